Context: an optimization exercise on an open-source flow, tuned for small area, a short achievable clock period and few clock cycles. The choices shown serve that exercise and are no tape-out recipe. Where RTL was checked, it was by simulation tests only, not by an equivalence proof against the original. Order is by start time. A run may have started before the one above it ended, and the first run may already hold edits. The series may have gaps, and a smaller design here may also do less where the tests do not look. No functional check of the RTL was part of runs 3 to 7.

--- flow/config.mk ---
export PLATFORM = sky130hd
export DESIGN_NAME = MDU
export DESIGN_NICKNAME = MDU
export VERILOG_FILES = /design/flow/design.v
export SDC_FILE = /design/flow/constraint.sdc
export NUM_CORES = 4
export LEC_CHECK = 0
export CAP_MARGIN = 20
export CELL_PAD_IN_SITES_DETAIL_PLACEMENT = 1
export CELL_PAD_IN_SITES_GLOBAL_PLACEMENT = 2
export CORE_MARGIN = 2
export CORE_UTILIZATION = 30
export PLACE_DENSITY = 0.5
export SLEW_MARGIN = 20
--- flow/run.sh ---
#!/bin/bash
# synth_recipe.tcl (not shown) runs the flow's synth.tcl, then flattens the netlist and writes it again
# the make line also repeats each setting of config.mk as NAME=value (left out here)
make -C /OpenROAD-flow-scripts/flow DESIGN_CONFIG=/design/flow/config.mk WORK_HOME=/design/flow/orfs CLKGATE_MAP_FILE= SYNTH_SCRIPT=/design/flow/synth_recipe.tcl finish
--- flow/constraint.sdc ---
create_clock -name core_clock -period 10.0 [get_ports {clk}]
set_input_delay 2.0000 -clock core_clock [delete_from_list [all_inputs] [get_ports {clk}]]
set_output_delay 2.0000 -clock core_clock [all_outputs]
set_load 0.01 [all_outputs]
--- flow/design.v ---
`timescale 1ns/1ps
module mux16_1 #(
    parameter DATA_WIDTH = 32
)(
    input   [DATA_WIDTH - 1:0] in0, in1, in2, in3, in4, in5, in6, in7, in8, in9
,   input   [DATA_WIDTH - 1:0] in10, in11, in12, in13, in14, in15
,   input   [3:0]               sel
,   output reg  [DATA_WIDTH - 1:0] res
);
    always @(*) begin
        case (sel)
            4'd0:       res = in0;
            4'd1:       res = in1;
            4'd2:       res = in2;
            4'd3:       res = in3;
            4'd4:       res = in4;    
            4'd5:       res = in5;
            4'd6:       res = in6;
            4'd7:       res = in7;
            4'd8:       res = in8;
            4'd9:       res = in9;
            4'd10:      res = in10;
            4'd11:      res = in11;
            4'd12:      res = in12;
            4'd13:      res = in13;
            4'd14:      res = in14;
            4'd15:      res = in15;
            default:    res = {32{1'b0}};
        endcase
    end 
endmodule
`timescale 1ns/1ps
module booth_decode #(
    parameter DATA_WIDH = 32
)(
    input   [DATA_WIDH - 1:0] A
,   input   [3:0]             sel
,   input   is_signed
,   output  [DATA_WIDH + 1:0] res
);
    wire [DATA_WIDH + 1:0] pp;
    wire [DATA_WIDH + 1:0] A_ex;
    assign A_ex = (is_signed) ? {{2{A[DATA_WIDH-1]}}, A} : {2'b0, A};
    mux16_1 #(.DATA_WIDTH(DATA_WIDH + 2)) mux16_1_inst (
        .in0({(DATA_WIDH + 2){1'b0}}),                     
        .in1(A_ex),                         
        .in2(A_ex),                         
        .in3(A_ex << 1),                    
        .in4(A_ex << 1),                    
        .in5((A_ex << 1) + A_ex),                
        .in6((A_ex << 1) + A_ex),                
        .in7(A_ex << 2),                    
        .in8(~(A_ex << 2) + 1'b1),          
        .in9(~(A_ex << 1) - A_ex + 1'b1),      
        .in10(~(A_ex << 1) - A_ex + 1'b1),     
        .in11(~(A_ex << 1) + 1'b1),         
        .in12(~(A_ex << 1) + 1'b1),         
        .in13(~(A_ex) + 1'b1),              
        .in14(~(A_ex) + 1'b1),              
        .in15({(DATA_WIDH + 2){1'b0}}),                    
        .sel(sel),
        .res(pp)
    );
    assign res = pp;
endmodule
`timescale 1ns/1ps
module csa #(
    parameter WIDTH = 32
)(
	input  [WIDTH - 1:0] x, y, z
,   output [WIDTH - 1:0] sum, carry
);
	wire [WIDTH - 1:0] carry_stage;
	genvar i;
	generate
		for (i = 0; i < WIDTH; i = i + 1) begin : CSA_STAGE
			fulladder fa (
				.a(x[i]),
				.b(y[i]),
				.cin(z[i]),
				.sum(sum[i]),
				.carry(carry_stage[i])
			);
		end
	endgenerate
	assign carry = carry_stage;
endmodule
module fulladder (
	input a, b, cin
,   output sum, carry
);
	assign {carry, sum} = a + b + cin;
endmodule
`timescale 1ns/1ps
module mul32 #(
    parameter DATA_WIDH = 32
)(
    input   clk, rst_n, valid_input
,   input   [1:0] is_unsigned         
,   input   [DATA_WIDH - 1:0] a, b
,   output  [DATA_WIDH - 1:0] R_high, R_low
,   output  valid_output 
,   output  reg is_busy
);
    localparam IDLE = 0, COMPUTE = 1, DONE = 2;
    localparam num_reg = 6;
    localparam OUTW    = DATA_WIDH*2;
    wire [OUTW-1:0] pp      [0:10];
    wire [OUTW-1:0] sum     [0:0];
    wire [OUTW-1:0] carry   [0:0];
    wire [61:0]     A_ex;
    wire sign_fill;
    reg [1:0]           state;
    reg [OUTW-1:0]      tmp         [0:num_reg-1];
    reg [OUTW-1:0]      result;
    reg [DATA_WIDH-1:0] reg_rs1, reg_rs2;
    reg [2:0]           compute_count;
    assign sign_fill = (is_unsigned == 2'b01) ? reg_rs2[DATA_WIDH-1] : 1'b0;
    integer i;
    always @(posedge clk or negedge rst_n) begin
        if (~rst_n) begin
            for (i = 0; i < num_reg; i = i + 1'b1) begin
                tmp[i] <= 64'd0;
            end
            state           <= IDLE;
            result          <= 64'd0;
            reg_rs1         <= 32'd0;
            reg_rs2         <= 32'd0;
            compute_count   <= 3'd0;
            is_busy         <= 1'b0;
        end
        else begin
            case(state)
                IDLE: begin
                    tmp[0]          <= 64'd0;
                    tmp[1]          <= 64'd0;
                    tmp[2]          <= 64'd0;
                    tmp[3]          <= 64'd0;
                    tmp[4]          <= 64'd0;
                    tmp[5]          <= 64'd0;
                    reg_rs1         <= 32'd0;
                    reg_rs2         <= 32'd0;
                    compute_count   <= 3'd0;
                    is_busy         <= 1'b0;
                    if (valid_input) begin
                        reg_rs1 <= a;
                        reg_rs2 <= b;
                        state   <= COMPUTE;
                        is_busy <= 1'b1;
                    end 
                end 
                COMPUTE: begin
                    compute_count   <= compute_count + 1'b1;
                    case(compute_count)
                        3'd0: begin
                            tmp[0]  <= pp[0]         + (pp[1] << 3);
                            tmp[1]  <= (pp[2] << 6)  + (pp[3] << 9);
                            tmp[2]  <= (pp[4] << 12) + (pp[5] << 15);
                            tmp[3]  <= (pp[6] << 18) + (pp[7] << 21);
                            tmp[4]  <= (pp[8] << 24) + (pp[9] << 27);
                            tmp[5]  <= (pp[10] << 30);
                        end
                        3'd1: begin
                            tmp[0]  <= tmp[0] + tmp[1];
                            tmp[1]  <= tmp[2] + tmp[3];
                            tmp[2]  <= tmp[4] + tmp[5];        
                        end 
                        3'd2: begin
                            tmp[0]  <= sum[0];
                            tmp[1]  <= carry[0] << 1;
                        end
                        3'd3: begin
                            result  <= tmp[0] + tmp[1];
                            state   <= DONE;
                        end  
                    endcase
                end 
                DONE: begin
                    state           <= IDLE;
                    is_busy         <= 1'b0;
                    compute_count   <= 3'd0;
                end
            endcase
        end 
    end 
    assign R_high       = result[63:32];
    assign R_low        = result[31:0];
    assign valid_output = (state == DONE) ? 1'b1 : 1'b0;
    wire [3:0] sel0  = {reg_rs2[2:0],  1'b0};
    wire [3:0] sel1  = reg_rs2[5:2];
    wire [3:0] sel2  = reg_rs2[8:5];
    wire [3:0] sel3  = reg_rs2[11:8];
    wire [3:0] sel4  = reg_rs2[14:11];
    wire [3:0] sel5  = reg_rs2[17:14];
    wire [3:0] sel6  = reg_rs2[20:17];
    wire [3:0] sel7  = reg_rs2[23:20];
    wire [3:0] sel8  = reg_rs2[26:23];
    wire [3:0] sel9  = reg_rs2[29:26];
    wire [3:0] sel10 = {sign_fill, reg_rs2[31:29]};
    assign A_ex = (is_unsigned[0]) ? {{30{reg_rs1[31]}}, reg_rs1} : {30'd0, reg_rs1};
    booth_decode #(.DATA_WIDH(62)) u_bd0  (.A(A_ex), .is_signed(is_unsigned[0]), .sel(sel0),  .res(pp[0]));
    booth_decode #(.DATA_WIDH(62)) u_bd1  (.A(A_ex), .is_signed(is_unsigned[0]), .sel(sel1),  .res(pp[1]));
    booth_decode #(.DATA_WIDH(62)) u_bd2  (.A(A_ex), .is_signed(is_unsigned[0]), .sel(sel2),  .res(pp[2]));
    booth_decode #(.DATA_WIDH(62)) u_bd3  (.A(A_ex), .is_signed(is_unsigned[0]), .sel(sel3),  .res(pp[3]));
    booth_decode #(.DATA_WIDH(62)) u_bd4  (.A(A_ex), .is_signed(is_unsigned[0]), .sel(sel4),  .res(pp[4]));
    booth_decode #(.DATA_WIDH(62)) u_bd5  (.A(A_ex), .is_signed(is_unsigned[0]), .sel(sel5),  .res(pp[5]));
    booth_decode #(.DATA_WIDH(62)) u_bd6  (.A(A_ex), .is_signed(is_unsigned[0]), .sel(sel6),  .res(pp[6]));
    booth_decode #(.DATA_WIDH(62)) u_bd7  (.A(A_ex), .is_signed(is_unsigned[0]), .sel(sel7),  .res(pp[7]));
    booth_decode #(.DATA_WIDH(62)) u_bd8  (.A(A_ex), .is_signed(is_unsigned[0]), .sel(sel8),  .res(pp[8]));
    booth_decode #(.DATA_WIDH(62)) u_bd9  (.A(A_ex), .is_signed(is_unsigned[0]), .sel(sel9),  .res(pp[9]));
    booth_decode #(.DATA_WIDH(62)) u_bd10 (.A(A_ex), .is_signed(is_unsigned[0]), .sel(sel10), .res(pp[10]));
    csa #(.WIDTH(OUTW)) csa0(.x(tmp[0]), .y(tmp[1]), .z(tmp[2]), .sum(sum[0]), .carry(carry[0]));
endmodule
`timescale 1ns/1ps
module Div_unit #(
    parameter DATA_WIDTH = 32
)(
    input   [DATA_WIDTH:0]      A, M
,   input   [DATA_WIDTH - 1:0]  Q
,   output  [DATA_WIDTH:0]      A_new
,   output  [DATA_WIDTH - 1:0]  Q_new
);
    wire [DATA_WIDTH:0]     A_tmp;
    wire [DATA_WIDTH - 1:0] Q_tmp;
    assign {A_tmp, Q_tmp}   = {A[DATA_WIDTH-1:0], Q, 1'b0};
    assign A_new            = (A[DATA_WIDTH] ? A_tmp + M : A_tmp - M);
    assign Q_new            = {Q_tmp[DATA_WIDTH-1:1], (~A_new[DATA_WIDTH])};
endmodule
module DivStageK #(
  parameter W = 32,
  parameter K = 3
)(
  input  [W:0]    A_in
,   input  [W:0]    M_in
,   input  [W-1:0]  Q_in
,   output [W:0]    A_out
,   output [W-1:0]  Q_out
);
  wire [W:0]    A_bus [0:K];
  wire [W-1:0]  Q_bus [0:K];
  assign A_bus[0] = A_in;
  assign Q_bus[0] = Q_in;
  genvar i;
  generate
    for (i = 0; i < K; i = i + 1) begin : G
      Div_unit u_div_unit (
        .A     (A_bus[i]),
        .M     (M_in),
        .Q     (Q_bus[i]),
        .A_new (A_bus[i+1]),
        .Q_new (Q_bus[i+1])
      );
    end
  endgenerate
  assign A_out = A_bus[K];
  assign Q_out = Q_bus[K];
endmodule
`timescale 1ns/1ps
module non_restore #(
    parameter DATA_WIDTH = 32
)(
    input   clk, rst_n, is_unsigned, valid_input
,   input   [DATA_WIDTH - 1:0] dividend, divisor
,   output  [DATA_WIDTH - 1:0] quotient, remainder
,   output  valid_output
,   output  reg is_busy
);
    localparam IDLE = 0, INIT = 1, CALC = 2, DONE = 3;
    localparam num_reg = 17;
    localparam num_tmp = 17;
    reg [1:0]               state;
    reg [DATA_WIDTH-1:0]    reg_a, reg_b;
    reg [DATA_WIDTH:0]      M;
    reg [DATA_WIDTH:0]      A, A_res;
    reg [DATA_WIDTH-1:0]    Q, Q_res;
    reg                     sign;
    reg                     sign_r;
    reg [4:0]               count_calc;
    wire [DATA_WIDTH:0]     A_new [0:1];
    wire [DATA_WIDTH-1:0]   Q_new [0:1];
    wire [DATA_WIDTH:0]     divisor_ex;
    wire sign_a;
    wire sign_b;
    wire [DATA_WIDTH-1:0] abs_a, abs_b;
    wire [DATA_WIDTH:0] M0;
    assign divisor_ex   = (is_unsigned) ? {1'b0, reg_b} : {reg_b[DATA_WIDTH-1], reg_b};
    assign sign_a       = ~is_unsigned & reg_a[DATA_WIDTH-1];
    assign sign_b       = ~is_unsigned & reg_b [DATA_WIDTH-1];
    assign abs_a        = sign_a ? (~reg_a + 1'b1) : reg_a;
    assign abs_b        = sign_b ? (~reg_b  + 1'b1) : reg_b;
    assign M0           = {1'b0, abs_b};
    integer i;
    always @(posedge clk or negedge rst_n) begin
        if (~rst_n) begin
            for (i = 0; i < num_reg; i = i + 1) begin
                Q[i] <= {DATA_WIDTH{1'b0}};
                M[i] <= {(DATA_WIDTH + 1){1'b0}};
                A[i] <= {(DATA_WIDTH + 1){1'b0}};
            end 
            A           <= {(DATA_WIDTH + 1){1'b0}};
            A_res       <= {(DATA_WIDTH + 1){1'b0}};
            M           <= {(DATA_WIDTH + 1){1'b0}};
            reg_a       <= {(DATA_WIDTH){1'b0}};
            reg_b       <= {(DATA_WIDTH){1'b0}};
            Q           <= {DATA_WIDTH{1'b0}};
            Q_res       <= {DATA_WIDTH{1'b0}};
            state       <= IDLE;
            count_calc  <= 5'd0;
            is_busy     <= 1'b0;
            sign        <= 1'b0;
            sign_r      <= 1'b0;
        end 
        else begin
            case(state)
                IDLE: begin
                    A       <= {(DATA_WIDTH + 1){1'b0}};
                    reg_a   <= {(DATA_WIDTH){1'b0}};
                    reg_b   <= {(DATA_WIDTH){1'b0}};
                    Q       <= {DATA_WIDTH{1'b0}};
                    is_busy <= 1'b0;
                    if (valid_input) begin
                        reg_a   <= dividend;
                        reg_b   <= divisor;
                        state   <= INIT;
                        is_busy <= 1'b1;
                    end 
                end
                INIT: begin
                    M       <= M0;
                    Q       <= abs_a;
                    sign    <= (sign_a ^ sign_b) & (|reg_b);
                    sign_r  <= sign_a;
                    state   <= CALC;
                end 
                CALC: begin
                    count_calc  <= count_calc + 1'b1;
                    if (count_calc == 5'd0) begin
                        A   <= A_new[0];
                        Q   <= Q_new[0];
                    end
                    else if (count_calc <= 5'd15) begin
                        A   <= A_new[1];
                        Q   <= Q_new[1];
                    end
                    else begin
                        A_res   <= A_new[0];
                        Q_res   <= Q_new[0];
                        state   <= DONE;
                    end
                end
                DONE: begin
                    count_calc  <= 5'd0;
                    is_busy     <= 1'b0;
                    state       <= IDLE;
                end
            endcase
        end 
    end 
    wire [DATA_WIDTH-1:0] rem_abs;
    assign rem_abs      = (A_res[DATA_WIDTH])   ? A_res + M         : A_res;
    assign quotient     = (sign)                ? ~Q_res + 1'b1     : Q_res;
    assign remainder    = (sign_r)              ? ~rem_abs + 1'b1   : rem_abs;
    assign valid_output = (state == DONE);
    Div_unit u_stage_first (
        .A(A),
        .M(M),
        .Q(Q),
        .A_new(A_new[0]),
        .Q_new(Q_new[0])
    );
    DivStageK #(.W(DATA_WIDTH), .K(2)) stg(
        .A_in(A),
        .M_in(M),
        .Q_in(Q),
        .A_out(A_new[1]),
        .Q_out(Q_new[1]) 
    );
endmodule
`timescale 1ns/1ps
module MDU #(
    parameter DATA_WIDTH = 32
)(
    input   clk, rst_n, is_high, valid_input
,   input   [1:0]                   Mul_Div_unsigned 
,   input   [1:0]                   MulDivControl
,   input   [DATA_WIDTH - 1:0]      rs1, rs2
,   output reg [DATA_WIDTH - 1:0]   OutData
,   output stall
);
    wire    [DATA_WIDTH - 1:0]  E_MulHigh, E_MulLow;
    wire    [DATA_WIDTH - 1:0]  E_quotient, E_remainder;
    wire    mul_busy, div_busy, done;
    wire    valid_outputMul, valid_outputDiv;
    reg                         valid_inputMul, valid_inputDiv;
    reg     [1:0]               reg_control;
    reg     [DATA_WIDTH-1:0]    A, B;
    assign done = valid_outputDiv | valid_outputMul;
    assign stall = ((mul_busy | div_busy | valid_input) & (~done));
    always @(*) begin
        case(MulDivControl)
            2'b00: begin
                valid_inputMul  = valid_input;
                valid_inputDiv  = 1'b0;
                OutData         = (is_high) ? E_MulHigh : E_MulLow;
            end 
            2'b01: begin
                valid_inputMul  = 1'b0;
                valid_inputDiv  = valid_input;
                OutData         = E_quotient;
            end 
            2'b10: begin
                valid_inputMul  = 1'b0;
                valid_inputDiv  = valid_input;
                OutData         = E_remainder;
            end
            default: begin
                valid_inputMul = 1'b0;
                valid_inputDiv = 1'b0;
                OutData        = 32'd0;
            end
        endcase
    end
    mul32 mul_inst(
       .clk(clk),
       .rst_n(rst_n),
       .valid_input(valid_inputMul),
       .is_unsigned(Mul_Div_unsigned),
       .a(rs1),
       .b(rs2),
       .valid_output(valid_outputMul),
       .R_high(E_MulHigh),
       .R_low(E_MulLow),
       .is_busy(mul_busy)
    );
    non_restore div_inst(
       .clk(clk),
       .rst_n(rst_n),
       .valid_input(valid_inputDiv),
       .is_unsigned(Mul_Div_unsigned[0]),
       .dividend(rs1),
       .divisor(rs2),
       .valid_output(valid_outputDiv),
       .quotient(E_quotient),
       .remainder(E_remainder),
       .is_busy(div_busy)
    );
endmodule
==> key figures, run 1 <==
Status
  • Status: timing/DRC/antenna clean

Global route
  • GRT overflow: 0
  • Number of global-route vias before repair: about 96000
  • First-pass GRT wire length: 782 mm
  • Gr usage total: 0.389
  • Largest net degree at the start of global routing: approximately 140
  • Initial antenna violation count: 50

Layout
  • Most common cell after layout, fill and taps aside: a21oi_1
  • Nets@finish: 11800
  • Share of cells above drive strength 1: 0.107
  • Layout area overhead: 13.2%
  • Most frequent cells in the layout: a21oi_1 (1382), nand2_1 (1085), o21ai_0 (964), nor2_1 (749), dfrtp_1 (659)
  • FILL cells: 33300

CTS
  • Clock transition at path regs: 0.06 ns
  • Post_cts resized: 0
  • Total CTS buffers: 100
  • Cts hold-fix bufs: 0
  • Worst-Skew Late Latency: between 0.9 and 1 ns
  • TritonCTS clock tree: yes
  • Post-CTS Setup Inserts: 0
  • Clk buf depth: 4
  • Clock root buffer: clkbuf_16
  • H-tree depth: 3
  • CTS sink cnt: roughly 660

Placement
  • Routability cong.: 1.01
  • Final HPWL DP: between 400 and 500 mm
  • Buffers on Ports: roughly 100

Critical path
  • WS Path Type: reg -> reg
  • CP Max Fanout: 9
  • Worst Path Required: 10.79 ns
  • Crit. End Element: register
  • Arr. time, crit path: just over 10 ns
  • Highest-delay cell along the critical path: or4_4
  • Startpoint types: register
  • Worst path most repeated cell: buf_4
  • CP max stage delay: 0.47 ns

STA
  • Setup Skew: 0.102 ns
  • Count of final max-slew check failures: 0
  • Fin crit share: 0.946
  • Worst-Margin Slew: 1.26 ns
  • Max Freq: about 0.11 GHz
  • RSZ-0062 raised after global routing: no
  • Final setup viols: 0
  • Slew margin rel.: 0.157
  • Setup TNS Final: 0 ns
  • Min cycle time layout: 9.46 ns
  • Final Hold Vio Count: 0

Logic synthesis
  • Top cells by area, synth: dfrtp_1 (20%), ha_1 (8.9%), a21oi_1 (8.4%)
  • FFs w/ async S/R, synth: 1.00
  • Seq cells post-synth: 664
  • Ys Warns: 7
  • Mean post-synth cell area: around 7.4 µm²
  • Mapped Cells: 11200
  • Number of library cell types mapped by synthesis: 96
  • Syn nets: between 10000 and 15000
  • Post-synthesis sequential area ratio: 0.200
  • Mapped cell area: 82900 µm²
  • EDFF count, synth: 0
  • Yosys top cell area share: 0.200
  • Ys flop type: dfrtp_1
  • Largest area contributor in the netlist: dfrtp_1

Die
  • Die ar.: roughly 280000 µm²
  • # IOs: 105
  • Core area: roughly 280000 µm²
  • Die X: 530 µm
  • Die height: 530 µm
  • Std cell rows: 193
  • Starting Density: 0.301

Drt
  • Antenna viol nets, final: 0
  • DR DRC count: 0
  • First drt pass iteration count: 9
  • DR iter-0 viols: 11600
  • DR vias/cell: 6.54
  • Routed WL: 565 mm
  • Routed WL per cell: 38.0 µm
  • Via count: 97300

Min path
  • Hold crit path type: reg -> reg

Run
  • Max_cap viols: 0
## worst max-delay path, delay by kind of cell, from the launching register on
kind	cells	cell delay (ns)
AO/OA/AOI/OAI	12	2.63
AND/OR/NAND/NOR	14	3.82
adder cells (fa/ha/maj)	3	0.79
buffers and inverters	7	1.19
flip-flops	1	0.38
XOR/XNOR	3	0.56
## per-stage QoR
step	cell area [µm²]	cells	worst slack, ns	utilization	hold slack (ns)
CTS	93800	14900	0.468	0.340	0.443
global route	93800	14900	0.00485	0.340	0.467
floorplan	82900	11200	1.63	-	0.439
finish	93900	14900	0.542	0.340	0.448
global placement	90400	14700	0.737	0.328	0.458
detailed placement	90400	14700	0.634	0.328	0.467
## logic make-up after synthesis
| logic type | after synthesis | share of synthesized area |
|---|---|---|
| muxes | 192 | 0.0245 |
| and+or+nand+nor | 2923 | 0.160 |
| AOI/OAI and AO/OA | 4616 | 0.367 |
| xor gates and xnor gates | 758 | 0.0806 |
| buffers and inverters | 1393 | 0.0633 |
| adders and majority gates | 654 | 0.104 |
| DFF | 664 | 0.200 |
## final cells by class
cell class | count | area [µm²] | area share
Clock buffer | 126 | 2680 | 0.0286
Tap cell | 3705 | 4640 | 0.0494
Inverter | 455 | 1710 | 0.0182
Sequential cell | 664 | 16600 | 0.177
Multi-Input combinational cell | 9143 | 61800 | 0.659
Antenna cell | 13 | 32.5 | 0.000347
Timing Repair Buffer | 714 | 5710 | 0.0608
Clock inverter | 53 | 667 | 0.00710
## synthesized netlist by cell type, drive strengths merged, types with 21 or more instances
master,n
a21oi,1387
nand2,1096
o21ai,974
clkbuf,866
nor2,795
dfrtp,664
ha,590
xnor2,509
inv,447
a221oi,422
a21o,295
nand3,276
o221ai,256
xor2,247
nor3,151
o22ai,150
nand2b,114
a31oi,111
mux2i,103
a22oi,100
o221a,100
nor2b,96
mux2,89
a211oi,88
o21bai,87
a221o,82
and3,78
nand4,73
buf,72
o21a,71
o31ai,65
fa,63
or3,54
o211ai,53
a222oi,50
a21boi,43
and2,37
nor4,34
or2,31
a2111oi,26
a211o,21
o41ai,21
## registers in the layout, indices dropped and copies added (netlist names), 3 cells and up
register                flops
div_inst.reg_b             32
div_inst.M                 32
div_inst.A_res             33
mul_inst.compute_count      3
mul_inst.reg_rs1           32
div_inst.count_calc         5
div_inst.A                 33
div_inst.reg_a             32
div_inst.Q                 32
mul_inst.result            64
mul_inst.tmp              294
div_inst.Q_res             32
mul_inst.reg_rs2           32
## path summary, 6_finish.rpt
| check | from | endpoint | slack (ns) | cells past startpoint |
|---|---|---|---|---|
| max in group asynchronous | rst_n | mul_inst.tmp[4][53] | 6.72 | 3 |
| min reg2reg | mul_inst.tmp[0][5] | mul_inst.result[5] | 0.45 | 1 |
| min | mul_inst.tmp[0][5] | mul_inst.result[5] | 0.45 | 1 |
| max | div_inst.M[1] | div_inst.Q[0] | 0.54 | 39 |
| min in group asynchronous | rst_n | div_inst.A_res[1] | 1.11 | 1 |
| max reg2reg | div_inst.M[1] | div_inst.Q[0] | 0.54 | 39 |
## metal layers
metal / global-route usage / vias to the layer above / part of all wire
met5: 0.00222 / - / 0.00044
met4: 0.185 / 28 / 0.058
met3: 0.0875 / 1114 / 0.088
met2: 0.559 / 4892 / 0.40
met1: 0.546 / 49700 / 0.45
li1: - / 41600 / -
Testbench counts, summed over its fixed seeds: cycles 104,602.
Power of run 1 is left out: the tool's default activity adds up to more than one toggle a clock period on the data nets, which glitch-free logic cannot reach.
==> run 2, diff against run 1 <==
==> flow/design.v (replaced) <==
`timescale 1ns/1ps
module MDU #(
    parameter DATA_WIDTH = 32
)(
    input   clk, rst_n, is_high, valid_input
,   input   [1:0]                   Mul_Div_unsigned
,   input   [1:0]                   MulDivControl
,   input   [DATA_WIDTH - 1:0]      rs1, rs2
,   output  [DATA_WIDTH - 1:0]      OutData
,   output  stall
);
    localparam S_IDLE = 3'd0, S_NEG = 3'd1, S_SKIP = 3'd2, S_STEP = 3'd3,
               S_ALIGN = 3'd4, S_COPY = 3'd5, S_NEGR = 3'd6, S_DONE = 3'd7;
    reg [2:0]  state;
    reg [4:0]  cnt;
    reg [2:0]  jc;
    reg        mdiv, mrem, negres, selH, bprev, bext, nostep;
    reg [34:0] H;
    reg [31:0] L;
    reg [32:0] D;
    wire is_div = MulDivControl[0] | MulDivControl[1];
    wire is_rem = MulDivControl[1];
    wire dsg    = ~Mul_Div_unsigned[0];
    wire a_sg   = is_div ? dsg : (~is_high | Mul_Div_unsigned[0]);
    wire b_sg   = is_div ? dsg : (~is_high | (Mul_Div_unsigned[0] & ~Mul_Div_unsigned[1]));
    wire [32:0] A33 = {a_sg & rs1[31], rs1};
    wire [32:0] B33 = {b_sg & rs2[31], rs2};
    function [2:0] jof(input [32:0] v);
        begin
            if      (&v[32:1]  | ~|v[32:1])  jof = 3'd4;
            else if (&v[32:9]  | ~|v[32:9])  jof = 3'd3;
            else if (&v[32:17] | ~|v[32:17]) jof = 3'd2;
            else if (&v[32:25] | ~|v[32:25]) jof = 3'd1;
            else                             jof = 3'd0;
        end
    endfunction
    function [5:0] bitlen(input [31:0] x);
        integer i;
        begin
            bitlen = 6'd0;
            for (i = 0; i < 32; i = i + 1)
                if (x[i]) bitlen = i + 1;
        end
    endfunction
    wire [2:0] ja   = jof(A33);
    wire [2:0] jb   = jof(B33);
    wire       swap = ja > jb;
    wire [2:0] jm   = swap ? ja : jb;
    wire       negA  = dsg & rs1[31];
    wire       bneg  = dsg & rs2[31];
    wire       bzero = ~|rs2;
    wire [5:0] bla   = bitlen(rs1 ^ {32{negA}}) + {5'd0, negA};
    wire [5:0] blb   = bitlen(rs2 ^ {32{bneg}});
    wire [6:0] nsk   = 7'd31 + {1'b0, blb} - {1'b0, bla};
    wire [2:0] jd    = bzero ? 3'd0 : (nsk[6] ? 3'd0 : (nsk[5] ? 3'd4 : {1'b0, nsk[4:3]}));
    wire       negq  = dsg & (rs1[31] ^ rs2[31]) & ~bzero;
    wire       selA  = (state == S_IDLE) & (is_div ? negA : ~swap);
    wire       selL1 = is_div | swap;
    wire [32:0] Din  = selA ? A33 : B33;
    wire step   = (state == S_STEP);
    wire xdiv   = mdiv & step;
    wire mstep  = ~mdiv & step;
    wire last17 = mstep & (cnt == 5'd0) & (jc == 3'd0);
    wire b1     = last17 ? bext : L[1];
    wire b0     = last17 ? bext : L[0];
    wire bone   = b0 ^ bprev;
    wire btwo   = (~b1 & b0 & bprev) | (b1 & ~b0 & ~bprev);
    wire bneg_d = b1 & ~(b0 & bprev);
    wire one  = mstep ? bone   : 1'b1;
    wire two  = mstep ? btwo   : 1'b0;
    wire inv  = mstep ? bneg_d : (xdiv ? ~D[32] : 1'b1);
    wire [34:0] D35 = {{2{D[32]}}, D};
    wire [34:0] Y   = (one ? D35 : (two ? {D35[33:0], 1'b0} : 35'd0)) ^ {35{inv}};
    wire [34:0] X   = xdiv ? {H[33:0], L[31]} : {{2{H[34]}}, H[34:2]};
    wire [34:0] S   = X + Y + {34'd0, inv};
    always @(posedge clk or negedge rst_n) begin
        if (~rst_n) begin
            state <= S_IDLE;
        end else begin
            case (state)
                S_IDLE:  if (valid_input)
                             state <= is_div ? (negA ? S_NEG : (jd != 3'd0 ? S_SKIP : S_STEP)) : S_STEP;
                S_NEG:   state <= (jc != 3'd0) ? S_SKIP : S_STEP;
                S_SKIP:  if (jc == 3'd1) state <= nostep ? (negres ? S_COPY : S_DONE) : S_STEP;
                S_STEP:  if (cnt == 5'd0)
                             state <= mdiv ? (negres ? S_COPY : S_DONE)
                                           : (jc != 3'd0 ? S_ALIGN : S_DONE);
                S_ALIGN: if (jc == 3'd1) state <= S_DONE;
                S_COPY:  state <= S_NEGR;
                S_NEGR:  state <= S_DONE;
                default: state <= S_IDLE;
            endcase
        end
    end
    always @(posedge clk) begin
        case (state)
            S_IDLE: if (valid_input) begin
                H      <= 35'd0;
                L      <= selL1 ? rs1 : rs2;
                D      <= Din;
                mdiv   <= is_div;
                mrem   <= is_rem;
                bext   <= swap ? A33[32] : B33[32];
                bprev  <= 1'b0;
                selH   <= is_div ? is_rem : is_high;
                negres <= is_rem ? negA : negq;
                nostep <= jd[2];
                if (is_div) begin
                    jc  <= jd;
                    cnt <= 5'd31 - {jd[1:0], 3'd0};
                end else begin
                    jc  <= jm;
                    cnt <= 5'd16 - {jm, 2'd0};
                end
            end
            S_NEG: begin
                L <= S[31:0];
                D <= Din;
            end
            S_SKIP: begin
                H  <= {H[26:0], L[31:24]};
                L  <= {L[23:0], 8'd0};
                jc <= jc - 3'd1;
            end
            S_STEP: begin
                cnt   <= cnt - 5'd1;
                bprev <= L[1];
                if (mdiv) begin
                    H <= S[34] ? X : S;
                    L <= {L[30:0], ~S[34]};
                end else begin
                    H <= S;
                    L <= {H[1:0], L[31:2]};
                end
            end
            S_ALIGN: begin
                H  <= {{8{H[34]}}, H[34:8]};
                L  <= {H[7:0], L[31:8]};
                jc <= jc - 3'd1;
            end
            S_COPY: begin
                D <= {1'b0, mrem ? H[31:0] : L};
                H <= 35'd0;
            end
            S_NEGR: begin
                L    <= S[31:0];
                selH <= 1'b0;
            end
            default: ;
        endcase
    end
    assign OutData = selH ? H[31:0] : L;
    assign stall   = valid_input & (state != S_DONE);
endmodule
==> key figures, run 2 <==
Critical path
  • Worst path most repeated cell: a21oi_1
  • Arr. time, crit path: 8.04 ns
  • Worst path top cell family by delay: compound AO/OA/AOI/OAI gates
  • CP max stage delay: 0.75 ns
  • WS Path Type: in -> reg
  • Startpoint types: primary input
  • Worst Path Required: 10.18 ns
  • CP Max Fanout: 14
  • Number of buffer and inverter stages on the critical path: 2
  • Highest-delay cell along the critical path: clkdlybuf4s50_1
  • Crit. End Element: register

Status
  • Status: timing/DRC/antenna clean

CTS
  • H-tree depth: 4
  • TritonCTS clock tree: yes
  • Cts hold-fix bufs: 0
  • Clk buf depth: 2
  • Worst-Skew Late Latency: 0.45 ns
  • Clock root buffer: clkbuf_16
  • CTS sink cnt: 118
  • Post-CTS Setup Inserts: 0
  • Clock transition at path regs: ~0.060 ns
  • Post_cts resized: 0
  • Total CTS buffers: 17

STA
  • Fin crit share: 0.785
  • Setup TNS Final: 0 ns
  • Final setup viols: 0
  • Min cycle time layout: ~7.9 ns
  • Max Freq: approximately 0.13 GHz
  • Slew margin rel.: 0.322
  • Count of final max-slew check failures: 0
  • Setup Skew: 0.0106 ns
  • RSZ-0062 raised after global routing: no
  • Worst-Margin Slew: 1.01 ns
  • Final Hold Vio Count: 0

Min path
  • Hold crit path type: reg -> reg

Layout
  • Most frequent cells in the layout: nand2_1 (257), a21oi_1 (161), edfxtp_1 (115), nor2_1 (108), clkdlybuf4s50_1 (104)
  • Largest Register: H
  • Register area: 3530 µm²
  • FILL cells: 5473
  • Flip-flop count of the largest register after layout: 35
  • Layout area overhead: 16.0%
  • Multi-input gate area: 9640 µm²
  • Nets@finish: 1954
  • Top flop regs: H (35), D (33), L (32)
  • Most common cell after layout, fill and taps aside: nand2_1
  • Share of cells above drive strength 1: 0.0744

Logic synthesis
  • Most frequent cells after synthesis: nand2_1 (257), a21oi_1 (165), clkbuf_1 (140)
  • Ys flop type: edfxtp_1
  • Syn nets: 1948
  • Top cells by area, synth: edfxtp_1 (25%), nand2_1 (7.0%), a21oi_1 (6.0%)
  • Largest area contributor in the netlist: edfxtp_1
  • Mapped cell area: 13800 µm²
  • Number of library cell types mapped by synthesis: 86
  • Mean post-synth cell area: 7.56 µm²
  • Ys Warns: 1
  • Mapped Cells: 1823
  • EDFF count, synth: 115
  • Post-synthesis sequential area ratio: 0.256
  • FFs w/ async S/R, synth: 0.0254
  • Top-count cell post-synth: nand2_1
  • Yosys top cell area share: 0.251
  • Seq cells post-synth: 118

Placement
  • Routability cong.: between 0.8 and 0.9
  • Final HPWL DP: 54.6 mm
  • Buffers on Ports: 104

Global route
  • First-pass GRT wire length: 105 mm
  • Initial antenna violation count: 1
  • Number of global-route vias before repair: 14600
  • Largest net degree at the start of global routing: 66
  • Gr usage total: 0.301
  • GRT overflow: 0

Die
  • Die X: 218 µm
  • Core area: between 40000 and 50000 µm²
  • Die height: approximately 220 µm
  • Std cell rows: 78
  • Die ar.: about 48000 µm²
  • Starting Density: 0.304
  • # IOs: ~110

Drt
  • Routed WL per cell: 29.6 µm
  • DR DRC count: 0
  • Routed WL: 72.4 mm
  • Antenna viol nets, final: 0
  • DR vias/cell: 6.09
  • Via count: around 15000
  • First drt pass iteration count: 9
  • DR iter-0 viols: 1374

Run
  • Max_cap viols: 0
[run 2: changes by cell type after synthesis, sizes merged, moves of 243 or more]
| cell | delta |
|---|---|
| a21oi | -1221 |
| o21ai | -872 |
| nand2 | -839 |
| clkbuf | -725 |
| nor2 | -681 |
| dfrtp | -661 |
| ha | -538 |
| xnor2 | -459 |
| a221oi | -419 |
| inv | -408 |
| a21o | -275 |
| o221ai | -243 |
[run 2: metrics by stage]
step                      instance area, µm²  hold slack [ns]  instances  utilization  setup WS, ns
after global routing                   16000            0.638       2442        0.352          1.66
after floorplan                        13800            0.573       1823            -          3.04
after CTS                              16000            0.617       2442        0.352          2.14
after detailed placement               15400            0.609       2410        0.339          1.69
final                                  16000            0.612       2444        0.352          2.15
after global placement                 15400            0.603       2409        0.338          1.83
[run 2: logic make-up (layout without fill, tap and decap cells)]
kind of cell,Yosys count,after routing,share of synthesized area
other,0,2,0
AO/OA/AOI/OAI,572,572,0.267
multiplexers,101,101,0.0767
AND/OR/NAND/NOR,716,716,0.253
buffers and inverters,193,212,0.0530
XOR/XNOR,70,70,0.0455
adder cells (fa/ha/maj),53,53,0.0487
flip-flops,118,118,0.256
[run 2: final cells by class]
class | count | share of cell area
multi-input cells | 1512 | 0.603
flip-flops and latches | 118 | 0.221
repair buffers | 140 | 0.0833
well taps | 600 | 0.0470
clock buffers | 19 | 0.0271
inverters | 40 | 0.00947
clock inverters | 13 | 0.00861
diodes | 2 | 0.000313
[run 2: metal layers]
layer  track usage  vias to the layer above  share of wire
met5             0                        -              0
met4        0.0569                        0          0.012
met3        0.0230                       47          0.044
met2         0.497                      429           0.47
met1         0.430                     7599           0.47
li1              -                     6818              -
[run 2: path summary, 6_finish.rpt]
path                           from  depth (start not counted)  endpoint  slack (ns)
max                         rs1[31]                         25    cnt[3]        2.15
min                          cnt[0]                          1    cnt[0]        0.61
max reg2reg                state[1]                         22     H[20]        2.72
min reg2reg                  cnt[0]                          1    cnt[0]        0.61
max in group asynchronous     rst_n                          1  state[2]        8.08
min in group asynchronous     rst_n                          1  state[2]        1.74
Testbench counts for the RTL of run 2, summed over its fixed seeds: cycles 112,443.
Power of run 2 is not shown: the default activity estimate is doubtful for this run.
==> run 3, diff against run 2 <==
--- a/flow/design.v
+++ b/flow/design.v
@@ -16,3 +16,3 @@
     reg [2:0]  jc;
-    reg        mdiv, mrem, negres, selH, bprev, bext, nostep;
+    reg        mdiv, mrem, negres, selH, bprev, bext, nostep, done;
     reg [34:0] H;
@@ -36,8 +36,8 @@
     endfunction
-    function [5:0] bitlen(input [31:0] x);
+    function [3:0] lzn(input [31:0] x);
         integer i;
         begin
-            bitlen = 6'd0;
-            for (i = 0; i < 32; i = i + 1)
-                if (x[i]) bitlen = i + 1;
+            lzn = 4'd8;
+            for (i = 0; i < 8; i = i + 1)
+                if (|x[4*i +: 4]) lzn = 4'd7 - i;
         end
@@ -51,6 +51,6 @@
     wire       bzero = ~|rs2;
-    wire [5:0] bla   = bitlen(rs1 ^ {32{negA}}) + {5'd0, negA};
-    wire [5:0] blb   = bitlen(rs2 ^ {32{bneg}});
-    wire [6:0] nsk   = 7'd31 + {1'b0, blb} - {1'b0, bla};
-    wire [2:0] jd    = bzero ? 3'd0 : (nsk[6] ? 3'd0 : (nsk[5] ? 3'd4 : {1'b0, nsk[4:3]}));
+    wire [3:0] za    = lzn(rs1 ^ {32{negA}});
+    wire [3:0] zb    = lzn(rs2 ^ {32{bneg}});
+    wire [4:0] nsk   = {1'b0, za} + 5'd7 - {1'b0, zb} - {4'd0, negA};
+    wire [2:0] jd    = (bzero | nsk[4]) ? 3'd0 : ((nsk[3] & (nsk[2] | nsk[1])) ? 3'd4 : nsk[3:1]);
     wire       negq  = dsg & (rs1[31] ^ rs2[31]) & ~bzero;
@@ -75,2 +75,6 @@
     wire [34:0] S   = X + Y + {34'd0, inv};
+    wire nxt_done = (state == S_NEGR)
+                  | ((state == S_SKIP)  & (jc == 3'd1) & nostep & ~negres)
+                  | ((state == S_STEP)  & (cnt == 5'd0) & (mdiv ? ~negres : (jc == 3'd0)))
+                  | ((state == S_ALIGN) & (jc == 3'd1));
     always @(posedge clk or negedge rst_n) begin
@@ -78,3 +82,5 @@
             state <= S_IDLE;
+            done  <= 1'b0;
         end else begin
+            done <= nxt_done;
             case (state)
@@ -96,3 +102,3 @@
         case (state)
-            S_IDLE: if (valid_input) begin
+            S_IDLE, S_DONE: begin
                 H      <= 35'd0;
@@ -116,2 +122,3 @@
             S_NEG: begin
+                H <= 35'd0;
                 L <= S[31:0];
@@ -143,4 +150,6 @@
                 H <= 35'd0;
+                L <= S[31:0];
             end
-            S_NEGR: begin
+            default: begin  
+                H    <= 35'd0;
                 L    <= S[31:0];
@@ -148,3 +157,2 @@
             end
-            default: ;
         endcase
@@ -152,3 +160,3 @@
     assign OutData = selH ? H[31:0] : L;
-    assign stall   = valid_input & (state != S_DONE);
+    assign stall   = valid_input & ~done;
 endmodule
--- a/flow/config.mk
+++ b/flow/config.mk
@@ -7,2 +7,3 @@
 export LEC_CHECK = 0
+export ABC_CLOCK_PERIOD_IN_PS = 4500
 export CAP_MARGIN = 20
@@ -13,2 +14,3 @@
 export PLACE_DENSITY = 0.5
+export SETUP_SLACK_MARGIN = 5
 export SLEW_MARGIN = 20
==> key figures, run 3 <==
Critical path
  • R2R setup slack: 4.32 ns
  • Arr. time, crit path: approximately 6.1 ns
  • Critical path destination: H[30]
  • Highest-delay cell along the critical path: or4b_4
  • FF-to-FF path depth: 25
  • CP Max Fanout: 7
  • Worst path top cell family by delay: simple AND/OR/NAND/NOR gates
  • Worst flop-to-flop path startpoint: cnt[0]
  • Startpoint types: register
  • Worst Path Required: 10.37 ns
  • CP Depth: 25
  • Crit. End Element: register
  • Number of buffer and inverter stages on the critical path: 7
  • WS Path Type: reg -> reg
  • CP max stage delay: 0.52 ns
  • Critical path launch point: cnt[0]
  • Reg-to-Reg End: H[30]
  • Worst path most repeated cell: buf_12

Global route
  • Initial antenna violation count: 0
  • Met1 global-route usage: 0.467
  • Largest net degree at the start of global routing: 66
  • Gr usage total: 0.326
  • GRT overflow: 0
  • GRT busiest layer: met2
  • GR Util met3: 0.0319
  • Number of global-route vias before repair: ~13000
  • First-pass GRT wire length: 93.3 mm
  • Met2 Usage GRT: 0.516

Run
  • Max_cap viols: 0

Placement
  • Routability cong.: roughly 0.87
  • Final HPWL DP: 45.7 mm
  • Buffers on Ports: 104

Die
  • Core area: 37600 µm²
  • # IOs: 105
  • Die height: 199 µm
  • Std cell rows: 71
  • Starting Density: 0.303
  • Die X: 199 µm
  • Die ar.: approximately 40000 µm²

Layout
  • Most frequent cells in the layout: nand2_1 (210), buf_4 (106), a21oi_1 (79), dfxtp_1 (66), nor2_1 (65)
  • Top flop regs: H (35), D (33), L (32)
  • Largest Register: H
  • Most common cell after layout, fill and taps aside: nand2_1
  • Share of cells above drive strength 1: 0.341
  • Flip-flop count of the largest register after layout: 35
  • Diodes inserted: 0
  • Nets@finish: around 1800
  • Layout area overhead: 49.5%

CTS
  • Clock transition at path regs: 0.06 ns
  • Clock root buffer: clkbuf_16
  • Worst-Skew Late Latency: 0.43 ns
  • TritonCTS clock tree: yes
  • Clk buf depth: 2
  • CTS sink cnt: ~120
  • Cts hold-fix bufs: 0
  • H-tree depth: 4
  • Total CTS buffers: 17

Drt
  • DR iter-0 viols: around 1400
  • Routed WL per cell: 29.7 µm
  • Routed WL: 65.2 mm
  • Via count: between 10000 and 15000
  • First drt pass iteration count: 7
  • DR DRC count: 0
  • DR vias/cell: 6.00
  • Antenna viol nets, final: 0

Logic synthesis
  • Post-synthesis sequential area ratio: 0.254
  • Syn nets: ~1600
  • Mean post-synth cell area: 7.71 µm²
  • Mapped cell area: 11400 µm²
  • Largest area contributor in the netlist: edfxtp_1
  • Top cells by area, synth: edfxtp_1 (13%), dfxtp_1 (12%), nand2_1 (8.4%)
  • Seq cells post-synth: 119
  • Mapped Cells: approximately 1500
  • Top-count cell post-synth: nand2_1
  • Ys Warns: 1
  • Number of library cell types mapped by synthesis: between 70 and 80
  • FFs w/ async S/R, synth: 0.0336
  • Ys flop type: dfxtp_1
  • EDFF count, synth: between 40 and 50
  • Most frequent cells after synthesis: nand2_1 (254), a21oi_1 (100), clkbuf_1 (83)
  • Yosys top cell area share: 0.129

STA
  • RSZ-0062 raised after global routing: yes
  • Fin crit share: 0.568
  • Setup TNS Final: 0 ns
  • Max Freq: 0.176 GHz
  • Worst-Margin Slew: about 1.1 ns
  • Final setup viols: 0
  • Min cycle time layout: 5.68 ns
  • Final Hold Vio Count: 0
  • Setup Skew: 0.00971 ns
  • Count of final max-slew check failures: 0
  • Slew margin rel.: 0.261

Status
  • Status: timing/DRC/antenna clean

Min path
  • Hold crit path type: reg -> reg
-- run 3: changes by cell type in the layout (fill, tap and decap cells not counted), sizes merged, moves of 31 or more --
cell | before | now
edfxtp | 115 | 49
a22oi | 28 | 61
clkdlybuf4s50 | 104 | 37
xor2 | 19 | 50
o21ai | 102 | 67
nor2 | 114 | 80
buf | 36 | 182
and3 | 52 | 15
a21oi | 166 | 100
dfxtp | 0 | 66
-- run 3: cell families after synthesis --
kind of cell / count (synthesis) / synth area share
flip-flops: 119 / 0.254
multiplexers: 89 / 0.0838
AO/OA/AOI/OAI: 447 / 0.265
buffers and inverters: 129 / 0.0440
adder cells (fa/ha/maj): 54 / 0.0612
AND/OR/NAND/NOR: 567 / 0.235
XOR/XNOR: 73 / 0.0573
-- run 3: how the worst min path moves through the flow --
stage           from  cells after the start  slack (ns)  endpoint
6_report       H[32]                      2        0.58     H[24]
5_1_grt        H[32]                      2        0.63     H[24]
4_1_cts        H[32]                      2        0.58     H[24]
3_5_place_dp   H[32]                      2        0.57     H[24]
3_3_place_gp   H[32]                      2        0.57     H[24]
2_1_floorplan  H[33]                      2        0.50     H[25]
-- run 3: layer usage --
layer  part of all wire  vias up
li1                   -     5923
met1               0.47     6699
met2               0.46      441
met3              0.046       86
met4              0.031        0
met5                  0        -
-- run 3: stage by stage --
| step | setup WS [ns] | hold WS [ns] | instance area (µm²) | utilization | std cells |
|---|---|---|---|---|---|
| final | 4.32 | 0.579 | 17000 | 0.454 | 2191 |
| after global routing | 4.13 | 0.625 | 17000 | 0.454 | 2191 |
| after CTS | 4.42 | 0.581 | 16000 | 0.426 | 2165 |
| after detailed placement | 2.78 | 0.570 | 13100 | 0.349 | 2018 |
| after global placement | 2.79 | 0.574 | 13100 | 0.349 | 2018 |
| after floorplan | 4.47 | 0.496 | 11700 | - | 1478 |
-- run 3: worst min-delay path, cell delays in order, from the launching register on --
cell      delay [ns]
dfxtp_1         0.37
a22oi_1         0.10
o211ai_1        0.08
-- run 3: repair_timing --
action / CTS / global route
buffers inserted: 99 / 22
resized for setup: 405 / 215
pin swaps: 104 / 135
cloned: 16 / 4
setup endpoints to repair: 110 / 109
-- run 3: final cells by class --
class / count / area, µm²
sequential: 119 / 2900
multi-input combinational: 1232 / 10000
fill: 4332 / 20500
timing repair buffer: 266 / 2790
clock buffer: 19 / 433
tap: 511 / 639
clock inverter: 13 / 133
inverter: 31 / 123
Power of run 3 is not shown: the default activity estimate is doubtful for this run.
==> run 4, diff against run 3 <==
--- a/flow/config.mk
+++ b/flow/config.mk
@@ -7,3 +7,2 @@
 export LEC_CHECK = 0
-export ABC_CLOCK_PERIOD_IN_PS = 4500
 export CAP_MARGIN = 20
==> key figures, run 4 <==
Status
  • Status: timing/DRC/antenna clean

Logic synthesis
  • Top cells by area, synth: edfxtp_1 (13%), dfxtp_1 (12%), nand2_1 (8.4%)
  • Mapped cell area: 11400 µm²
  • Mapped Cells: 1478
  • Ys Warns: 1
  • Mean post-synth cell area: 7.71 µm²
  • Number of library cell types mapped by synthesis: 74
  • Top-count cell post-synth: nand2_1
  • Syn nets: 1604
  • Post-synthesis sequential area ratio: 0.254
  • FFs w/ async S/R, synth: 0.0336
  • Largest area contributor in the netlist: edfxtp_1
  • Most frequent cells after synthesis: nand2_1 (254), a21oi_1 (100), clkbuf_1 (83)
  • Seq cells post-synth: 119
  • EDFF count, synth: 49
  • Ys flop type: dfxtp_1
  • Yosys top cell area share: 0.129

Global route
  • Gr usage total: 0.326
  • Largest net degree at the start of global routing: 66
  • GRT overflow: 0
  • First-pass GRT wire length: 93.3 mm
  • Number of global-route vias before repair: between 10000 and 15000
  • Initial antenna violation count: 0

CTS
  • Total CTS buffers: 17
  • Clk buf depth: 2
  • Cts hold-fix bufs: 0
  • Worst-Skew Late Latency: 0.43 ns
  • Clock transition at path regs: 0.06 ns
  • H-tree depth: 4
  • CTS sink cnt: 119
  • TritonCTS clock tree: yes
  • Clock root buffer: clkbuf_16

Layout
  • Flip-flop count of the largest register after layout: 35
  • Nets@finish: 1793
  • Most common cell after layout, fill and taps aside: nand2_1
  • Largest Register: H
  • Top flop regs: H (35), D (33), L (32)
  • Register area: 2900 µm²
  • FILL cells: 4332
  • Most frequent cells in the layout: nand2_1 (210), buf_4 (106), a21oi_1 (79), dfxtp_1 (66), nor2_1 (65)
  • Share of cells above drive strength 1: 0.341
  • Diodes inserted: 0
  • Layout area overhead: 49.5%
  • Multi-input gate area: 10000 µm²

Drt
  • DR DRC count: 0
  • Routed WL: between 60 and 70 mm
  • First drt pass iteration count: 7
  • Via count: 13100
  • DR iter-0 viols: 1388
  • Antenna viol nets, final: 0
  • DR vias/cell: 6.00
  • Routed WL per cell: just under 30 µm

Die
  • Core area: 37600 µm²
  • Die ar.: 39600 µm²
  • Die height: ~200 µm
  • Starting Density: 0.303
  • # IOs: 105
  • Die X: 199 µm
  • Std cell rows: 71

Critical path
  • Worst Path Required: 10.37 ns
  • Crit. End Element: register
  • CP Max Fanout: 7
  • WS Path Type: reg -> reg
  • Arr. time, crit path: 6.05 ns
  • Startpoint types: register

Placement
  • Final HPWL DP: 45.7 mm
  • Buffers on Ports: 104
  • Routability cong.: 0.869
  • Post-Place Setup Slack: 2.78 ns

STA
  • Final worst setup slack: 4.32 ns
  • Slew margin rel.: 0.261
  • Min cycle time layout: 5.68 ns
  • Final setup viols: 0
  • Final Hold Vio Count: 0
  • Max Freq: 0.176 GHz
  • Worst-Margin Slew: approximately 1.1 ns
  • Count of final max-slew check failures: 0
  • Setup TNS Final: 0 ns
  • RSZ-0062 raised after global routing: yes
  • Setup Skew: just under 0.01 ns
  • Fin crit share: 0.568

Run
  • Max_cap viols: 0

Min path
  • Hold crit path type: reg -> reg
==> run 4: cell counts after synthesis <==
Identical to the previous run, type by type.
==> run 4: critical path: stages (launching register included) <==
cell and delay [ns]:
edfxtp_1 0.42, inv_2 0.11, ha_4 0.12, or4b_4 0.52, nor3_4 0.21, mux2_4 0.33, ha_4 0.23, nand2b_4 0.17
buf_12 0.16, buf_12 0.12, nor2_4 0.15, buf_4 0.16, a22oi_1 0.08, xor2_1 0.17, ha_1 0.42, and2_1 0.26
and3_1 0.24, nor2b_1 0.40, a31oi_4 0.16, a31o_4 0.28, a21boi_4 0.22, buf_12 0.19, buf_12 0.12, buf_16 0.12
nand3_1 0.10, nand3_1 0.12
==> run 4: routing by layer <==
metal  part of all wire  GRT usage
met1               0.47      0.467
met2               0.46      0.516
met3              0.046     0.0319
met4              0.031      0.101
met5                  0          0
==> run 4: cell type report <==
type | count | share of cell area
repair buffers | 266 | 0.164
flip-flops and latches | 119 | 0.170
inverters | 31 | 0.00719
clock buffers | 19 | 0.0254
well taps | 511 | 0.0375
multi-input cells | 1232 | 0.589
clock inverters | 13 | 0.00778
==> run 4: per-stage QoR <==
step	area [µm²]	hold WS [ns]	instances	utilization
3_5_place_dp	13100	0.570	2018	0.349
5_1_grt	17000	0.625	2191	0.454
3_3_place_gp	13100	0.574	2018	0.349
6_report	17000	0.579	2191	0.454
4_1_cts	16000	0.581	2165	0.426
2_1_floorplan	11700	0.496	1478	-
==> run 4: path summary, 6_finish.rpt <==
check                             from  endpoint  slack (ns)  cells after the start
max in group asynchronous        rst_n  state[1]        8.03                      1
worst min-delay path             H[32]     H[24]        0.58                      2
worst max-delay path            cnt[0]     H[30]        4.32                     25
worst min register to register   H[32]     H[24]        0.58                      2
min in group asynchronous        rst_n      done        1.77                      1
worst max register to register  cnt[0]     H[30]        4.32                     25
==> run 4: cells by family after synthesis <==
| kind of cell | synth area share |
|---|---|
| AO/OA/AOI/OAI | 0.265 |
| XOR/XNOR | 0.0573 |
| adder cells (fa/ha/maj) | 0.0612 |
| buffers and inverters | 0.0440 |
| flip-flops | 0.254 |
| multiplexers | 0.0838 |
| AND/OR/NAND/NOR | 0.235 |
==> run 4: repair_timing <==
| item | 4_1_cts | 5_1_grt |
|---|---|---|
| resized for setup | 405 | 215 |
| pin swaps | 104 | 135 |
| setup buffers | 99 | 22 |
| setup endpoints to repair | 110 | 109 |
| gates cloned | 16 | 4 |
Power of run 4 is not shown: the default activity estimate is doubtful for this run.
==> run 5, diff against run 4 <==
--- a/flow/design.v
+++ b/flow/design.v
@@ -11,8 +11,11 @@
 );
-    localparam S_IDLE = 3'd0, S_NEG = 3'd1, S_SKIP = 3'd2, S_STEP = 3'd3,
-               S_ALIGN = 3'd4, S_COPY = 3'd5, S_NEGR = 3'd6, S_DONE = 3'd7;
-    reg [2:0]  state;
+    localparam S_IDLE = 4'd0, S_NEG = 4'd1, S_SKIP = 4'd2, S_STEP = 4'd3,
+               S_ALIGN = 4'd4, S_FIX = 4'd5, S_COPY = 4'd6, S_NEGR = 4'd7,
+               S_DONE = 4'd8, S_SWAP = 4'd9;
+    reg [3:0]  state, nstate;
+    reg        done;
     reg [4:0]  cnt;
     reg [2:0]  jc;
-    reg        mdiv, mrem, negres, selH, bprev, bext, nostep, done;
+    reg        mdiv, mrem, negres, selH, bext, nostep, bneg_r;
+    reg        one_r, two_r, inv_r;
     reg [34:0] H;
@@ -56,25 +59,58 @@
     wire       negq  = dsg & (rs1[31] ^ rs2[31]) & ~bzero;
-    wire       selA  = (state == S_IDLE) & (is_div ? negA : ~swap);
-    wire       selL1 = is_div | swap;
-    wire [32:0] Din  = selA ? A33 : B33;
-    wire step   = (state == S_STEP);
-    wire xdiv   = mdiv & step;
-    wire mstep  = ~mdiv & step;
-    wire last17 = mstep & (cnt == 5'd0) & (jc == 3'd0);
-    wire b1     = last17 ? bext : L[1];
-    wire b0     = last17 ? bext : L[0];
-    wire bone   = b0 ^ bprev;
-    wire btwo   = (~b1 & b0 & bprev) | (b1 & ~b0 & ~bprev);
-    wire bneg_d = b1 & ~(b0 & bprev);
-    wire one  = mstep ? bone   : 1'b1;
-    wire two  = mstep ? btwo   : 1'b0;
-    wire inv  = mstep ? bneg_d : (xdiv ? ~D[32] : 1'b1);
+    wire        idle  = (state == S_IDLE) | (state == S_DONE);
+    wire        st_swap = (state == S_SWAP);
+    wire        selA  = idle & (~is_div | negA);
+    wire        selL1 = is_div | st_swap;
+    wire [32:0] Din   = selA ? A33 : B33;
+    wire [31:0] Lin   = selL1 ? rs1 : rs2;
+    wire st_step = (state == S_STEP);
+    wire xdiv    = mdiv & st_step;
+    wire xfix    = (state == S_FIX);
     wire [34:0] D35 = {{2{D[32]}}, D};
-    wire [34:0] Y   = (one ? D35 : (two ? {D35[33:0], 1'b0} : 35'd0)) ^ {35{inv}};
-    wire [34:0] X   = xdiv ? {H[33:0], L[31]} : {{2{H[34]}}, H[34:2]};
-    wire [34:0] S   = X + Y + {34'd0, inv};
-    wire nxt_done = (state == S_NEGR)
-                  | ((state == S_SKIP)  & (jc == 3'd1) & nostep & ~negres)
-                  | ((state == S_STEP)  & (cnt == 5'd0) & (mdiv ? ~negres : (jc == 3'd0)))
-                  | ((state == S_ALIGN) & (jc == 3'd1));
+    wire [34:0] Y   = (one_r ? D35 : (two_r ? {D35[33:0], 1'b0} : 35'd0)) ^ {35{inv_r}};
+    wire [34:0] X   = xdiv ? {H[33:0], L[31]} : (xfix ? H : {{2{H[34]}}, H[34:2]});
+    wire [34:0] S   = X + Y + {34'd0, inv_r};
+    always @(*) begin
+        case (state)
+            S_IDLE:  nstate = valid_input ? (is_div ? (negA ? S_NEG : (jd != 3'd0 ? S_SKIP : S_STEP))
+                                                    : (swap ? S_SWAP : S_STEP))
+                                          : S_IDLE;
+            S_SWAP:  nstate = S_STEP;
+            S_NEG:   nstate = (jc != 3'd0) ? S_SKIP : S_STEP;
+            S_SKIP:  nstate = (jc != 3'd1) ? S_SKIP : (nostep ? (negres ? S_COPY : S_DONE) : S_STEP);
+            S_STEP:  nstate = (cnt != 5'd0) ? S_STEP
+                            : (mdiv ? ((mrem & S[34]) ? S_FIX : (negres ? S_COPY : S_DONE))
+                                    : (jc != 3'd0 ? S_ALIGN : S_DONE));
+            S_ALIGN: nstate = (jc != 3'd1) ? S_ALIGN : S_DONE;
+            S_FIX:   nstate = negres ? S_COPY : S_DONE;
+            S_COPY:  nstate = S_NEGR;
+            S_NEGR:  nstate = S_DONE;
+            default: nstate = S_IDLE;
+        endcase
+    end
+    wire        last17 = (cnt == 5'd1) & (jc == 3'd0);
+    wire [1:0]  nb     = idle ? (swap ? rs1[1:0] : rs2[1:0]) : (st_swap ? rs1[1:0] : (last17 ? {bext, bext} : L[3:2]));
+    wire        np     = (idle | st_swap) ? 1'b0 : L[1];
+    wire        bk_one = nb[0] ^ np;
+    wire        bk_two = (~nb[1] & nb[0] & np) | (nb[1] & ~nb[0] & ~np);
+    wire        bk_neg = nb[1] & ~(nb[0] & np);
+    reg n_one, n_two, n_inv;
+    always @(*) begin
+        n_one = 1'b1; n_two = 1'b0; n_inv = 1'b1;
+        case (state)
+            S_IDLE, S_DONE:
+                if (~is_div) begin
+                    n_one = bk_one; n_two = bk_two; n_inv = bk_neg;
+                end else
+                    n_inv = negA | ~bneg;
+            S_NEG, S_SKIP:
+                n_inv = ~bneg_r;
+            S_STEP, S_SWAP:
+                if (~mdiv) begin
+                    n_one = bk_one; n_two = bk_two; n_inv = bk_neg;
+                end else
+                    n_inv = (cnt != 5'd0) ? ~(bneg_r ^ S[34]) : bneg_r;
+            default: ;
+        endcase
+    end
     always @(posedge clk or negedge rst_n) begin
@@ -84,16 +120,4 @@
         end else begin
-            done <= nxt_done;
-            case (state)
-                S_IDLE:  if (valid_input)
-                             state <= is_div ? (negA ? S_NEG : (jd != 3'd0 ? S_SKIP : S_STEP)) : S_STEP;
-                S_NEG:   state <= (jc != 3'd0) ? S_SKIP : S_STEP;
-                S_SKIP:  if (jc == 3'd1) state <= nostep ? (negres ? S_COPY : S_DONE) : S_STEP;
-                S_STEP:  if (cnt == 5'd0)
-                             state <= mdiv ? (negres ? S_COPY : S_DONE)
-                                           : (jc != 3'd0 ? S_ALIGN : S_DONE);
-                S_ALIGN: if (jc == 3'd1) state <= S_DONE;
-                S_COPY:  state <= S_NEGR;
-                S_NEGR:  state <= S_DONE;
-                default: state <= S_IDLE;
-            endcase
+            state <= nstate;
+            done  <= (nstate == S_DONE);
         end
@@ -101,2 +125,5 @@
     always @(posedge clk) begin
+        one_r <= n_one;
+        two_r <= n_two;
+        inv_r <= n_inv;
         case (state)
@@ -104,3 +131,3 @@
                 H      <= 35'd0;
-                L      <= selL1 ? rs1 : rs2;
+                L      <= Lin;
                 D      <= Din;
@@ -108,4 +135,4 @@
                 mrem   <= is_rem;
+                bneg_r <= bneg;
                 bext   <= swap ? A33[32] : B33[32];
-                bprev  <= 1'b0;
                 selH   <= is_div ? is_rem : is_high;
@@ -120,2 +147,7 @@
                 end
+            end
+            S_SWAP: begin
+                H <= 35'd0;
+                L <= Lin;
+                D <= Din;
             end
@@ -132,11 +164,6 @@
             S_STEP: begin
-                cnt   <= cnt - 5'd1;
-                bprev <= L[1];
-                if (mdiv) begin
-                    H <= S[34] ? X : S;
-                    L <= {L[30:0], ~S[34]};
-                end else begin
-                    H <= S;
-                    L <= {H[1:0], L[31:2]};
-                end
+                cnt <= cnt - 5'd1;
+                H   <= S;
+                if (mdiv) L <= {L[30:0], ~S[34]};
+                else      L <= {H[1:0], L[31:2]};
             end
@@ -146,2 +173,6 @@
                 jc <= jc - 3'd1;
+            end
+            S_FIX: begin
+                H <= S;
+                L <= S[31:0];
             end
==> key figures, run 5 <==
Drt
  • Routed WL per cell: roughly 28 µm
  • DR vias/cell: 5.85
  • DR iter-0 viols: 897
  • Routed WL: 57.8 mm
  • Antenna viol nets, final: 0
  • Via count: roughly 12000
  • DR DRC count: 0
  • First drt pass iteration count: 5

Critical path
  • Worst Path Required: 10.33 ns
  • Critical path launch point: MulDivControl[1]
  • Arr. time, crit path: 5.34 ns
  • Worst flop-to-flop path startpoint: state[2]
  • CP Max Fanout: 7
  • Startpoint types: primary input
  • WS Path Type: in -> reg
  • Crit. End Element: register
  • FF-to-FF path depth: 16

CTS
  • Clk buf depth: 2
  • Clock root buffer: clkbuf_16
  • TritonCTS clock tree: yes
  • H-tree depth: 4
  • Total CTS buffers: 17
  • CTS sink cnt: between 100 and 150
  • Clock transition at path regs: about 0.060 ns
  • Worst-Skew Late Latency: 0.45 ns

STA
  • RSZ-0062 raised after global routing: yes
  • Fin crit share: 0.502
  • Final setup viols: 0
  • Setup TNS Final: 0 ns
  • Final Hold Vio Count: 0
  • Worst-Margin Slew: 0.797 ns
  • Max Freq: 0.199 GHz
  • Slew margin rel.: 0.469
  • Min cycle time layout: 5.02 ns
  • Count of final max-slew check failures: 0
  • Setup Skew: 0.0132 ns

Logic synthesis
  • EDFF count, synth: 49
  • Mean post-synth cell area: 8.03 µm²
  • Yosys top cell area share: 0.128
  • Mapped Cells: 1426
  • Ys Warns: 1
  • Mapped cell area: 11500 µm²
  • Number of library cell types mapped by synthesis: 72
  • Top-count cell post-synth: nand2_1
  • Top cells by area, synth: edfxtp_1 (13%), dfxtp_1 (12%), mux2i_1 (8.2%)
  • Syn nets: 1552
  • Seq cells post-synth: around 120
  • FFs w/ async S/R, synth: 0.0407
  • Largest area contributor in the netlist: edfxtp_1
  • Post-synthesis sequential area ratio: 0.260
  • Ys flop type: dfxtp_1
  • Most frequent cells after synthesis: nand2_1 (127), nor2_1 (121), a21oi_1 (112)

Global route
  • Initial antenna violation count: 1
  • Largest net degree at the start of global routing: 62
  • Gr usage total: 0.290
  • GRT overflow: 0
  • First-pass GRT wire length: 83.8 mm
  • Number of global-route vias before repair: 12000

Layout
  • Nets@finish: 1655
  • FILL cells: 4464
  • Final Util: 0.390
  • Most common cell after layout, fill and taps aside: nand2_1
  • Top flop regs: H (35), D (33), L (32)
  • Multi-input gate area: 8820 µm²
  • Layout area overhead: 28.3%
  • Diodes inserted: 0
  • Share of cells above drive strength 1: 0.230
  • Register area: 2980 µm²
  • Largest Register: H
  • Final instance area: 14700 µm²
  • Flip-flop count of the largest register after layout: 35
  • Most frequent cells in the layout: nand2_1 (124), nor2_1 (109), a21oi_1 (102), mux2i_1 (91), buf_4 (76)

Die
  • Die X: 199 µm
  • Core area: 37700 µm²
  • Starting Density: 0.304
  • Die height: 199 µm
  • Std cell rows: 71
  • Die ar.: 39800 µm²
  • # IOs: 105

Min path
  • Hold crit path type: reg -> reg
  • Min-delay src: L[0]
  • Hold depth: 2

Placement
  • Buffers on Ports: around 100
  • Area post-placement: 13100 µm²
  • Final HPWL DP: 42.5 mm
  • Routability cong.: 0.865

Run
  • Max_cap viols: 0

Status
  • Status: timing/DRC/antenna clean
[run 5: cell types whose count changed after synthesis, moves of 30 or more]
cell and delta:
nand2_1 -127, nor2_1 +42, mux2i_1 +57, o21ai_0 +34, xnor2_1 +33, xor2_1 -31, nand3_1 -30
[run 5: worst max-delay path, cell delays in order]
cell and delay [ns]:
buf_6 0.12, or4b_4 0.55, nand3_4 0.12, nor4_4 0.06
nor3b_4 0.15, a41o_2 0.27, nor2_2 0.21, ha_4 0.24
a21o_1 0.21, a21oi_4 0.20, buf_6 0.13, a31oi_4 0.04
a21oi_2 0.16, nor2_1 0.07, a211oi_2 0.27, ha_2 0.33
or2_4 0.22
[run 5: layout make-up]
type                    count  area share
inverters                  33      0.0101
clock inverters            15      0.0101
repair buffers            180       0.103
multi-input cells        1173       0.600
repair inverters            1    0.000596
clock buffers              17      0.0289
flip-flops and latches    123       0.203
well taps                 511      0.0435
[run 5: metrics by stage]
| stage | setup slack, ns | hold slack [ns] | cells |
|---|---|---|---|
| after floorplan | 5.00 | 0.493 | 1426 |
| after global routing | 4.86 | 0.604 | 2053 |
| after detailed placement | 3.34 | 0.574 | 1962 |
| after global placement | 3.29 | 0.554 | 1962 |
| after CTS | 5.00 | 0.588 | 2025 |
| final | 4.98 | 0.595 | 2053 |
[run 5: cells by family (layout without fill, tap and decap cells)]
logic type | after synthesis | in the layout | share of synthesized area
compound gates | 477 | 478 | 0.275
xor+xnor | 74 | 74 | 0.0566
fa+ha+maj | 54 | 54 | 0.0609
buf+inv | 131 | 246 | 0.0435
flops | 123 | 123 | 0.260
mux | 134 | 134 | 0.121
simple gates | 433 | 433 | 0.183
[run 5: path summary, 6_finish.rpt]
check / slack (ns) / end
worst max-delay path: 4.98 / one_r
worst min-delay path: 0.59 / L[8]
worst max register to register: 5.21 / state[2]
worst min register to register: 0.59 / L[8]
max in group asynchronous: 7.98 / state[1]
min in group asynchronous: 1.79 / done
[run 5: timing repair]
item / CTS / global route
hold buffers: 0 / 0
setup endpoints to repair: 40 / 23
gates resized for setup: 354 / 115
pin swaps: 56 / 52
buffers inserted: 30 / 26
cloned: 1 / 1
[run 5: per-layer routing]
| layer | share of wire | GRT usage | wire (µm) |
|---|---|---|---|
| met5 | 0 | 0 | 0 |
| met4 | 0.019 | 0.0661 | 1120 |
| met3 | 0.041 | 0.0341 | 2350 |
| met2 | 0.46 | 0.456 | 26400 |
| met1 | 0.48 | 0.423 | 27900 |
Power of run 5 is not shown: the default activity estimate is doubtful for this run.
==> run 6, diff against run 5 <==
--- a/flow/config.mk
+++ b/flow/config.mk
@@ -13,3 +13,3 @@
 export PLACE_DENSITY = 0.5
-export SETUP_SLACK_MARGIN = 5
+export SETUP_SLACK_MARGIN = 4
 export SLEW_MARGIN = 20
==> key figures, run 6 <==
Status
  • Status: timing/DRC/antenna clean

CTS
  • Total CTS buffers: 17
  • Clock root buffer: clkbuf_16
  • H-tree depth: 4
  • TritonCTS clock tree: yes
  • CTS sink cnt: ~120
  • Clock transition at path regs: 0.06 ns
  • Cts hold-fix bufs: 0
  • Clk buf depth: 2
  • Worst-Skew Late Latency: 0.44 ns

Global route
  • Met2 Usage GRT: 0.453
  • Gr usage total: 0.287
  • Met1 global-route usage: 0.422
  • Number of global-route vias before repair: 11800
  • First-pass GRT wire length: 82.7 mm
  • GRT overflow: 0
  • Largest net degree at the start of global routing: between 60 and 70
  • GR Util met3: 0.0263
  • GRT busiest layer: met2
  • Initial antenna violation count: 0

Min path
  • Min-delay src: L[0]
  • Hold depth: 2
  • Hold crit path type: reg -> reg
  • Hold endpoint: L[8]

Layout
  • Top flop regs: H (35), D (33), L (32)
  • Most common cell after layout, fill and taps aside: nand2_1
  • Nets@finish: approximately 1600
  • Most frequent cells in the layout: nand2_1 (127), nor2_1 (117), a21oi_1 (110), mux2i_1 (93), clkdlybuf4s50_1 (88)
  • FILL cells: 4468
  • Largest Register: H
  • Flip-flop count of the largest register after layout: 35
  • Share of cells above drive strength 1: 0.104
  • Diodes inserted: 0
  • Layout area overhead: 20.8%

Critical path
  • Reg-to-Reg End: state[3]
  • FF-to-FF path depth: 16
  • Crit. End Element: register
  • WS Path Type: in -> reg
  • R2R setup slack: 4.40 ns
  • CP Max Fanout: 10
  • Startpoint types: primary input
  • Worst Path Required: 10.31 ns
  • Worst flop-to-flop path startpoint: state[0]
  • Arr. time, crit path: just over 6 ns

Logic synthesis
  • Top-count cell post-synth: nand2_1
  • Mapped cell area: about 11000 µm²
  • Seq cells post-synth: 123
  • Largest area contributor in the netlist: edfxtp_1
  • Most frequent cells after synthesis: nand2_1 (127), nor2_1 (121), a21oi_1 (112)
  • Top cells by area, synth: edfxtp_1 (13%), dfxtp_1 (12%), mux2i_1 (8.2%)
  • Post-synthesis sequential area ratio: 0.260
  • FFs w/ async S/R, synth: 0.0407
  • Mapped Cells: 1426
  • Syn nets: 1552
  • Ys flop type: dfxtp_1
  • Number of library cell types mapped by synthesis: 72
  • Mean post-synth cell area: 8.03 µm²
  • EDFF count, synth: 49
  • Ys Warns: 1
  • Yosys top cell area share: 0.128

STA
  • RSZ-0062 raised after global routing: yes
  • Final Hold Vio Count: 0
  • Setup Skew: about 0.018 ns
  • WHS: 0.608 ns
  • Fin crit share: 0.582
  • Min cycle time layout: 5.82 ns
  • Worst-Margin Slew: 1.12 ns
  • Final setup viols: 0
  • Setup TNS Final: 0 ns
  • Slew margin rel.: 0.254
  • Count of final max-slew check failures: 0
  • Max Freq: 0.172 GHz

Drt
  • DR iter-0 viols: ~950
  • Via count: 11700
  • Routed WL: 56.7 mm
  • DR DRC count: 0
  • DR vias/cell: roughly 5.8
  • First drt pass iteration count: 5
  • Antenna viol nets, final: 0
  • Routed WL per cell: 28.3 µm

Die
  • Die X: 199 µm
  • Std cell rows: 71
  • # IOs: 105
  • Starting Density: 0.304
  • Die ar.: roughly 40000 µm²
  • Die height: 199 µm
  • Core area: 37700 µm²

Placement
  • Buffers on Ports: about 100
  • Final HPWL DP: 42.9 mm
  • Routability cong.: 0.841

Run
  • Max_cap viols: 0
==> run 6: how the worst max path moves through the flow <==
stage | start | endpoint | slack (ns) | depth (start not counted)
after CTS | Mul_Div_unsigned[0] | cnt[3] | 4.02 | 21
after floorplan | Mul_Div_unsigned[0] | state[0] | 4.50 | 21
final | rs1[29] | one_r | 4.18 | 17
after global routing | rs2[13] | cnt[3] | 3.96 | 19
after global placement | rs2[31] | cnt[3] | 3.08 | 18
after detailed placement | rs2[31] | cnt[3] | 3.05 | 18
==> run 6: cells by family after synthesis <==
logic type,after synthesis,synth area share
AO/OA/AOI/OAI,477,0.275
XOR/XNOR,74,0.0566
adder cells (fa/ha/maj),54,0.0609
buffers and inverters,131,0.0435
flip-flops,123,0.260
multiplexers,134,0.121
AND/OR/NAND/NOR,433,0.183
==> run 6: layer usage <==
metal / routed length, µm / vias to the layer above
met3: 2520 / 42
met4: 974 / 0
li1: - / 5481
met1: 27800 / 5842
met5: 0 / -
met2: 25400 / 334
==> run 6: metrics by stage <==
stage	util	worst slack, ns	cell area [µm²]	instances
after floorplan	-	4.50	11500	1426
after global routing	0.367	3.96	13800	2004
after global placement	0.344	3.08	13000	1963
final	0.367	4.18	13800	2004
after detailed placement	0.344	3.05	13000	1963
after CTS	0.363	4.02	13700	2002
==> run 6: timing repair <==
item	CTS	global route
setup endpoints to repair	9	15
gates cloned	1	0
pin swaps	0	3
setup buffers	6	2
gates resized for setup	23	39
==> run 6: final cells by class <==
class                   instances  area, µm²  share of cell area
flip-flops and latches        123       2980               0.215
well taps                     511        639              0.0462
clock inverters                 9       87.6             0.00633
repair buffers                132       1280              0.0928
clock buffers                  23        479              0.0346
inverters                      33        134             0.00968
multi-input cells            1172       8220               0.594
repair inverters                1       7.51            0.000543
==> run 6: critical path, cell delays in order <==
cell             delay, ns
clkdlybuf4s50_1       0.61
nor4_4                0.45
nand4_1               0.26
nor4_1                0.42
and2_1                0.19
a41o_2                0.18
nor2_1                0.09
ha_1                  0.30
a21o_1                0.17
a21oi_1               0.14
a31oi_1               0.05
buf_4                 0.19
a21oi_1               0.17
nor2_1                0.07
a211oi_2              0.27
ha_1                  0.28
or2_2                 0.29
Power of run 6 is not shown: the default activity estimate is doubtful for this run.
==> run 7, diff against run 6 <==
==> flow/design.v (replaced) <==
`timescale 1ns/1ps
module MDU #(
    parameter DATA_WIDTH = 32
)(
    input   clk, rst_n, is_high, valid_input
,   input   [1:0]                   Mul_Div_unsigned
,   input   [1:0]                   MulDivControl
,   input   [DATA_WIDTH - 1:0]      rs1, rs2
,   output  [DATA_WIDTH - 1:0]      OutData
,   output  stall
);
    localparam S_IDLE = 4'd0, S_NEG = 4'd1, S_SKIP = 4'd2, S_MSTEP = 4'd3,
               S_ALIGN = 4'd4, S_FIX = 4'd5, S_COPY = 4'd6, S_NEGR = 4'd7,
               S_DONE = 4'd8, S_SWAP = 4'd9, S_DSTEP = 4'd10;
    reg [3:0]  state, nstate;
    reg        done;
    reg [4:0]  cnt;
    reg [2:0]  jc;
    reg        mdiv, mrem, negres, selH, bext, nostep, bneg_r;
    reg        one_r, two_r, inv_r;
    reg        c_ld, c_dld, c_dcp, c_hS, c_lS, c_skip, c_align, c_mstep, c_dstep, c_xfix;
    reg [34:0] H;
    reg [31:0] L;
    reg [32:0] D;
    wire is_div = MulDivControl[0] | MulDivControl[1];
    wire is_rem = MulDivControl[1];
    wire dsg    = ~Mul_Div_unsigned[0];
    wire a_sg   = is_div ? dsg : (~is_high | Mul_Div_unsigned[0]);
    wire b_sg   = is_div ? dsg : (~is_high | (Mul_Div_unsigned[0] & ~Mul_Div_unsigned[1]));
    wire [32:0] A33 = {a_sg & rs1[31], rs1};
    wire [32:0] B33 = {b_sg & rs2[31], rs2};
    function [3:0] jtherm(input [31:0] x, input sg);
        begin
            jtherm[3] = ~|x[31:1]  | (sg & &x[31:1]);
            jtherm[2] = ~|x[31:9]  | (sg & &x[31:9]);
            jtherm[1] = ~|x[31:17] | (sg & &x[31:17]);
            jtherm[0] = ~|x[31:25] | (sg & &x[31:25]);
        end
    endfunction
    function [7:0] nzt(input [31:0] x);
        integer k;
        begin
            for (k = 1; k <= 8; k = k + 1)
                nzt[k-1] = ~|(x >> (32 - 4*k));
        end
    endfunction
    wire [3:0] ta    = jtherm(rs1, a_sg);
    wire [3:0] tb    = jtherm(rs2, b_sg);
    wire       swap  = |(ta & ~tb);
    wire [3:0] tm    = swap ? ta : tb;    
    wire [2:0] jm    = {tm[3], tm[1] & ~tm[3], (tm[0] & ~tm[1]) | (tm[2] & ~tm[3])};
    wire       negA  = dsg & rs1[31];
    wire       bneg  = dsg & rs2[31];
    wire       bzero = ~|rs2;
    wire [7:0] tap   = nzt(rs1);
    wire [7:0] tan   = nzt(~rs1);
    wire [7:0] tza   = negA ? tan : tap;
    wire [7:0] tzb   = nzt(rs2 ^ {32{bneg}});
    function zge(input [7:0] t, input integer n);
        zge = (n <= 0) ? 1'b1 : ((n > 8) ? 1'b0 : t[n-1]);
    endfunction
    function dle(input [7:0] ta_, input [7:0] tb_, input integer d);
        integer n;
        begin
            dle = 1'b1;
            for (n = 1; n <= 10; n = n + 1)
                if (zge(tb_, n + d) & ~zge(ta_, n)) dle = 1'b0;
        end
    endfunction
    wire [3:0] tjd_p = {dle(tza, tzb, -1), dle(tza, tzb, 1), dle(tza, tzb, 3), dle(tza, tzb, 5)};
    wire [3:0] tjd_n = {dle(tza, tzb, -2), dle(tza, tzb, 0), dle(tza, tzb, 2), dle(tza, tzb, 4)};
    wire [3:0] tjd   = bzero ? 4'd0 : (negA ? tjd_n : tjd_p);
    wire [2:0] jd    = {tjd[3], tjd[1] & ~tjd[3], (tjd[0] & ~tjd[1]) | (tjd[2] & ~tjd[3])};
    wire       negq  = dsg & (rs1[31] ^ rs2[31]) & ~bzero;
    wire        idle    = (state == S_IDLE) | (state == S_DONE);
    wire        st_swap = (state == S_SWAP);
    wire        selA    = idle & (~is_div | negA);
    wire        selL1   = is_div | st_swap;
    wire [32:0] Din     = selA ? A33 : B33;
    wire [31:0] Lin     = selL1 ? rs1 : rs2;
    wire [34:0] D35 = {{2{D[32]}}, D};
    wire [34:0] Y   = (one_r ? D35 : (two_r ? {D35[33:0], 1'b0} : 35'd0)) ^ {35{inv_r}};
    wire [34:0] X   = c_dstep ? {H[33:0], L[31]} : (c_xfix ? H : {{2{H[34]}}, H[34:2]});
    wire [34:0] S   = X + Y + {34'd0, inv_r};
    always @(*) begin
        case (state)
            S_IDLE:  nstate = ~valid_input ? S_IDLE
                            : (is_div ? (negA ? S_NEG : (tjd[0] ? S_SKIP : S_DSTEP))
                                      : (swap ? S_SWAP : S_MSTEP));
            S_SWAP:  nstate = S_MSTEP;
            S_NEG:   nstate = (jc != 3'd0) ? S_SKIP : S_DSTEP;
            S_SKIP:  nstate = (jc != 3'd1) ? S_SKIP : (nostep ? (negres ? S_COPY : S_DONE) : S_DSTEP);
            S_MSTEP: nstate = (cnt != 5'd0) ? S_MSTEP : (jc != 3'd0 ? S_ALIGN : S_DONE);
            S_DSTEP: nstate = (cnt != 5'd0) ? S_DSTEP
                            : ((mrem & S[34]) ? S_FIX : (negres ? S_COPY : S_DONE));
            S_ALIGN: nstate = (jc != 3'd1) ? S_ALIGN : S_DONE;
            S_FIX:   nstate = negres ? S_COPY : S_DONE;
            S_COPY:  nstate = S_NEGR;
            S_NEGR:  nstate = S_DONE;
            default: nstate = S_IDLE;
        endcase
    end
    wire        last17 = (cnt == 5'd1) & (jc == 3'd0);
    wire [1:0]  nb     = idle ? rs2[1:0] : (st_swap ? rs1[1:0] : (last17 ? {bext, bext} : L[3:2]));
    wire        np     = (idle | st_swap) ? 1'b0 : L[1];
    wire        bk_one = nb[0] ^ np;
    wire        bk_two = (~nb[1] & nb[0] & np) | (nb[1] & ~nb[0] & ~np);
    wire        bk_neg = nb[1] & ~(nb[0] & np);
    reg n_one, n_two, n_inv;
    always @(*) begin
        n_one = 1'b1; n_two = 1'b0; n_inv = 1'b1;
        case (state)
            S_IDLE, S_DONE:
                if (~is_div) begin
                    n_one = bk_one; n_two = bk_two; n_inv = bk_neg;
                end else
                    n_inv = negA | ~bneg;
            S_NEG, S_SKIP:
                n_inv = ~bneg_r;
            S_MSTEP, S_SWAP: begin
                n_one = bk_one; n_two = bk_two; n_inv = bk_neg;
            end
            S_DSTEP:
                n_inv = (cnt != 5'd0) ? ~(bneg_r ^ S[34]) : bneg_r;
            default: ;
        endcase
    end
    always @(posedge clk or negedge rst_n) begin
        if (~rst_n) begin
            state   <= S_IDLE;
            done    <= 1'b0;
            c_ld    <= 1'b1;
            c_dld   <= 1'b1;
            c_dcp   <= 1'b0;
            c_hS    <= 1'b0;
            c_lS    <= 1'b0;
            c_skip  <= 1'b0;
            c_align <= 1'b0;
            c_mstep <= 1'b0;
            c_dstep <= 1'b0;
            c_xfix  <= 1'b0;
        end else begin
            state   <= nstate;
            done    <= (nstate == S_DONE);
            c_ld    <= (nstate == S_IDLE) | (nstate == S_DONE) | (nstate == S_SWAP);
            c_dld   <= (nstate == S_IDLE) | (nstate == S_DONE) | (nstate == S_SWAP) | (nstate == S_NEG);
            c_dcp   <= (nstate == S_COPY);
            c_hS    <= (nstate == S_MSTEP) | (nstate == S_DSTEP) | (nstate == S_FIX);
            c_lS    <= (nstate == S_NEG) | (nstate == S_FIX) | (nstate == S_COPY) | (nstate == S_NEGR);
            c_skip  <= (nstate == S_SKIP);
            c_align <= (nstate == S_ALIGN);
            c_mstep <= (nstate == S_MSTEP);
            c_dstep <= (nstate == S_DSTEP);
            c_xfix  <= (nstate == S_FIX);
        end
    end
    always @(posedge clk) begin
        one_r <= n_one;
        two_r <= n_two;
        inv_r <= n_inv;
        H <= ({35{c_hS}}    & S)
           | ({35{c_skip}}  & {H[26:0], L[31:24]})
           | ({35{c_align}} & {{8{H[34]}}, H[34:8]});
        L <= ({32{c_ld}}    & Lin)
           | ({32{c_lS}}    & S[31:0])
           | ({32{c_dstep}} & {L[30:0], ~S[34]})
           | ({32{c_mstep}} & {H[1:0], L[31:2]})
           | ({32{c_skip}}  & {L[23:0], 8'd0})
           | ({32{c_align}} & {H[7:0], L[31:8]});
        if (c_dld)        D <= Din;
        else if (c_dcp)   D <= {1'b0, mrem ? H[31:0] : L};
        if (idle) begin
            mdiv   <= is_div;
            mrem   <= is_rem;
            bneg_r <= bneg;
            bext   <= swap ? A33[32] : B33[32];
            selH   <= is_div ? is_rem : is_high;
            negres <= is_rem ? negA : negq;
            nostep <= jd[2];
            if (is_div) begin
                jc  <= jd;
                cnt <= 5'd31 - {jd[1:0], 3'd0};
            end else begin
                jc  <= jm;
                cnt <= 5'd16 - {jm, 2'd0};
            end
        end else begin
            if (c_mstep | c_dstep)   cnt <= cnt - 5'd1;
            if (c_skip | c_align)    jc  <= jc - 3'd1;
            if (state == S_NEGR)     selH <= 1'b0;
        end
    end
    assign OutData = selH ? H[31:0] : L;
    assign stall   = valid_input & ~done;
endmodule
--- a/flow/config.mk
+++ b/flow/config.mk
@@ -13,3 +13,3 @@
 export PLACE_DENSITY = 0.5
-export SETUP_SLACK_MARGIN = 4
+export SETUP_SLACK_MARGIN = 5
 export SLEW_MARGIN = 20
==> key figures, run 7 <==
Run
  • Max_cap viols: 0

Critical path
  • Critical path launch point: rs2[0]
  • CP Max Fanout: 7
  • CP Cell Sequence: clkdlybuf4s50_1 -> or4_1 -> o22ai_2 -> nor3b_1 -> o21ai_0 -> a21boi_1 -> o21ai_0 -> o311a_1 -> o31ai_2 -> nor2_1 -> a211o_1
  • Startpoint types: primary input
  • FF-to-FF path depth: 17
  • Worst path most repeated cell: o21ai_0
  • Highest-delay cell along the critical path: clkdlybuf4s50_1
  • Worst flop-to-flop path startpoint: one_r
  • Number of buffer and inverter stages on the critical path: 1
  • CP Depth: 11
  • Crit. End Element: register
  • CP max stage delay: 0.72 ns
  • Worst path top cell family by delay: compound AO/OA/AOI/OAI gates
  • Worst Path Required: 10.32 ns
  • Arr. time, crit path: 5.29 ns
  • WS Path Type: in -> reg

Logic synthesis
  • Largest family of logic cells by synthesized area: compound AO/OA/AOI/OAI gates
  • Seq cells post-synth: about 130
  • Largest area contributor in the netlist: edfxtp_1
  • FFs w/ async S/R, synth: 0.114
  • Synth Area in Simple Gates: 0.176
  • Mean post-synth cell area: 8.27 µm²
  • Most frequent cells after synthesis: nand2_1 (129), a21oi_1 (99), a22oi_1 (90)
  • Ys flop type: dfxtp_1
  • Adder-cell area share of the yosys netlist: 0.0441
  • Mapped Cells: approximately 1400
  • Syn nets: roughly 1500
  • Post-synthesis sequential area ratio: 0.270
  • Ys Warns: 1
  • Top-count cell post-synth: nand2_1
  • Yosys top cell area share: 0.119
  • EDFF count, synth: 47
  • Mapped cell area: approximately 12000 µm²
  • Number of library cell types mapped by synthesis: 83
  • Xor/xnor cell area share of the yosys netlist: 0.0519
  • Post-synthesis mux area share: 0.119
  • Top cells by area, synth: edfxtp_1 (12%), dfxtp_1 (12%), mux2i_1 (6.0%)
  • Post-synthesis compound-gate area fraction: 0.288

STA
  • Count of final max-slew check failures: 0
  • Setup TNS Final: 0 ns
  • WHS: about 0.6 ns
  • Max Freq: 0.201 GHz
  • Setup Skew: 0.0207 ns
  • Min cycle time layout: 4.98 ns
  • RSZ-0062 raised after global routing: no
  • Final setup viols: 0
  • Fin crit share: 0.498
  • Slew margin rel.: 0.403
  • Final Hold Vio Count: 0
  • Worst-Margin Slew: 0.896 ns

Global route
  • Initial antenna violation count: 1
  • Number of global-route vias before repair: between 10000 and 15000
  • Gr usage total: 0.276
  • GRT overflow: 0
  • Largest net degree at the start of global routing: 67
  • First-pass GRT wire length: 83.4 mm

Drt
  • Routed WL: 57.6 mm
  • DR DRC count: 0
  • Routed WL per cell: between 20 and 30 µm
  • First drt pass iteration count: 6
  • DR iter-0 viols: 942
  • Antenna viol nets, final: 0
  • DR vias/cell: 5.95
  • Via count: 12000

Status
  • Status: timing/DRC/antenna clean

Die
  • Die ar.: 41000 µm²
  • # IOs: 105
  • Starting Density: 0.305
  • Core area: 38700 µm²
  • Die X: 202 µm
  • Std cell rows: 72
  • Die height: 202 µm

CTS
  • Clock root buffer: clkbuf_16
  • Worst-Skew Late Latency: 0.44 ns
  • Total CTS buffers: 17
  • Clk buf depth: 2
  • Cts hold-fix bufs: 0
  • Clock transition at path regs: 0.06 ns
  • H-tree depth: 4
  • CTS sink cnt: 132
  • TritonCTS clock tree: yes

Layout
  • Largest Register: H
  • Flip-flop count of the largest register after layout: 35
  • Nets@finish: 1600
  • Top flop regs: H (35), D (33), L (32)
  • Share of cells above drive strength 1: 0.149
  • Layout area overhead: 22.4%
  • Most common cell after layout, fill and taps aside: nand2_1
  • Diodes inserted: 0
  • Most frequent cells in the layout: nand2_1 (128), a21oi_1 (97), a22oi_1 (89), o21ai_0 (84), clkdlybuf4s50_1 (72)

Placement
  • Routability cong.: 0.894
  • Final HPWL DP: 43.9 mm
  • Buffers on Ports: ~100

Min path
  • Min-delay src: L[0]
  • Hold depth: 2
  • Hold crit path type: reg -> reg
## run 7: layout make-up
cell class                      instances  area (µm²)
Clock buffer                           21         514
Clock inverter                         11         120
Fill cell                            4541       24300
Inverter                               53         201
Multi-Input combinational cell       1141        8430
Sequential cell                       132        3200
Tap cell                              518         648
Timing Repair Buffer                  142        1350
## run 7: per-layer routing
metal  wire length [µm]  GRT usage
met1              27500      0.392
met2              26000      0.440
met3               2700     0.0302
met4               1430     0.0785
met5                 13          0
## run 7: logic make-up after synthesis
| family | count (synthesis) |
|---|---|
| XOR/XNOR | 70 |
| flip-flops | 132 |
| adder cells (fa/ha/maj) | 41 |
| AND/OR/NAND/NOR | 411 |
| AO/OA/AOI/OAI | 486 |
| multiplexers | 133 |
| buffers and inverters | 156 |
## run 7: final timing paths
check	end	slack (ns)
worst max-delay path	c_hS	5.02
worst min-delay path	L[1]	0.60
worst max register to register	c_hS	5.21
worst min register to register	L[1]	0.60
max in group asynchronous	c_dstep	7.53
min in group asynchronous	state[0]	1.97
## run 7: repair_timing
item,in CTS,in global routing
gates cloned,0,0
setup buffers,11,9
endpoints found under the setup margin,33,12
gates resized for setup,91,36
pin swaps,20,17
## run 7: worst reg2reg max path: stages, from the launching register on
cell and delay [ns]:
dfxtp_1 0.30, buf_4 0.26, nor2b_2 0.16, buf_4 0.34
a22oi_1 0.17, xnor2_1 0.24, inv_1 0.09, fa_1 0.44
nor2b_1 0.19, o31a_1 0.20, o22ai_2 0.18, o221ai_4 0.32
a31oi_2 0.21, o21a_1 0.36, a2111oi_4 0.53, nor2_1 0.21
and3_1 0.24, a211o_1 0.26
## run 7: stage by stage
step / area [µm²] / utilization / cells / setup slack [ns]
2_1_floorplan: 11800 / - / 1429 / 5.00
3_3_place_gp: 13300 / 0.343 / 1964 / 3.80
3_5_place_dp: 13300 / 0.343 / 1964 / 3.82
4_1_cts: 14200 / 0.367 / 2007 / 5.00
5_1_grt: 14500 / 0.373 / 2018 / 4.99
6_report: 14500 / 0.373 / 2018 / 5.02
Power of run 7 is not shown: the default activity estimate is doubtful for this run.
==> run 8, diff against run 7 <==
--- a/flow/design.v
+++ b/flow/design.v
@@ -17,3 +17,4 @@
     reg [4:0]  cnt;
-    reg [2:0]  jc;
+    reg [3:0]  jt;       
+    reg        ov_swp, ov_skp, bz_r;
     reg        mdiv, mrem, negres, selH, bext, nostep, bneg_r;
@@ -46,2 +47,3 @@
     endfunction
+    wire        st_swap;
     wire [3:0] ta    = jtherm(rs1, a_sg);
@@ -49,4 +51,2 @@
     wire       swap  = |(ta & ~tb);
-    wire [3:0] tm    = swap ? ta : tb;    
-    wire [2:0] jm    = {tm[3], tm[1] & ~tm[3], (tm[0] & ~tm[1]) | (tm[2] & ~tm[3])};
     wire       negA  = dsg & rs1[31];
@@ -71,7 +71,6 @@
     wire [3:0] tjd_n = {dle(tza, tzb, -2), dle(tza, tzb, 0), dle(tza, tzb, 2), dle(tza, tzb, 4)};
-    wire [3:0] tjd   = bzero ? 4'd0 : (negA ? tjd_n : tjd_p);
-    wire [2:0] jd    = {tjd[3], tjd[1] & ~tjd[3], (tjd[0] & ~tjd[1]) | (tjd[2] & ~tjd[3])};
+    wire [3:0] tjd   = negA ? tjd_n : tjd_p;
     wire       negq  = dsg & (rs1[31] ^ rs2[31]) & ~bzero;
     wire        idle    = (state == S_IDLE) | (state == S_DONE);
-    wire        st_swap = (state == S_SWAP);
+    assign      st_swap = (state == S_SWAP);
     wire        selA    = idle & (~is_div | negA);
@@ -82,3 +81,3 @@
     wire [34:0] Y   = (one_r ? D35 : (two_r ? {D35[33:0], 1'b0} : 35'd0)) ^ {35{inv_r}};
-    wire [34:0] X   = c_dstep ? {H[33:0], L[31]} : (c_xfix ? H : {{2{H[34]}}, H[34:2]});
+    wire [34:0] X   = e_dstep ? {H[33:0], L[31]} : (c_xfix ? H : {{2{H[34]}}, H[34:2]});
     wire [34:0] S   = X + Y + {34'd0, inv_r};
@@ -90,8 +89,8 @@
             S_SWAP:  nstate = S_MSTEP;
-            S_NEG:   nstate = (jc != 3'd0) ? S_SKIP : S_DSTEP;
-            S_SKIP:  nstate = (jc != 3'd1) ? S_SKIP : (nostep ? (negres ? S_COPY : S_DONE) : S_DSTEP);
-            S_MSTEP: nstate = (cnt != 5'd0) ? S_MSTEP : (jc != 3'd0 ? S_ALIGN : S_DONE);
+            S_NEG:   nstate = jt[0] ? S_SKIP : S_DSTEP;
+            S_SKIP:  nstate = jt[1] ? S_SKIP : (nostep ? (mrem ? S_FIX : (negres ? S_COPY : S_DONE)) : S_DSTEP);
+            S_MSTEP: nstate = (cnt != 5'd0) ? S_MSTEP : (jt[0] ? S_ALIGN : S_DONE);
             S_DSTEP: nstate = (cnt != 5'd0) ? S_DSTEP
-                            : ((mrem & S[34]) ? S_FIX : (negres ? S_COPY : S_DONE));
-            S_ALIGN: nstate = (jc != 3'd1) ? S_ALIGN : S_DONE;
+                            : (mrem ? S_FIX : (negres ? S_COPY : S_DONE));
+            S_ALIGN: nstate = jt[1] ? S_ALIGN : S_DONE;
             S_FIX:   nstate = negres ? S_COPY : S_DONE;
@@ -102,3 +101,3 @@
     end
-    wire        last17 = (cnt == 5'd1) & (jc == 3'd0);
+    wire        last17 = (cnt == 5'd1) & ~jt[0];
     wire [1:0]  nb     = idle ? rs2[1:0] : (st_swap ? rs1[1:0] : (last17 ? {bext, bext} : L[3:2]));
@@ -117,4 +116,9 @@
                     n_inv = negA | ~bneg;
-            S_NEG, S_SKIP:
+            S_NEG:
                 n_inv = ~bneg_r;
+            S_SKIP:
+                if (nostep & ~jt[1]) begin       
+                    n_one = 1'b0; n_inv = 1'b0;
+                end else
+                    n_inv = ~bneg_r;
             S_MSTEP, S_SWAP: begin
@@ -123,3 +127,7 @@
             S_DSTEP:
-                n_inv = (cnt != 5'd0) ? ~(bneg_r ^ S[34]) : bneg_r;
+                if (cnt != 5'd0)
+                    n_inv = ~(bneg_r ^ S[34]);
+                else begin                       
+                    n_one = S[34]; n_inv = bneg_r & S[34];
+                end
             default: ;
@@ -127,16 +135,11 @@
     end
+    wire st_idle = (state == S_IDLE);
+    wire [3:0] nsel = (st_idle & valid_input & ~is_div) ? S_MSTEP
+                    : ((st_idle & valid_input & ~negA) ? S_DSTEP : nstate);
     always @(posedge clk or negedge rst_n) begin
         if (~rst_n) begin
+            ov_swp  <= 1'b0;
+            ov_skp  <= 1'b0;
             state   <= S_IDLE;
             done    <= 1'b0;
-            c_ld    <= 1'b1;
-            c_dld   <= 1'b1;
-            c_dcp   <= 1'b0;
-            c_hS    <= 1'b0;
-            c_lS    <= 1'b0;
-            c_skip  <= 1'b0;
-            c_align <= 1'b0;
-            c_mstep <= 1'b0;
-            c_dstep <= 1'b0;
-            c_xfix  <= 1'b0;
         end else begin
@@ -144,15 +147,23 @@
             done    <= (nstate == S_DONE);
-            c_ld    <= (nstate == S_IDLE) | (nstate == S_DONE) | (nstate == S_SWAP);
-            c_dld   <= (nstate == S_IDLE) | (nstate == S_DONE) | (nstate == S_SWAP) | (nstate == S_NEG);
-            c_dcp   <= (nstate == S_COPY);
-            c_hS    <= (nstate == S_MSTEP) | (nstate == S_DSTEP) | (nstate == S_FIX);
-            c_lS    <= (nstate == S_NEG) | (nstate == S_FIX) | (nstate == S_COPY) | (nstate == S_NEGR);
-            c_skip  <= (nstate == S_SKIP);
-            c_align <= (nstate == S_ALIGN);
-            c_mstep <= (nstate == S_MSTEP);
-            c_dstep <= (nstate == S_DSTEP);
-            c_xfix  <= (nstate == S_FIX);
-        end
-    end
+            ov_swp  <= (state == S_IDLE) & valid_input & ~is_div & swap;
+            ov_skp  <= (state == S_IDLE) & valid_input & is_div & ~negA & tjd[0];
+        end
+    end
+    wire e_ld    = c_ld | ov_swp;
+    wire e_dld   = c_dld | ov_swp;
+    wire e_hS    = c_hS & ~(ov_swp | ov_skp);
+    wire e_mstep = c_mstep & ~ov_swp;
+    wire e_dstep = c_dstep & ~ov_skp;
+    wire e_skip  = c_skip | ov_skp;
     always @(posedge clk) begin
+            c_ld    <= (nsel == S_IDLE) | (nsel == S_DONE) | (nsel == S_SWAP);
+            c_dld   <= (nsel == S_IDLE) | (nsel == S_DONE) | (nsel == S_SWAP) | (nsel == S_NEG);
+            c_dcp   <= (nsel == S_COPY);
+            c_hS    <= (nsel == S_MSTEP) | (nsel == S_DSTEP) | (nsel == S_FIX);
+            c_lS    <= (nsel == S_NEG) | (nsel == S_FIX) | (nsel == S_COPY) | (nsel == S_NEGR);
+            c_skip  <= (nsel == S_SKIP);
+            c_align <= (nsel == S_ALIGN);
+            c_mstep <= (nsel == S_MSTEP);
+            c_dstep <= (nsel == S_DSTEP);
+            c_xfix  <= (nsel == S_FIX);
         one_r <= n_one;
@@ -160,13 +171,13 @@
         inv_r <= n_inv;
-        H <= ({35{c_hS}}    & S)
-           | ({35{c_skip}}  & {H[26:0], L[31:24]})
+        H <= ({35{e_hS}}    & S)
+           | ({35{e_skip}}  & {H[26:0], L[31:24]})
            | ({35{c_align}} & {{8{H[34]}}, H[34:8]});
-        L <= ({32{c_ld}}    & Lin)
+        L <= ({32{e_ld}}    & Lin)
            | ({32{c_lS}}    & S[31:0])
-           | ({32{c_dstep}} & {L[30:0], ~S[34]})
-           | ({32{c_mstep}} & {H[1:0], L[31:2]})
-           | ({32{c_skip}}  & {L[23:0], 8'd0})
+           | ({32{e_dstep}} & {L[30:0], ~S[34]})
+           | ({32{e_mstep}} & {H[1:0], L[31:2]})
+           | ({32{e_skip}}  & {L[23:0], {8{bz_r}}})
            | ({32{c_align}} & {H[7:0], L[31:8]});
-        if (c_dld)        D <= Din;
-        else if (c_dcp)   D <= {1'b0, mrem ? H[31:0] : L};
+        if (e_dld)        D <= Din;
+        else if (c_dcp)   D <= {1'b0, L};
         if (idle) begin
@@ -175,17 +186,22 @@
             bneg_r <= bneg;
-            bext   <= swap ? A33[32] : B33[32];
-            selH   <= is_div ? is_rem : is_high;
+            bz_r   <= bzero;
+            bext   <= B33[32];
+            selH   <= ~is_div & is_high;
             negres <= is_rem ? negA : negq;
-            nostep <= jd[2];
+            nostep <= tjd[3];
             if (is_div) begin
-                jc  <= jd;
-                cnt <= 5'd31 - {jd[1:0], 3'd0};
+                jt  <= tjd;
+                cnt <= 5'd31;
             end else begin
-                jc  <= jm;
-                cnt <= 5'd16 - {jm, 2'd0};
+                jt  <= tb;
+                cnt <= {~tb[0], tb[0] & ~tb[2], (tb[0] & ~tb[1]) | (tb[2] & ~tb[3]), 2'b00};
             end
+        end else if (st_swap) begin
+            bext <= A33[32];
+            jt   <= ta;
+            cnt  <= {~ta[0], ta[0] & ~ta[2], (ta[0] & ~ta[1]) | (ta[2] & ~ta[3]), 2'b00};
         end else begin
-            if (c_mstep | c_dstep)   cnt <= cnt - 5'd1;
-            if (c_skip | c_align)    jc  <= jc - 3'd1;
-            if (state == S_NEGR)     selH <= 1'b0;
+            if (e_mstep | e_dstep)   cnt <= cnt - 5'd1;
+            if (e_skip)              cnt <= cnt - 5'd8;
+            if (e_skip | c_align)    jt  <= {1'b0, jt[3:1]};
         end
==> flow/flow/run.sh (new file) <==
#!/bin/bash
# Standard ORFS layout, with these changes to how it is made:
#  - ports are buffered with buf_1 instead of the delay cell buffer_ports
#    picks by default;
set -e
export BUFFER_PORTS_ARGS="-buffer_cell sky130_fd_sc_hd__buf_1"
SETUP_SLACK_MARGIN=4 bash standard.sh synth floorplan > standard_floorplan.log 2>&1
SETUP_SLACK_MARGIN=5.6 bash standard.sh > standard.log 2>&1
==> flow/standard.sh (new file) <==
#!/bin/bash
# synth_recipe.tcl (not shown) runs the flow's synth.tcl, then flattens the netlist and writes it again
# the make line also repeats each setting of config.mk as NAME=value (left out here)
make -C /OpenROAD-flow-scripts/flow DESIGN_CONFIG=/design/flow/config.mk WORK_HOME=/design/flow/orfs CLKGATE_MAP_FILE= SYNTH_SCRIPT=/design/flow/synth_recipe.tcl "${@:-finish}"
--- a/flow/config.mk
+++ b/flow/config.mk
@@ -11,5 +11,6 @@
 export CORE_MARGIN = 2
-export CORE_UTILIZATION = 30
-export PLACE_DENSITY = 0.5
-export SETUP_SLACK_MARGIN = 5
+export CORE_UTILIZATION = 45
+export CTS_BUF_LIST = sky130_fd_sc_hd__clkbuf_4 sky130_fd_sc_hd__clkbuf_8
+export CTS_CLUSTER_SIZE = 30
+export PLACE_DENSITY = 0.65
 export SLEW_MARGIN = 20
removed: flow/run.sh
==> key figures, run 8 <==
Status
  • Status: timing/DRC/antenna clean

Layout
  • FILL cells: between 3000 and 4000
  • Layout area overhead: 14.5%
  • Nets@finish: 1559
  • Most frequent cells in the layout: nand2_1 (151), o21ai_0 (112), mux2i_1 (99), buf_1 (99), a22oi_1 (92)
  • Most common cell after layout, fill and taps aside: nand2_1
  • Flip-flop count of the largest register after layout: 35
  • Largest Register: H
  • Top flop regs: H (35), D (33), L (32)
  • Share of cells above drive strength 1: 0.129

Logic synthesis
  • Top cells by area, synth: dfxtp_1 (14%), edfxtp_1 (13%), mux2i_1 (8.8%)
  • Ys Warns: 1
  • Mean post-synth cell area: 8.31 µm²
  • Mapped Cells: roughly 1400
  • Seq cells post-synth: 136
  • Ys flop type: dfxtp_1
  • Syn nets: between 1000 and 1500
  • Post-synthesis sequential area ratio: 0.284
  • Mapped cell area: 11400 µm²
  • Largest area contributor in the netlist: dfxtp_1
  • FFs w/ async S/R, synth: 0.0515
  • Most frequent cells after synthesis: nand2_1 (153), o21ai_0 (117), mux2i_1 (100)
  • Yosys top cell area share: 0.140
  • Number of library cell types mapped by synthesis: slightly above 80
  • EDFF count, synth: ~50
  • Top-count cell post-synth: nand2_1

Die
  • # IOs: 105
  • Std cell rows: 58
  • Die X: about 160 µm
  • Die height: between 150 and 200 µm
  • Core area: 25000 µm²
  • Starting Density: 0.457
  • Die ar.: 26700 µm²

Critical path
  • Arr. time, crit path: 2.39 ns
  • Reg-to-Reg End: inv_r
  • FF-to-FF path depth: 19
  • R2R setup slack: 5.66 ns
  • Highest-delay cell along the critical path: nor2b_1
  • CP max stage delay: roughly 0.15 ns
  • Crit. End Element: primary output
  • Worst path top cell family by delay: buffers and inverters
  • CP Cell Sequence: buf_1 -> nor2b_1 -> buf_2
  • CP Max Fanout: 3
  • Startpoint types: primary input
  • Number of buffer and inverter stages on the critical path: 2
  • Worst flop-to-flop path startpoint: L[31]
  • Worst Path Required: 8.00 ns
  • WS Path Type: in -> out

STA
  • Slew margin rel.: 0.293
  • Final setup viols: 0
  • Max Freq: 0.228 GHz
  • Worst-Margin Slew: roughly 1.1 ns
  • Setup Skew: 0.0229 ns
  • Setup TNS Final: 0 ns
  • Min cycle time layout: 4.39 ns
  • Fin crit share: 0.439
  • RSZ-0062 raised after global routing: yes
  • Count of final max-slew check failures: 0
  • Final Hold Vio Count: 0
  • Final worst setup slack: 5.61 ns

Drt
  • Routed WL per cell: 28.3 µm
  • Via count: about 12000
  • DR vias/cell: 6.85
  • Antenna viol nets, final: 0
  • DR DRC count: 0
  • DR iter-0 viols: 1354
  • First drt pass iteration count: 6
  • Routed WL: 50.8 mm

CTS
  • Clock root buffer: clkbuf_8
  • Worst-Skew Late Latency: 0.48 ns
  • TritonCTS clock tree: yes
  • Cts hold-fix bufs: 0
  • Clk buf depth: 2
  • H-tree depth: 4
  • Total CTS buffers: 17
  • CTS sink cnt: between 100 and 150
  • Clock transition at path regs: 0.10 ns

Global route
  • Initial antenna violation count: 2
  • Gr usage total: 0.368
  • Number of global-route vias before repair: 11400
  • Largest net degree at the start of global routing: 66
  • GRT overflow: 0
  • First-pass GRT wire length: 73.4 mm

Placement
  • Buffers on Ports: 104
  • Final HPWL DP: 37.0 mm
  • Post-Place Setup Slack: 4.51 ns
  • Routability cong.: 1.05

Min path
  • Min-delay src: H[21]
  • Hold depth: 2
  • Hold crit path type: reg -> reg
  • Hold endpoint: H[13]

Run
  • Max_cap viols: 0
## run 8: cell count changes in the layout (fill, tap and decap cells not counted), sizes merged, moves of 15 or more
| cell | delta |
|---|---|
| buf | +98 |
| clkdlybuf4s50 | -72 |
| a211oi | -34 |
| o21ai | +31 |
| nor2b | -30 |
| mux2i | +29 |
| mux2 | -26 |
| a21oi | -25 |
| a221o | -24 |
| nand2 | +24 |
| o2111ai | +21 |
| dlygate4sd2 | -16 |
| a222oi | -15 |
| nand3 | -15 |
## run 8: cells by family (layout without fill, tap and decap cells)
group / count (synthesis) / after routing / share of synthesized area
AO/OA/AOI/OAI: 488 / 488 / 0.293
AND/OR/NAND/NOR: 383 / 384 / 0.165
multiplexers: 136 / 136 / 0.123
flip-flops: 136 / 136 / 0.284
buffers and inverters: 129 / 215 / 0.0427
XOR/XNOR: 65 / 65 / 0.0498
adder cells (fa/ha/maj): 38 / 38 / 0.0423
other: 0 / 2 / 0
## run 8: layer usage
metal,wire [µm],track usage,up-vias
met5,0,0,-
met1,21500,0.508,6097
met4,1620,0.120,0
met3,4330,0.0584,73
li1,-,-,5420
met2,23400,0.585,691
## run 8: worst min-delay path: cells and delay by family (launching register included)
kind / cells / cell delay (ns)
AND/OR/NAND/NOR: 2 / 0.15
flip-flops: 1 / 0.38
## run 8: final cells by class
type,count,area (µm²),share of cell area
Inverter,37,139,0.0106
Timing Repair Buffer,146,840,0.0641
Multi-Input combinational cell,1111,8060,0.616
Clock inverter,15,144,0.0110
Antenna cell,2,5.00,0.000382
Clock buffer,17,234,0.0179
Sequential cell,136,3260,0.249
Tap cell,330,413,0.0315
## run 8: timing repair
item	4_1_cts	5_1_grt
resized for setup	22	64
cloned	2	3
setup endpoints to repair	53	17
setup buffers	9	13
pin swaps	4	22
## run 8: through the flow
stage          std cells  area [µm²]  hold WS [ns]  utilization
6_report            1794       13100         0.582        0.523
5_1_grt             1792       13100         0.624        0.523
4_1_cts             1776       12600         0.575        0.505
3_5_place_dp        1733       12000         0.564        0.481
3_3_place_gp        1733       12000         0.549        0.481
2_1_floorplan       1375       11400         0.485            -
## run 8: how the worst max path moves through the flow
stage | depth (start not counted) | endpoint | start | slack [ns]
3_5_place_dp | 19 | inv_r | ov_skp | 4.51
4_1_cts | 19 | inv_r | ov_skp | 5.44
2_1_floorplan | 8 | jt[2] | rs1[28] | 5.55
5_1_grt | 21 | inv_r | one_r | 5.50
6_report | 3 | stall | valid_input | 5.61
3_3_place_gp | 19 | inv_r | ov_skp | 4.65
Testbench counts for the RTL of run 8, summed over its fixed seeds: cycles 120,523.
Power of run 8 is not shown: the default activity estimate is doubtful for this run.

-- separate check: timing with driven ports --
The flow's constraints put no driver on any port. The routed layouts listed below were extracted and timed again, unchanged, in two steps. Step 1 (the two cells are an assumption about what drives the block):
set clk [get_ports {clk}]
set_driving_cell -lib_cell sky130_fd_sc_hd__clkbuf_16 $clk
set_driving_cell -lib_cell sky130_fd_sc_hd__buf_2 [delete_from_list [all_inputs] $clk]
Step 2 times the ports against the registers' clock, not the clock port: input delays grow and output delays shrink by t, the midpoint of the rising clock arrivals with the driver on. Three values: ideal, step 1, step 2; two values: the first two.
run | t (ns) | setup WS [ns] | worst setup path at the end
run 1 | 0.976 | 0.542 / 0.509 / 0.542 | register to register
run 2 | 0.501 | 2.146 / 2.180 / 1.679 | input to register
run 3 | 0.484 | 4.318 / 4.318 / 3.942 | input to register
run 4 | 0.484 | 4.318 / 4.318 / 3.942 | input to register
run 5 | 0.490 | 4.985 / 5.005 / 4.514 | input to register
run 6 | 0.481 | 4.176 / 4.201 / 3.720 | input to register
run 7 | 0.483 | 5.023 / 5.043 / 4.560 | input to register
run 8 | 0.514 | 5.613 / 5.587 / 5.161 | input to register
After both steps setup and hold are still met in every run listed. For run 5, which loses most, drivers alone change the setup slack by +0.020 ns; drivers and shift together by -0.471 ns.
